This is an optimization exercise on Yosys and OpenROAD, whose aim is small area, not a production implementation. RTL that was checked went through simulation tests only; none was proved equivalent to the original. Order is by start time. A run may have started before the one above it ended, and the first run may already hold edits. Not every run is shown, and edits may drop behaviour that the tests do not exercise. The RTL of run 1 was laid out without a check of its function. Power and IR drop assume default switching activity.

## design.v

```verilog
module lfsr (
    input clock,
    input reset,
    output [5:0] rnd_out  
);
    reg [15:0] lfsr_reg;
    wire feedback = lfsr_reg[15] ^ lfsr_reg[13] ^ lfsr_reg[12] ^ lfsr_reg[10];
    always @(posedge clock or posedge reset) begin
        if (reset)
            lfsr_reg <= 16'hACE1; 
        else
            lfsr_reg <= {lfsr_reg[14:0], feedback};
    end
    assign rnd_out = lfsr_reg [10:5];
endmodule
module debouncer(clock,reset,botao_in,out);
	input clock,reset,botao_in;
	output reg out;
	parameter limit_timer = 20'd500000;
	reg [19:0] contador;
	reg sync_0,sync_1;
	reg estado_estavel;
	reg estado_antigo;
	always @(posedge clock) begin
		sync_0 <= botao_in;
		sync_1 <= sync_0;
	end
	always @(posedge clock, posedge reset) begin
		if (reset) begin
			contador <= 0;
			estado_estavel <= 0;
		end
		else begin
			if (sync_1 != estado_estavel) begin
				if (contador >= limit_timer) begin
					estado_estavel <= sync_1;
					contador <= 0;
				end
				else begin
					contador <= contador +1;
				end
			end
			else begin 
				contador <= 0;
			end
		end
	end
	always @(posedge clock, posedge reset) begin
		if (reset) begin 
			out <=0;
			estado_antigo <=0;
		end
		else begin
			estado_antigo <= estado_estavel;
			if (estado_estavel == 1 && estado_antigo == 0)
				out <= 1;
			else 
				out <= 0;
		end
	end
endmodule
module bin2BCD(binary,Dezenas,Unidades);
	input [5:0] binary;
	output reg [3:0] Dezenas,Unidades; 
	integer i;
	always @* begin
		Dezenas = 4'b0000;
		Unidades = 4'b0000;
		for (i=5;i>=0;i=i-1) begin 
			if (Dezenas >= 5) Dezenas = Dezenas + 3;
			if (Unidades >= 5) Unidades = Unidades + 3;
			Dezenas = Dezenas << 1;
			Dezenas[0] = Unidades[3];  
			Unidades = Unidades << 1;
			Unidades[0] = binary[i];  
		end
	end
endmodule
module driver7seg(b,d);
	input [3:0] b;
	output reg [6:0] d;
	always @* begin 
		case (b)
			4'b0000: d = 7'b1000000;
			4'b0001: d = 7'b1111001;
			4'b0010: d = 7'b0100100;
			4'b0011: d = 7'b0110000;
			4'b0100: d = 7'b0011001;
			4'b0101: d = 7'b0010010;
			4'b0110: d = 7'b0110010;
			4'b0111: d = 7'b1111000;
			4'b1000: d = 7'b0000000;
			4'b1001: d = 7'b0010000;
			default: d = 7'b1111111;
		endcase
	end
endmodule
module baralho #(
    parameter SHUFFLE_LIMIT = 128 
)(
    input clock,
    input reset,
    input embaralhar_start,       
    input [5:0] ler_endereco,     
    output reg [3:0] q,           
    output reg embaralhar_ok      
);
    reg [3:0] ram [0:51];
    reg [7:0] swap_counter;      
    wire [5:0] random_num;       
    reg [5:0] pos_A, pos_B;
    reg [1:0] state; 
    integer i;
    lfsr RNG (
        .clock(clock),
        .reset(reset),
        .rnd_out(random_num)
    );
    parameter IDLE = 0, SWAP_GET_ADDR = 1, SWAP_DO = 2, FINISH = 3;
    reg [3:0] base_val;  
    always @(posedge clock or posedge reset) begin
        if (reset) begin
            for (i = 0; i < 52; i = i + 1) begin
                if ((i % 13) == 0) 
                    ram[i] <= 4'd1;         
                else if ((i % 13) < 10)
                    ram[i] <= (i % 13) + 1;  
                else
                    ram[i] <= 4'd11;        
            end
            state <= IDLE;
            embaralhar_ok <= 0;
            swap_counter <= 0;
        end
        else begin
            case (state)
                IDLE: begin
                    embaralhar_ok <= 0;
                    if (embaralhar_start) begin
                        swap_counter <= SHUFFLE_LIMIT;  
                        state <= SWAP_GET_ADDR;
                    end
                end
                SWAP_GET_ADDR: begin
                    if (random_num < 52) begin
                        pos_A <= random_num;
                        pos_B <= (random_num + swap_counter) % 52; 
                        state <= SWAP_DO;
                    end
                end
                SWAP_DO: begin
                    ram[pos_A] <= ram[pos_B];
                    ram[pos_B] <= ram[pos_A];
                    if (swap_counter == 0)
                        state <= FINISH;
                    else begin
                        swap_counter <= swap_counter - 1;
                        state <= SWAP_GET_ADDR;
                    end
                end
                FINISH: begin
                    embaralhar_ok <= 1;
                end
            endcase
        end
    end
    always @(*) begin
        if (ler_endereco < 52)
            q = ram[ler_endereco];
        else
            q = 4'd0;  
    end
endmodule
module pontuacao(clock,reset,carta,endereco,pjogador,pdealer,pts_jogador,pts_dealer,cartaok);
	input clock,reset,pjogador,pdealer;
	input [3:0] carta;  
	output reg [5:0] pts_jogador, pts_dealer;
	output reg cartaok;
	output reg [5:0] endereco;
	parameter inicio = 4'b0000,
				 ler_carta = 4'b0001,
				 espera = 4'b0010,
				 verifica_carta = 4'b0011,
				 soma = 4'b0100,
				 check = 4'b0101,
				 fim=4'b0110;
	reg [3:0] estado_atual, estado_futuro;
	reg temJQK_jog, temJQK_dealer, temAS_jog,temAS_dealer;
	reg as_contabilizado_jog, as_contabilizado_dealer;  
	reg [3:0] valor;  
	reg check_jog, check_dealer;
	always @(*) begin
		if (carta >= 10) 
			valor = 10;  
		else if (carta == 1)
			valor = 1;  
		else
			valor = carta;
	end
	always @(*) begin
		estado_futuro = estado_atual;
		case (estado_atual)
			inicio: begin
				if (pjogador || pdealer)
					estado_futuro = ler_carta;
			end
			ler_carta: begin
				estado_futuro = espera;
			end
			espera: begin
				estado_futuro = verifica_carta;
			end
			verifica_carta: begin
				estado_futuro = soma;
			end
			soma: begin
				estado_futuro = check;
			end
			check: begin
				estado_futuro = fim;
			end
			fim: begin
				if (!pjogador && !pdealer)
				estado_futuro = inicio;
			else
				estado_futuro = fim;
			end
		endcase
	end
	always @(posedge clock,posedge reset) begin
		if (reset) begin
			temAS_jog <= 0;
            temAS_dealer <= 0;
            as_contabilizado_jog <= 0;
            as_contabilizado_dealer <= 0;
            endereco <= 0;
            pts_jogador <= 0;
            pts_dealer <= 0;
            cartaok <= 0;
            estado_atual <= inicio;
		end
		else begin
			estado_atual <= estado_futuro;
			case (estado_atual)
                inicio: begin
                    cartaok <= 0;
                end
                verifica_carta: begin
                    if (pjogador && carta == 1) temAS_jog <= 1;
                    if (pdealer && carta == 1) temAS_dealer <= 1;
                end
                soma: begin
                    if (pjogador) pts_jogador <= pts_jogador + valor;
                    else if (pdealer) pts_dealer <= pts_dealer + valor;
                end
                check: begin
                    endereco <= endereco + 1;  
                    if (pjogador) begin
                        if (temAS_jog && !as_contabilizado_jog && (pts_jogador + 10 <= 21)) begin
                            pts_jogador <= pts_jogador + 10;
                            as_contabilizado_jog <= 1;  
                        end
                    end
                    else if (pdealer) begin  
                        if (temAS_dealer && !as_contabilizado_dealer && (pts_dealer + 10 <= 21)) begin
                            pts_dealer <= pts_dealer + 10;
                            as_contabilizado_dealer <= 1;
                        end
                    end
                end
                fim: begin
                    cartaok <= 1;
                end
            endcase
        end    
    end
endmodule
module blackjack #( 
    parameter TIMER_LIMIT = 27'd100000000
)(
    input embaralhar_ok, clock, reset, hit, stay, cartaok,
    input [5:0] pts_jogador, pts_dealer,
    output reg pjogador, pdealer, player_hit, dealer_hit, player_stay, dealer_stay, win, lose, tie, embaralhar_start
);
    parameter inicio          = 5'b00000,
              embaralhar      = 5'b00001,
              carta1_jogador  = 5'b00010,
              wait1_jogador   = 5'b00011,
              carta1_dealer   = 5'b00100,
              wait1_dealer    = 5'b00101, 
              carta2_jogador  = 5'b00110,
              wait2_jogador   = 5'b00111,
              carta2_dealer   = 5'b01000,
              wait2_dealer    = 5'b01001,
              vez_jogador     = 5'b01010,
              hit_jogador     = 5'b01011,  
              fetch_hit_jog   = 5'b01100,  
              wait_jogador    = 5'b01101,  
              stay_jogador    = 5'b01110,
              vez_dealer      = 5'b01111,
              hit_dealer      = 5'b10000,  
              fetch_hit_deal  = 5'b10001,  
              wait_dealer     = 5'b10010,
              stay_dealer     = 5'b10011,
              check           = 5'b10100,
              fim_jogo        = 5'b10101;
    reg [4:0] estado_atual, proximo_estado;
    reg [26:0] contador_tempo;
    reg ativar_timer;
    wire timer_done;
    assign timer_done = (contador_tempo >= TIMER_LIMIT);
    always @(posedge clock, posedge reset) begin
        if (reset) begin
            estado_atual <= inicio;
            contador_tempo <= 0;
        end
        else begin
            estado_atual <= proximo_estado;
            if (ativar_timer) begin
                if (!timer_done)
                    contador_tempo <= contador_tempo + 1;
                else
                    contador_tempo <= 0;  
            end
            else begin
                contador_tempo <= 0;
            end
        end
    end
    always @(*) begin
        proximo_estado = estado_atual;
        pjogador = 0;
        pdealer = 0;
        ativar_timer = 0;
        player_hit = 0;
        player_stay = 0;
        dealer_stay = 0;
        dealer_hit = 0;
        win = 0;
        lose = 0;
        tie = 0;
        embaralhar_start = 0;
        case(estado_atual)
            inicio: begin
                if (hit) proximo_estado = embaralhar;  
            end
            embaralhar: begin
                embaralhar_start = 1;
                if (embaralhar_ok)
                    proximo_estado = carta1_jogador;
            end
            carta1_jogador: begin
                pjogador = 1;
                if (cartaok) proximo_estado = wait1_jogador;
            end
            wait1_jogador: begin
                if (!cartaok) proximo_estado = carta1_dealer;
            end
            carta1_dealer: begin
                pdealer = 1;
                if (cartaok) proximo_estado = wait1_dealer;
            end
            wait1_dealer: begin
                if (!cartaok) proximo_estado = carta2_jogador;
            end
            carta2_jogador: begin
                pjogador = 1;
                if (cartaok) proximo_estado = wait2_jogador;
            end
            wait2_jogador: begin
                if (!cartaok) proximo_estado = carta2_dealer;
            end
            carta2_dealer: begin
                pdealer = 1;
                if (cartaok) proximo_estado = wait2_dealer;
            end
            wait2_dealer: begin
                if (!cartaok) proximo_estado = vez_jogador;
            end
            vez_jogador: begin
                if (pts_jogador > 21)
                    proximo_estado = fim_jogo;
                else if (pts_jogador == 21)  
                    proximo_estado = vez_dealer;
                else begin
                    if (hit)
                        proximo_estado = hit_jogador;
                    else if (stay)
                        proximo_estado = stay_jogador;
                end
            end
            hit_jogador: begin 
                player_hit = 1;
                ativar_timer = 1;
                if (timer_done)
                    proximo_estado = fetch_hit_jog;
            end
            fetch_hit_jog: begin
                pjogador = 1;  
                if (cartaok)
                    proximo_estado = wait_jogador;
            end
            wait_jogador: begin
                if (!cartaok)
                    proximo_estado = vez_jogador;
            end
            stay_jogador: begin
                player_stay = 1;
                ativar_timer = 1;
                if (timer_done) 
                    proximo_estado = vez_dealer;
            end
            vez_dealer: begin
                if (pts_dealer > 21)
                    proximo_estado = fim_jogo;
                else if (pts_dealer >= 17)
                    proximo_estado = stay_dealer;
                else
                    proximo_estado = hit_dealer;
            end
            hit_dealer: begin
                dealer_hit = 1;
                ativar_timer = 1;
                if (timer_done)
                    proximo_estado = fetch_hit_deal;
            end
            fetch_hit_deal: begin
                pdealer = 1;
                if (cartaok)
                    proximo_estado = wait_dealer;
            end
            wait_dealer: begin
                if (!cartaok)
                    proximo_estado = vez_dealer;
            end
            stay_dealer: begin
                dealer_stay = 1;
                ativar_timer = 1;
                if (timer_done) 
                    proximo_estado = check;
            end
            check: proximo_estado = fim_jogo;
            fim_jogo: begin
                if (pts_jogador > 21)
                    lose = 1;
                else if (pts_dealer > 21)
                    win = 1;
                else if (pts_jogador > pts_dealer)
                    win = 1;
                else if (pts_dealer > pts_jogador)
                    lose = 1;
                else
                    tie = 1;
            end
            default: proximo_estado = inicio;
        endcase
    end
endmodule
module main #(
    parameter SIM_DEBOUNCE_TIMER = 20'd5,
    parameter SIM_GAME_TIMER = 27'd100,
    parameter SIM_SHUFFLE_LIMIT  = 128
)(
    input CLOCK_50,         
    input [3:0] KEY,        
    output [17:0] LEDR,     
    output [6:0] HEX0, HEX1,  
    output [6:0] HEX4, HEX5   
);
    assign LEDR[14:4] = 11'b0;  
    wire reset_clean, hit_clean, stay_clean;
    wire w_embaralhar_ok, w_embaralhar_start;
    wire w_pjogador, w_pdealer;
    wire w_cartaok;
    wire [5:0] w_pts_jogador, w_pts_dealer;
    wire [5:0] w_endereco;
    wire [3:0] w_carta_valor;
    wire [3:0] jog_uni, jog_dez, deal_uni, deal_dez;
    wire [6:0] disp_jog_uni, disp_jog_dez, disp_deal_uni, disp_deal_dez;
    debouncer #(.limit_timer(SIM_DEBOUNCE_TIMER)) db_rst  
        (.clock(CLOCK_50), .reset(1'b0), .botao_in(~KEY[0]), .out(reset_clean));
    debouncer #(.limit_timer(SIM_DEBOUNCE_TIMER)) db_hit  
        (.clock(CLOCK_50), .reset(reset_clean), .botao_in(~KEY[1]), .out(hit_clean));
    debouncer #(.limit_timer(SIM_DEBOUNCE_TIMER)) db_stay 
        (.clock(CLOCK_50), .reset(reset_clean), .botao_in(~KEY[2]), .out(stay_clean));
    blackjack #(.TIMER_LIMIT(SIM_GAME_TIMER)) FSM(
        .clock(CLOCK_50),
        .reset(reset_clean),
        .hit(hit_clean),
        .stay(stay_clean),
        .embaralhar_ok(w_embaralhar_ok),
        .cartaok(w_cartaok),
        .pts_jogador(w_pts_jogador),
        .pts_dealer(w_pts_dealer),
        .embaralhar_start(w_embaralhar_start),
        .pjogador(w_pjogador),
        .pdealer(w_pdealer),
        .player_hit(LEDR[0]),
        .player_stay(LEDR[1]),
        .dealer_hit(LEDR[2]),
        .dealer_stay(LEDR[3]),
        .win(LEDR[17]),
        .lose(LEDR[16]),
        .tie(LEDR[15])
    );
    baralho #( 
        .SHUFFLE_LIMIT(SIM_SHUFFLE_LIMIT)
    )MEMORIA(
        .clock(CLOCK_50),
        .reset(reset_clean),
        .embaralhar_start(w_embaralhar_start),
        .ler_endereco(w_endereco),
        .q(w_carta_valor),
        .embaralhar_ok(w_embaralhar_ok)
    );
    pontuacao SCORE (
        .clock(CLOCK_50),
        .reset(reset_clean),
        .carta(w_carta_valor),
        .pjogador(w_pjogador),
        .pdealer(w_pdealer),
        .endereco(w_endereco),
        .pts_jogador(w_pts_jogador),
        .pts_dealer(w_pts_dealer),
        .cartaok(w_cartaok)
    );
    bin2BCD bcd_jog (.binary(w_pts_jogador), .Dezenas(jog_dez), .Unidades(jog_uni));
    driver7seg seg_jog_u (.b(jog_uni), .d(HEX0));
    driver7seg seg_jog_d (.b(jog_dez), .d(HEX1));
    bin2BCD bcd_deal (.binary(w_pts_dealer), .Dezenas(deal_dez), .Unidades(deal_uni));
    driver7seg seg_deal_u (.b(deal_uni), .d(HEX4));
    driver7seg seg_deal_d (.b(deal_dez), .d(HEX5));
endmodule
```

## config.mk

```make
export PLATFORM = sky130hd
export DESIGN_NAME = main
export DESIGN_NICKNAME = main
export VERILOG_FILES = /design/flow/design.v
export SDC_FILE = /design/flow/constraint.sdc
export NUM_CORES = 4
export LEC_CHECK = 0
export CAP_MARGIN = 20
export CORE_MARGIN = 2
export CORE_UTILIZATION = 45
export PLACE_DENSITY = 0.6
export SLEW_MARGIN = 20
```

## constraint.sdc

```tcl
create_clock -name core_clock -period 10.0 [get_ports {CLOCK_50}]
set_input_delay 2.0000 -clock core_clock [delete_from_list [all_inputs] [get_ports {CLOCK_50}]]
set_output_delay 2.0000 -clock core_clock [all_outputs]
set_load 0.01 [all_outputs]
```

## run.sh

```bash
#!/bin/bash
# synth_recipe.tcl (not shown) runs the flow's synth.tcl, then flattens the netlist and writes it again
# the make line also repeats each setting of config.mk as NAME=value (left out here)
make -C /OpenROAD-flow-scripts/flow DESIGN_CONFIG=/design/flow/config.mk WORK_HOME=/design/flow/orfs CLKGATE_MAP_FILE= SYNTH_SCRIPT=/design/flow/synth_recipe.tcl finish
```

==> out/qor.yml, run 1 <==
worst_setup_path:
  end_kind: "output pin"
  setup.worst_path.start: "SCORE.pts_dealer[3]$_DFFE_PP0P_"
  criticalPathCategory: "reg -> out"
  crit_fanout: 8
  max_stage_delay_ps: 490
  r2r-start: "MEMORIA.pos_A[2]$_DFFE_PP_"
  critPathRequiredTime_ps: 8000
  slowest_stage: "clkdlybuf4s50_1"
  crit_family: "compound AO/OA/AOI/OAI gates"
  arrival_ps: 5430
  r2r_setup_slack_ps: 4280
  cp_cell_sequence: "inv_1 -> ha_1 -> inv_1 -> ha_1 -> a21oi_1 -> xnor2_1 -> ha_1 -> nand2b_1 -> a21boi_0 -> xnor2_1 -> ha_1 -> nand2b_1 -> a21oi_1 -> xnor2_1 -> inv_1 -> ha_1 -> a21boi_0 -> a21oi_1 -> clkdlybuf4s50_1"
  crit_path_start_kind: "register"
  crit_top_cell: "ha_1"
  crit_buf_inv: 4
logic_synthesis:
  synth_edf_count: 13
  synthArstFlopShare_pct: 89.21
  syn_area_um2: 25070
  yosysSeqAreaShare_pct: 38.19
  synth_cell_types: 102
  synth_top_area_share_pct: 22.66
  ys.flop_type: "dfrtp_1"
  yosys_warnings: 8
  synthCells: 2814
  synth_area_leaders: "dfrtp_1, dfstp_2, mux2_2, nand2_1, o21ai_0"
  yosys.area.top_type: "dfrtp_1"
  synth.avg_cell_area_um2: 8.908
  synth_seq_cells: 380
final_layout:
  drive_above_1_share_pct: 17.96
  layout_common_cells: "nand2_1, nor2_1, dfrtp_1"
  largest_reg_flops: 208
  area_growth_pct: 11.66
  fin_nets: 2967
  final_cells: 3671
  fillCellCount: 5058
  layout_commonest_cell: "nand2_1"
  largest_register: "MEMORIA.ram"
floorplanning:
  dieArea_um2: 57610
  die_h_um: 240.0
  io_pins: 51
  dieWidth_um: 240.0
  rows: 86
  start_util_pct: 45.50
  core_um2: 55090
clock_network:
  ctsResizeCount: 0
  cts_root_buf: "clkbuf_16"
  numCtsBuffers: 44
  cts_tree: "done"
  cts_sinks: 380
  cts_hold_buffers: 0
  clkTransAtPathRegs_ps: 60
  cts_setup_buffers: 0
  clk_latency_ps: 630
  cts.htree.levels: 2
  clock_tree.buffer_depth: 3
route:
  firstDrtPassIters: 14
  vias: 26210
  drt-total-wl_um: 140400
  ant_nets: 0
  vias_per_cell: 7.139
  route.detailed.drc: 0
  wire_per_inst_um: 38.24
  drt_iter0_markers: 4105
place:
  place_inst: 3577
  routabilityCongestion: 1.166
  hpwl_um: 102600
  port_buffers: 38
  place_ws_ps: 3270
grt:
  grt_pass1_vias: 24690
  grt_max_degree: 165
  grt_pass1_wl_um: 193700
  antenna_found_initial: 24
  grt_usage_pct: 48.67
  grt-ovfl-total: 0
sta:
  max_slew_margin_pct: 10.34
  max_freq_mhz: 134.5
  tns_ps: 0
  fin_crit_sh_pct: 74.33
  tightest_slew_ps: 1340
  fin_crit_ps: 7433
  hold_viol: 0
  finalMaxSlewViolations: 0
  rsz0062_at_grt: "false"
  skew_ps: 31.90
  worst_slack_ps: 2567
  finalSetupViolCount: 0
  holdWs_ps: 328.7
job:
  cap_viol_max_count: 0
pwr:
  p_leak_nw: 11.07
  power.density_nw_per_um2: 208.1
  ir_worst_vdd_mv: 0.3839
hold_path:
  hp-start: "db_stay.sync_0$_DFF_P_"
  min_path_type: "reg -> reg"
status:
  status: "finished clean"
[synth_stat cells (59+ instances only)]
master      n
nor2_1    236
nand2_1   416
mux2_2    224
dfstp_2   112
o21ai_1    97
clkbuf_1   82
a22oi_1   123
o21ai_0   224
nand3_1    90
a21oi_1    89
ha_1       83
inv_1      59
dfrtp_1   227
[layout make-up]
class	instances	area, um2	share of cell area [%]
Antenna cell	11	27.53	0.09834
Clock buffer	60	1261	4.506
Clock inverter	22	316.6	1.131
Inverter	60	232.7	0.8314
Multi-Input combinational cell	2289	14780	52.79
Sequential cell	380	9575	34.21
Tap cell	748	935.9	3.343
Timing Repair Buffer	101	865.8	3.093
[cells by family after synthesis]
family	after synthesis	synth area share [%]
other cells	1	0.01496
fa+ha+maj	88	4.467
compound gates	811	21.48
flops	380	38.19
buf+inv	223	4.562
xor+xnor	55	1.922
simple gates	1001	18.04
mux	255	11.32
[metal layers]
metal	part of all wire (%)	GRT usage (%)
met1	36	59.39
met5	0.14	1.905
met2	39	66.37
met4	10	37.87
met3	15	21.50
[through the flow]
stage	util, %	cell area, um2	power (W)
global route	50.77	27970	0.006074
finish	50.81	27990	0.005825
global placement	47.86	26370	0.003865
CTS	50.73	27950	0.005778
floorplan	-	25360	0.003110
detailed placement	47.87	26370	0.004025
[report_power, final]
| part | switching [W] | internal [W] | total [W] |
|---|---|---|---|
| clock | 0.000729 | 0.00103 | 0.00176 |
| combinational | 0.00131 | 0.00103 | 0.00234 |
| sequential | 0.000129 | 0.00160 | 0.00173 |
| total | 0.00217 | 0.00366 | 0.00583 |
[final timing paths]
path	end	depth (start not counted)
max	HEX4[0]	19
min reg2reg	db_stay.sync_1$_DFF_P_	0
max in group asynchronous	SCORE.endereco[2]$_DFFE_PP0P_	3
min in group asynchronous	MEMORIA.swap_counter[4]$_DFFE_PP0P_	1
max reg2reg	MEMORIA.ram[29][3]$_DFFE_PP0P_	12
min	db_stay.sync_1$_DFF_P_	0
==> run 2, diff against run 1 <==
==> design.v (replaced) <==
module lfsr (
    input             clock,
    input             reset,
    output reg [15:0] lfsr_reg
);
    wire feedback = lfsr_reg[15] ^ lfsr_reg[13] ^ lfsr_reg[12] ^ lfsr_reg[10];
    always @(posedge clock or posedge reset) begin
        if (reset)
            lfsr_reg <= 16'hACE1;
        else
            lfsr_reg <= {lfsr_reg[14:0], feedback};
    end
endmodule
module debouncer #(
    parameter limit_timer = 5
)(
    input      clock,
    input      reset,
    input      botao_in,
    output reg out,
    output     pre
);
    function integer bits(input integer n);    
        begin bits = 1; while ((1 << bits) < n) bits = bits + 1; end
    endfunction
    localparam W = bits(limit_timer + 2);
    localparam [W-1:0] JC = limit_timer + 1;
    reg         sync_0, sync_1;
    reg         estado_estavel;
    reg [W-1:0] contador;
    wire         just = (contador == JC);
    wire [W-1:0] c    = just ? {W{1'b0}} : contador;
    assign pre = estado_estavel & just;
    always @(posedge clock) begin
        sync_0 <= botao_in;
        sync_1 <= sync_0;
        if (reset) begin
            contador       <= 0;
            estado_estavel <= 0;
            out            <= 0;
        end else begin
            out <= pre;
            if (sync_1 != estado_estavel) begin
                if (c >= limit_timer) begin
                    estado_estavel <= sync_1;
                    contador       <= JC;
                end else
                    contador <= c + 1'b1;
            end else
                contador <= 0;
        end
    end
endmodule
module driver7seg(b, d);
    input      [3:0] b;
    output reg [6:0] d;
    always @* begin
        case (b)
            4'd0: d = 7'b1000000;
            4'd1: d = 7'b1111001;
            4'd2: d = 7'b0100100;
            4'd3: d = 7'b0110000;
            4'd4: d = 7'b0011001;
            4'd5: d = 7'b0010010;
            4'd6: d = 7'b0110010;
            4'd7: d = 7'b1111000;
            4'd8: d = 7'b0000000;
            4'd9: d = 7'b0010000;
            default: d = 7'b1111111;
        endcase
    end
endmodule
module baralho (
    input            clock,
    input            reset,
    input            we,
    input      [5:0] wa,
    input      [3:0] wd,
    input      [5:0] ra,
    output reg [3:0] q
);
    reg [3:0] ram [0:51];
    function [3:0] init_val(input integer i);
        init_val = (i % 13) == 0 ? 4'd1 : (i % 13) < 10 ? (i % 13) + 1 : 4'd10;
    endfunction
    genvar g;
    generate
        for (g = 0; g < 52; g = g + 1) begin : ent
            always @(posedge clock)
                if (reset)
                    ram[g] <= init_val(g);
                else if (we && wa == g)
                    ram[g] <= wd;
        end
    endgenerate
    integer i;
    always @(*) begin
        q = 4'd0;
        for (i = 0; i < 52; i = i + 1)
            if (ra == i) q = ram[i];
    end
endmodule
module pontuacao (
    input            clock,
    input            reset,
    input            add,
    input            bonus,
    input      [3:0] v,
    output reg [1:0] tens,
    output reg [3:0] units
);
    wire [4:0] s     = units + v;
    wire       carry = (s >= 10);
    always @(posedge clock) begin
        if (reset) begin
            tens  <= 0;
            units <= 0;
        end else if (add) begin
            units <= carry ? s - 5'd10 : s;
            tens  <= tens + carry;
        end else if (bonus)
            tens  <= tens + 1'b1;
    end
endmodule
module main #(
    parameter SIM_DEBOUNCE_TIMER = 20'd5,
    parameter SIM_GAME_TIMER     = 27'd100,
    parameter SIM_SHUFFLE_LIMIT  = 128
)(
    input        CLOCK_50,
    input  [3:0] KEY,
    output [17:0] LEDR,
    output [6:0] HEX0, HEX1,
    output [6:0] HEX4, HEX5
);
    wire reset_clean, reset_pre, hit, stay;
    wire rst = reset_pre | reset_clean;
    debouncer #(.limit_timer(SIM_DEBOUNCE_TIMER)) db_rst
        (.clock(CLOCK_50), .reset(1'b0), .botao_in(~KEY[0]), .out(reset_clean), .pre(reset_pre));
    debouncer #(.limit_timer(SIM_DEBOUNCE_TIMER)) db_hit
        (.clock(CLOCK_50), .reset(rst), .botao_in(~KEY[1]), .out(hit), .pre());
    debouncer #(.limit_timer(SIM_DEBOUNCE_TIMER)) db_stay
        (.clock(CLOCK_50), .reset(rst), .botao_in(~KEY[2]), .out(stay), .pre());
    wire [15:0] lf;
    lfsr RNG (.clock(CLOCK_50), .reset(reset_clean), .lfsr_reg(lf));
    localparam [4:0] S_IDLE = 0,  S_PRE = 1,  S_G  = 2,  S_GW = 3,  S_S  = 4,
                     S_F1   = 5,  S_F2  = 6,  S_CP = 7,  S_CD = 8,  S_VJ = 9,
                     S_HJ   = 10, S_SJ  = 11, S_VD = 12, S_HD = 13, S_SD = 14,
                     S_CHK  = 15, S_FIM = 16;
    reg [4:0] st, nst;
    localparam MAXV = (SIM_SHUFFLE_LIMIT > SIM_GAME_TIMER) ? SIM_SHUFFLE_LIMIT : SIM_GAME_TIMER;
    function integer bits(input integer n);    
        begin bits = 1; while ((1 << bits) < n) bits = bits + 1; end
    endfunction
    localparam QW   = bits(MAXV / 52 + 1);
    localparam [QW+5:0] L_SHUF = (SIM_SHUFFLE_LIMIT / 52) * 64 + SIM_SHUFFLE_LIMIT % 52;
    localparam [QW+5:0] L_TIM  = (SIM_GAME_TIMER / 52) * 64 + SIM_GAME_TIMER % 52;
    localparam [QW+5:0] L_CARD = 10;
    reg  [QW+5:0] cnt;
    wire [5:0]    r    = cnt[5:0];
    wire [QW-1:0] qq   = cnt[QW+5:6];
    wire          zero = (cnt == 0);
    wire [QW+5:0] dec  = (r == 0) ? {qq - 1'b1, 6'd51} : {qq, r - 1'b1};
    wire          step_add   = (cnt == 6);
    wire          step_bonus = (cnt == 5);
    wire [1:0] pjt, pdt;
    wire [3:0] pju, pdu;
    wire [5:0] pj = {pjt, pju};
    wire [5:0] pd = {pdt, pdu};
    wire pj_over = (pjt == 3) || (pjt == 2 && pju >= 2);
    wire pj_21   = (pjt == 2) && (pju == 1);
    wire pd_over = (pdt == 3) || (pdt == 2 && pdu >= 2);
    wire pd_17   = (pdt >= 2) || (pdt == 1 && pdu >= 7);
    wire pj_le11 = (pjt == 0) || (pjt == 1 && pju <= 1);
    wire pd_le11 = (pdt == 0) || (pdt == 1 && pdu <= 1);
    reg [4:0] endereco;
    always @(*) begin
        nst = st;
        case (st)
            S_IDLE: if (hit) nst = S_PRE;
            S_PRE:  nst = S_G;
            S_G, S_GW: if (lf[10:5] < 52) nst = S_S;
                       else nst = S_G;
            S_S:    nst = zero ? S_F1 : S_GW;
            S_F1:   nst = S_F2;
            S_F2:   nst = S_CP;
            S_CP:   if (zero) nst = (endereco < 4) ? S_CD : S_VJ;
            S_CD:   if (zero) nst = (endereco < 3) ? S_CP : (endereco < 5) ? S_VJ : S_VD;
            S_VJ: begin
                if (pj_over)    nst = S_FIM;
                else if (pj_21) nst = S_VD;
                else if (hit)   nst = S_HJ;
                else if (stay)  nst = S_SJ;
            end
            S_HJ:   if (zero) nst = S_CP;
            S_SJ:   if (zero) nst = S_VD;
            S_VD:   nst = pd_over ? S_FIM : pd_17 ? S_SD : S_HD;
            S_HD:   if (zero) nst = S_CD;
            S_SD:   if (zero) nst = S_CHK;
            S_CHK:  nst = S_FIM;
            S_FIM:  nst = S_FIM;
            default: nst = S_IDLE;
        endcase
    end
    always @(posedge CLOCK_50) begin
        if (rst) st <= S_IDLE;
        else     st <= nst;
    end
    always @(posedge CLOCK_50) begin
        case (st)
            S_PRE:                    cnt <= L_SHUF;
            S_F2, S_VJ, S_VD:         cnt <= (st == S_F2) ? L_CARD : L_TIM;
            S_CP, S_CD, S_HJ, S_HD:   cnt <= zero ? L_CARD : dec;
            S_G, S_GW, S_F1:          cnt <= cnt;
            default:                  cnt <= dec;
        endcase
    end
    wire [5:0] a_s   = lf[11:6];             
    wire [5:0] a_w   = lf[12:7];             
    wire [6:0] sumab = a_s + r;
    wire [5:0] b_s   = (sumab >= 52) ? sumab - 7'd52 : sumab[5:0];
    wire       in_s  = (st == S_S);
    wire       in_w  = (st == S_GW) || (st == S_F1);
    wire       card  = (st == S_CP) || (st == S_CD);
    reg  [3:0] T;
    wire [3:0] q;
    wire [5:0] ra = in_s ? b_s : card ? {1'b0, endereco} : lf[10:5];
    baralho MEMORIA (
        .clock(CLOCK_50), .reset(rst),
        .we(in_s | in_w), .wa(in_s ? b_s : a_w), .wd(T),
        .ra(ra), .q(q)
    );
    always @(posedge CLOCK_50)
        if (!(st == S_GW && lf[10:5] == a_w))
            T <= q;
    wire is_p  = (st == S_CP);
    wire is_d  = (st == S_CD);
    wire ace   = (q == 4'd1);
    always @(posedge CLOCK_50) begin
        if (rst) endereco <= 0;
        else if (card && step_bonus) endereco <= endereco + 1'b1;
    end
    pontuacao SCORE_J (.clock(CLOCK_50), .reset(rst),
        .add(is_p && step_add), .bonus(is_p && step_bonus && ace && pj_le11),
        .v(q), .tens(pjt), .units(pju));
    pontuacao SCORE_D (.clock(CLOCK_50), .reset(rst),
        .add(is_d && step_add), .bonus(is_d && step_bonus && ace && pd_le11),
        .v(q), .tens(pdt), .units(pdu));
    wire fim = (st == S_FIM);
    assign LEDR[0]    = (st == S_HJ);
    assign LEDR[1]    = (st == S_SJ);
    assign LEDR[2]    = (st == S_HD);
    assign LEDR[3]    = (st == S_SD);
    assign LEDR[14:4] = 11'b0;
    assign LEDR[17]   = fim && !pj_over && (pd_over || pj > pd);
    assign LEDR[16]   = fim && (pj_over || (!pd_over && pd > pj));
    assign LEDR[15]   = fim && !pj_over && !pd_over && pj == pd;
    driver7seg seg_jog_u  (.b(pju),          .d(HEX0));
    driver7seg seg_jog_d  (.b({2'b0, pjt}),  .d(HEX1));
    driver7seg seg_deal_u (.b(pdu),          .d(HEX4));
    driver7seg seg_deal_d (.b({2'b0, pdt}),  .d(HEX5));
endmodule
--- a/config.mk
+++ b/config.mk
@@ -7,2 +7,3 @@
 export LEC_CHECK = 0
+export ABC_AREA = 1
 export CAP_MARGIN = 20
==> run 2 against run 1 <==
Net effect: still clean; core utilization is 0.69 points higher; clock skew is 9.3 ps lower; global-route usage is 25 points lower; synthesized cell count is 28% lower; count of clock-buffer cells in the layout is 9 lower; via count is 50% lower; clock power is 22% lower; non-clock buffer count is 56 lower; synthesized area is 41% lower; worst hold slack worse by 41 ps; wire length is 71% lower; total power is 1.8% lower; critical endpoint is now HEX0[3]$_DFF_P_.
==> out/qor.yml, run 2 <==
status:
  status: "finished clean"  # unchanged
pwr:
  p_leak_nw: 7.450  # was 11.07 nW
  power.total_w: 0.005719  # was 0.005825 W
  power.density_nw_per_um2: 343.0  # was 208.1 nW/um2
  ir_worst_vdd_mv: 0.2126  # was 0.3839 mV
worst_setup_path:
  crit_top_cell: "nand2_1"  # was ha_1
  end_kind: "register"  # was output pin
  max_stage_delay_ps: 580  # was 490 ps
  setup.worst_path.start: "RNG.lfsr_reg[6]$_DFF_PP1_"  # was SCORE.pts_dealer[3]$_DFFE_PP0P_
  crit_fanout: 16  # was 8
  r2r-start: "RNG.lfsr_reg[6]$_DFF_PP1_"  # was MEMORIA.pos_A[2]$_DFFE_PP_
  crit_path_start_kind: "register"  # unchanged
  arrival_ps: 9220  # was 5430 ps
  criticalPathCategory: "reg -> reg"  # was reg -> out
  slowest_stage: "dfstp_2"  # was clkdlybuf4s50_1
  critPathRequiredTime_ps: 10400  # was 8000 ps
logic_synthesis:
  synthCells: 2032  # was 2814
  syn_area_um2: 14710  # was 25070 um2
  yosysSeqAreaShare_pct: 42.72  # was 38.19%
  synth_top_area_share_pct: 37.28  # was 22.66%
  synthArstFlopShare_pct: 5.281  # was 89.21%
  ys.flop_type: "dfxtp_1"  # was dfrtp_1
  synth_cell_types: 55  # was 102
  synth_area_leaders: "dfxtp_1, nand2_1, nor2_1, inv_1, a21oi_1"  # was dfrtp_1, dfstp_2, mux2_2, nand2_1, o21ai_0
  yosys-top-cells-count: "nand2_1, nor2_1, dfxtp_1"  # was nand2_1, nor2_1, dfrtp_1
  synth.avg_cell_area_um2: 7.241  # was 8.908 um2
  synth_seq_cells: 303  # was 380
  synth_edf_count: 13  # unchanged
  yosys_warnings: 7  # was 8
  synth.most_common_cell: "nand2_1"  # unchanged
  yosys.area.top_type: "dfxtp_1"  # was dfrtp_1
grt:
  grt_pass1_wl_um: 65120  # was 193700 um
  grt_pass1_vias: 12470  # was 24690
  grt_usage_pct: 24.09  # was 48.67%
  grt_max_degree: 91  # was 165
  antenna_found_initial: 0  # was 24
  grt-ovfl-total: 0  # unchanged
route:
  vias: 13130  # was 26210
  wire_per_inst_um: 15.93  # was 38.24 um
  drt_iter0_markers: 906  # was 4105
  drt-total-wl_um: 40240  # was 140400 um
  ant_nets: 0  # unchanged
  vias_per_cell: 5.196  # was 7.139
  firstDrtPassIters: 6  # was 14
  route.detailed.drc: 0  # unchanged
final_layout:
  layout_common_cells: "nand2_1, nor2_1, dfxtp_1"  # was nand2_1, nor2_1, dfrtp_1
  utilization_pct: 51.50  # was 50.81%
  layout_commonest_cell: "nand2_1"  # unchanged
  fin_nets: 2106  # was 2967
  area_growth_pct: 13.30  # was 11.66%
  fin_area_um2: 16670  # was 27990 um2
  largest_reg_flops: 208  # unchanged
  antenna_cells: 0  # was 11
  drive_above_1_share_pct: 6.667  # was 17.96%
clock_network:
  cts_setup_buffers: 0  # unchanged
  clk_latency_ps: 540  # was 630 ps
  cts_tree: "done"  # unchanged
  clkTransAtPathRegs_ps: 60  # about the same
  clock_tree.buffer_depth: 3  # unchanged
  numCtsBuffers: 36  # was 44
  cts.htree.levels: 2  # unchanged
  cts_root_buf: "clkbuf_16"  # unchanged
  cts_hold_buffers: 0  # unchanged
  cts_sinks: 303  # was 380
  ctsResizeCount: 0  # unchanged
floorplanning:
  dieWidth_um: 184.8  # was 240.0 um
  dieArea_um2: 34160  # was 57610 um2
  rows: 66  # was 86
  io_pins: 51  # unchanged
  die_h_um: 184.8  # was 240.0 um
  core_um2: 32370  # was 55090 um2
  start_util_pct: 45.45  # was 45.50%
sta:
  hold_viol: 0  # unchanged
  skew_ps: 22.59  # was 31.90 ps
  fin_crit_sh_pct: 88.19  # was 74.33%
  tns_ps: 0  # unchanged
  max_slew_margin_pct: 29.45  # was 10.34%
  rsz0062_at_grt: "false"  # unchanged
  max_freq_mhz: 113.4  # was 134.5 MHz
  finalSetupViolCount: 0  # unchanged
  worst_slack_ps: 1181  # was 2567 ps
  tightest_slew_ps: 1050  # was 1340 ps
  finalMaxSlewViolations: 0  # unchanged
  fin_crit_ps: 8819  # was 7433 ps
place:
  routabilityCongestion: 0.9119  # was 1.166
  hpwl_um: 27680  # was 102600 um
  port_buffers: 36  # was 38
  place_area_um2: 15410  # was 26370 um2
  place_ws_ps: 1259  # was 3270 ps
job:
  cap_viol_max_count: 0  # unchanged
hold_path:
  min_path_type: "reg -> async"  # was reg -> reg
run 2: path summary, 6_finish.rpt:
path	end	slack [ps]	cells after the start
max	HEX0[3]$_DFF_P_	1180	68
min	RNG.lfsr_reg[14]$_DFF_PP0_	290	1
max reg2reg	HEX0[3]$_DFF_P_	1180	68
min reg2reg	RNG.lfsr_reg[14]$_DFF_PP0_	290	1
max in group asynchronous	RNG.lfsr_reg[7]$_DFF_PP1_	9340	1
min in group core_clock	db_rst.sync_1$_DFF_P_	320	0
run 2: report_power, final:
part | switching (W) | leakage [nW] | internal, W | total [W]
clock network | 0.000529 | 0.626 | 0.000840 | 0.00137
logic | 0.00171 | 4.25 | 0.000884 | 0.00259
registers | 0.000219 | 2.58 | 0.00154 | 0.00176
total | 0.00246 | 7.45 | 0.00326 | 0.00572
run 2: cell type report:
| cell class | count | area (um2) |
|---|---|---|
| clock buffer | 51 | 1089 |
| clock inverter | 15 | 167.7 |
| fill | 3244 | 15700 |
| inverter | 273 | 1026 |
| multi-input combinational | 1398 | 7122 |
| sequential | 303 | 6286 |
| tap | 442 | 553.0 |
| timing repair buffer | 45 | 427.9 |
run 2: critical path, delay by kind of cell, from the launching register on:
family / cells / cell delay (ps)
AO/OA/AOI/OAI: 5 / 770
XOR/XNOR: 2 / 360
adder cells (fa/ha/maj): 7 / 1710
buffers and inverters: 8 / 690
flip-flops: 1 / 580
AND/OR/NAND/NOR: 46 / 4540
run 2: logic make-up (layout without fill, tap and decap cells):
| group | after synthesis | after routing | share of synthesized area [%] |
|---|---|---|---|
| and+or+nand+nor | 854 | 854 | 24.55 |
| xor gates and xnor gates | 19 | 19 | 1.182 |
| DFF | 303 | 303 | 42.72 |
| buffers and inverters | 343 | 384 | 9.269 |
| adders and majority gates | 44 | 44 | 3.895 |
| AOI/OAI and AO/OA | 467 | 467 | 18.28 |
| muxes | 1 | 1 | 0.07653 |
| other | 1 | 13 | 0.02549 |
run 2: routing by layer:
metal	vias up	wire, um	track usage [%]
li1	6725	-	-
met1	6005	18170	31.72
met4	0	1340	8.508
met5	-	0	0
met2	323	18470	39.90
met3	77	2267	4.070
run 2: metrics by stage:
stage,hold WS (ps),cells
after floorplan,206.5,2044
after global placement,296.2,2461
after detailed placement,303.0,2461
after CTS,310.2,2527
after global routing,331.5,2527
final,287.6,2527
==> run 3, diff against run 2 <==
--- a/design.v
+++ b/design.v
@@ -26,3 +26,3 @@
     localparam W = bits(limit_timer + 2);
-    localparam [W-1:0] JC = limit_timer + 1;
+    localparam [W-1:0] JC = {W{1'b1}};           
     reg         sync_0, sync_1;
@@ -54,19 +54,10 @@
 module driver7seg(b, d);
-    input      [3:0] b;
-    output reg [6:0] d;
-    always @* begin
-        case (b)
-            4'd0: d = 7'b1000000;
-            4'd1: d = 7'b1111001;
-            4'd2: d = 7'b0100100;
-            4'd3: d = 7'b0110000;
-            4'd4: d = 7'b0011001;
-            4'd5: d = 7'b0010010;
-            4'd6: d = 7'b0110010;
-            4'd7: d = 7'b1111000;
-            4'd8: d = 7'b0000000;
-            4'd9: d = 7'b0010000;
-            default: d = 7'b1111111;
-        endcase
-    end
+    input  [3:0] b;
+    output [6:0] d;
+    localparam [111:0] TAB = {
+        7'b0010000, 7'b0000000, 7'b0010000, 7'b0000000,    
+        7'b0010000, 7'b0000000, 7'b0010000, 7'b0000000,    
+        7'b1111000, 7'b0110010, 7'b0010010, 7'b0011001,    
+        7'b0110000, 7'b0100100, 7'b1111001, 7'b1000000};   
+    assign d = TAB[b * 7 +: 7];
 endmodule
@@ -79,5 +70,4 @@
     input      [5:0] ra,
-    output reg [3:0] q
-);
-    reg [3:0] ram [0:51];
+    output     [3:0] q
+);
     function [3:0] init_val(input integer i);
@@ -85,18 +75,48 @@
     endfunction
-    genvar g;
+    wire [6:0] wrow; wire [7:0] wcol;
+    wire [6:0] rrow; wire [7:0] rcol;
+    genvar g, b;
+    generate
+        for (g = 0; g < 7; g = g + 1) begin : wrows
+            assign wrow[g] = reset | (we && wa[5:3] == g);
+        end
+        for (g = 0; g < 8; g = g + 1) begin : wcols
+            assign wcol[g] = reset | (wa[2:0] == g);
+        end
+        for (g = 0; g < 7; g = g + 1) begin : rrows
+            assign rrow[g] = (ra[5:3] == g);
+        end
+        for (g = 0; g < 8; g = g + 1) begin : rcols
+            assign rcol[g] = (ra[2:0] == g);
+        end
+    endgenerate
+    wire [3:0] wd0 = wd & {4{~reset}};
+    wire [3:0] wd1 = wd | {4{reset}};
+    wire [3:0] rv [0:51];
     generate
         for (g = 0; g < 52; g = g + 1) begin : ent
-            always @(posedge clock)
-                if (reset)
-                    ram[g] <= init_val(g);
-                else if (we && wa == g)
-                    ram[g] <= wd;
+            reg  [3:0] val;
+            wire       en  = wrow[g / 8] & wcol[g % 8];
+            wire [3:0] iv  = init_val(g);
+            for (b = 0; b < 4; b = b + 1) begin : bits
+                always @(posedge clock)
+                    if (en) val[b] <= iv[b] ? wd1[b] : wd0[b];
+            end
+            assign rv[g] = val;
         end
     endgenerate
-    integer i;
+    reg [3:0] grp [0:7];
+    reg [3:0] acc;
+    integer i, k;
     always @(*) begin
-        q = 4'd0;
-        for (i = 0; i < 52; i = i + 1)
-            if (ra == i) q = ram[i];
-    end
+        for (k = 0; k < 8; k = k + 1) begin
+            grp[k] = 4'd0;
+            for (i = k; i < 52; i = i + 8)
+                grp[k] = grp[k] | (rv[i] & {4{rrow[i/8]}});
+        end
+        acc = 4'd0;
+        for (k = 0; k < 8; k = k + 1)
+            acc = acc | (grp[k] & {4{rcol[k]}});
+    end
+    assign q = acc;
 endmodule
@@ -105,19 +125,22 @@
     input            reset,
-    input            add,
-    input            bonus,
+    input            sel_d,           
+    input            add_j, bonus_j,
+    input            add_d, bonus_d,
     input      [3:0] v,
-    output reg [1:0] tens,
-    output reg [3:0] units
-);
-    wire [4:0] s     = units + v;
+    output reg [1:0] tens_j, tens_d,
+    output reg [3:0] units_j, units_d
+);
+    wire [4:0] s     = (sel_d ? units_d : units_j) + v;
     wire       carry = (s >= 10);
+    wire [3:0] u     = carry ? s - 5'd10 : s;
     always @(posedge clock) begin
         if (reset) begin
-            tens  <= 0;
-            units <= 0;
-        end else if (add) begin
-            units <= carry ? s - 5'd10 : s;
-            tens  <= tens + carry;
-        end else if (bonus)
-            tens  <= tens + 1'b1;
+            tens_j <= 0; units_j <= 0;
+            tens_d <= 0; units_d <= 0;
+        end else begin
+            if (add_j) units_j <= u;
+            if (add_d) units_d <= u;
+            if ((add_j & carry) | bonus_j) tens_j <= tens_j + 1'b1;
+            if ((add_d & carry) | bonus_d) tens_d <= tens_d + 1'b1;
+        end
     end
@@ -145,7 +168,7 @@
     lfsr RNG (.clock(CLOCK_50), .reset(reset_clean), .lfsr_reg(lf));
-    localparam [4:0] S_IDLE = 0,  S_PRE = 1,  S_G  = 2,  S_GW = 3,  S_S  = 4,
-                     S_F1   = 5,  S_F2  = 6,  S_CP = 7,  S_CD = 8,  S_VJ = 9,
-                     S_HJ   = 10, S_SJ  = 11, S_VD = 12, S_HD = 13, S_SD = 14,
-                     S_CHK  = 15, S_FIM = 16;
-    reg [4:0] st, nst;
+    localparam [3:0] S_IDLE = 4'd0,  S_PRE = 4'd1,  S_G   = 4'd2,  S_GW  = 4'd3,
+                     S_S    = 4'd6,  S_CP  = 4'd8,  S_CD  = 4'd9,  S_VJ  = 4'd10,
+                     S_VD   = 4'd11, S_HJ  = 4'd12, S_HD  = 4'd13, S_SJ  = 4'd14,
+                     S_SD   = 4'd15, S_CHK = 4'd4,  S_FIM = 4'd5;
+    reg [3:0] st, nst;
     localparam MAXV = (SIM_SHUFFLE_LIMIT > SIM_GAME_TIMER) ? SIM_SHUFFLE_LIMIT : SIM_GAME_TIMER;
@@ -154,3 +177,3 @@
     endfunction
-    localparam QW   = bits(MAXV / 52 + 1);
+    localparam QW   = bits(MAXV / 52 + 2);     
     localparam [QW+5:0] L_SHUF = (SIM_SHUFFLE_LIMIT / 52) * 64 + SIM_SHUFFLE_LIMIT % 52;
@@ -162,2 +185,3 @@
     wire          zero = (cnt == 0);
+    wire          wrap = &qq;
     wire [QW+5:0] dec  = (r == 0) ? {qq - 1'b1, 6'd51} : {qq, r - 1'b1};
@@ -176,2 +200,3 @@
     reg [4:0] endereco;
+    wire acc = (lf[10:5] < 52);
     always @(*) begin
@@ -181,7 +206,5 @@
             S_PRE:  nst = S_G;
-            S_G, S_GW: if (lf[10:5] < 52) nst = S_S;
-                       else nst = S_G;
-            S_S:    nst = zero ? S_F1 : S_GW;
-            S_F1:   nst = S_F2;
-            S_F2:   nst = S_CP;
+            S_G:    nst = wrap ? S_CP : acc ? S_S : S_G;
+            S_GW:   nst = (acc && !wrap) ? S_S : S_G;
+            S_S:    nst = S_GW;
             S_CP:   if (zero) nst = (endereco < 4) ? S_CD : S_VJ;
@@ -211,5 +234,6 @@
             S_PRE:                    cnt <= L_SHUF;
-            S_F2, S_VJ, S_VD:         cnt <= (st == S_F2) ? L_CARD : L_TIM;
+            S_G:                      cnt <= wrap ? L_CARD : cnt;
+            S_GW:                     cnt <= cnt;
+            S_VJ, S_VD:               cnt <= L_TIM;
             S_CP, S_CD, S_HJ, S_HD:   cnt <= zero ? L_CARD : dec;
-            S_G, S_GW, S_F1:          cnt <= cnt;
             default:                  cnt <= dec;
@@ -222,3 +246,3 @@
     wire       in_s  = (st == S_S);
-    wire       in_w  = (st == S_GW) || (st == S_F1);
+    wire       in_w  = (st == S_GW);
     wire       card  = (st == S_CP) || (st == S_CD);
@@ -242,8 +266,6 @@
     end
-    pontuacao SCORE_J (.clock(CLOCK_50), .reset(rst),
-        .add(is_p && step_add), .bonus(is_p && step_bonus && ace && pj_le11),
-        .v(q), .tens(pjt), .units(pju));
-    pontuacao SCORE_D (.clock(CLOCK_50), .reset(rst),
-        .add(is_d && step_add), .bonus(is_d && step_bonus && ace && pd_le11),
-        .v(q), .tens(pdt), .units(pdu));
+    pontuacao SCORE (.clock(CLOCK_50), .reset(rst), .sel_d(is_d),
+        .add_j(is_p && step_add), .bonus_j(is_p && step_bonus && ace && pj_le11),
+        .add_d(is_d && step_add), .bonus_d(is_d && step_bonus && ace && pd_le11),
+        .v(q), .tens_j(pjt), .units_j(pju), .tens_d(pdt), .units_d(pdu));
     wire fim = (st == S_FIM);
==> flow/run.sh (new file) <==
#!/bin/bash
# Own layout flow: the standard flow, except that synthesis maps the logic
# for area only (ORFS synthesis with its ABC script replaced by flow/abc_area.script
# and without full-adder extraction; the flip-flops are mapped before ABC runs, so
# the registers are the standard synthesis's), and the ports are buffered with
# the smallest buffer.
set -euo pipefail
W=$(pwd)

# ORFS scripts folder with our ABC script in place of abc_area.script
mkdir -p "$W/scripts_area"
for f in "$FLOW_HOME"/scripts/*; do
    ln -sfn "$f" "$W/scripts_area/$(basename "$f")"
done
rm -f "$W/scripts_area/abc_area.script"
cp "$W/flow/abc_area.script" "$W/scripts_area/abc_area.script"

bash standard.sh SCRIPTS_DIR="$W/scripts_area" ADDER_MAP_FILE= synth > "$W/synth.log" 2>&1

export BUFFER_PORTS_ARGS="-buffer_cell sky130_fd_sc_hd__buf_1"
bash standard.sh finish > "$W/layout.log" 2>&1
==> flow/abc_area.script (new file) <==
strash
balance
rewrite
refactor
balance
rewrite
rewrite -z
balance
refactor -z
rewrite -z
balance
dch
map -a
strash
dch
map -a
topo
dnsize -c
==> standard.sh (new file) <==
#!/bin/bash
# synth_recipe.tcl (not shown) runs the flow's synth.tcl, then flattens the netlist and writes it again
# the make line also repeats each setting of config.mk as NAME=value (left out here)
make -C /OpenROAD-flow-scripts/flow DESIGN_CONFIG=/design/flow/config.mk WORK_HOME=/design/flow/orfs CLKGATE_MAP_FILE= SYNTH_SCRIPT=/design/flow/synth_recipe.tcl "${@:-finish}"
--- a/config.mk
+++ b/config.mk
@@ -8,6 +8,9 @@
 export ABC_AREA = 1
-export CAP_MARGIN = 20
+export CAP_MARGIN = 0
 export CORE_MARGIN = 2
-export CORE_UTILIZATION = 45
-export PLACE_DENSITY = 0.6
-export SLEW_MARGIN = 20
+export CORE_UTILIZATION = 65
+export CTS_BUF_LIST = sky130_fd_sc_hd__clkbuf_16
+export CTS_CLUSTER_DIAMETER = 100
+export CTS_CLUSTER_SIZE = 25
+export PLACE_DENSITY = 0.75
+export SLEW_MARGIN = 0
removed: run.sh
==> run 3 against run 2 <==
Net effect: still clean; final cell count fell by 46%; synthesized area fell by 20%; clock power fell by 54%; combinational power fell by 53%; critical path depth fell by 25; final area fell by 24%; core utilization rose by 20 points; die area fell by 44%; global-route usage rose by 4.9 points; critical path type unchanged; largest cell class is now flip-flops and latches; largest power group is now sequential cells.
==> out/qor.yml, run 3 <==
status:
  status: "finished clean"  # unchanged
worst_setup_path:
  end_kind: "register"  # unchanged
  slowest_stage: "dfstp_2"  # unchanged
  r2r_setup_slack_ps: 3270  # was 1180 ps
  crit_path_start_kind: "register"  # unchanged
  timing.rr.end: "SCORE.units_d[2]$_SDFFE_PP0P_"  # was HEX0[3]$_DFF_P_
  r2r_cells: 43  # was 68
  setup.worst_path.start: "RNG.lfsr_reg[6]$_DFF_PP1_"  # unchanged
  crit_fanout: 23  # was 16
  r2r-start: "RNG.lfsr_reg[6]$_DFF_PP1_"  # unchanged
  arrival_ps: 7110  # was 9220 ps
  criticalPathCategory: "reg -> reg"  # unchanged
  crit_top_cell: "nor2_1"  # was nand2_1
  critPathRequiredTime_ps: 10380  # was 10400 ps
  max_stage_delay_ps: 570  # was 580 ps
logic_synthesis:
  synth.most_common_cell: "edfxtp_1"  # was nand2_1
  synthCells: 1054  # was 2032
  synth_seq_cells: 278  # was 303
  yosys_warnings: 6  # was 7
  synthAdderAreaFrac_pct: 0  # was 3.895%
  ys.flop_type: "edfxtp_1"  # was dfxtp_1
  yosysSeqAreaShare_pct: 66.84  # was 42.72%
  syn_area_um2: 11770  # was 14710 um2
  yosys-top-cells-count: "edfxtp_1, nor2_1, clkinv_1"  # was nand2_1, nor2_1, dfxtp_1
  synthArstFlopShare_pct: 5.755  # was 5.281%
  synth-simple-area-share_pct: 12.44  # was 24.55%
  synth_edf_count: 221  # was 13
  synth.avg_cell_area_um2: 11.17  # was 7.241 um2
  synth_xor_xnor_area_share_pct: 1.116  # was 1.182%
  synth_cell_types: 41  # was 55
  yosys.area.top_type: "edfxtp_1"  # was dfxtp_1
  synth_compound_area_share_pct: 14.91  # was 18.28%
  synth_area_leaders: "edfxtp_1, dfxtp_1, nor2_1, a22oi_1, clkinv_1"  # was dfxtp_1, nand2_1, nor2_1, inv_1, a21oi_1
  synth_top_area_share_pct: 56.38  # was 37.28%
  synth_top_family_by_area: "compound AO/OA/AOI/OAI gates"  # was simple AND/OR/NAND/NOR gates
  muxShareOfSynthArea_pct: 0  # was 0.07653%
place:
  place_area_um2: 12250  # was 15410 um2
  routabilityCongestion: 0.8985  # was 0.9119
  hpwl_um: 18470  # was 27680 um
  place_ws_ps: 3441  # was 1259 ps
  port_buffers: 36  # unchanged
job:
  cap_viol_max_count: 0  # unchanged
sta:
  max_freq_mhz: 148.7  # was 113.4 MHz
  rsz0062_at_grt: "false"  # unchanged
  tns_ps: 0  # unchanged
  finalMaxSlewViolations: 0  # unchanged
  finalSetupViolCount: 0  # unchanged
  worst_slack_ps: 3274  # was 1181 ps
  hold_viol: 0  # unchanged
  max_slew_margin_pct: 12.48  # was 29.45%
  fin_crit_ps: 6726  # was 8819 ps
  fin_crit_sh_pct: 67.26  # was 88.19%
  skew_ps: 21.30  # was 22.59 ps
  tightest_slew_ps: 1307  # was 1050 ps
final_layout:
  layout_common_cells: "edfxtp_1, nor2_1, clkinv_1"  # was nand2_1, nor2_1, dfxtp_1
  largest_reg_flops: 208  # unchanged
  fin_nets: 1122  # was 2106
  drive_above_1_share_pct: 4.444  # was 6.667%
  antenna_cells: 0  # unchanged
  fillCellCount: 1308  # was 3244
  utilization_pct: 71.11  # was 51.50%
  layout_commonest_cell: "edfxtp_1"  # was nand2_1
  multi_input_area_um2: 3425  # was 7122 um2
  area_growth_pct: 7.781  # was 13.30%
  seq_area_um2: 7868  # was 6286 um2
  fin_area_um2: 12690  # was 16670 um2
route:
  vias_per_cell: 6.257  # was 5.196
  drt_iter0_markers: 939  # was 906
  firstDrtPassIters: 5  # was 6
  drt-total-wl_um: 28010  # was 40240 um
  vias: 8472  # was 13130
  ant_nets: 0  # unchanged
  route.detailed.drc: 0  # unchanged
  wire_per_inst_um: 20.69  # was 15.93 um
grt:
  grt-ovfl-total: 0  # unchanged
  grt_usage_pct: 28.95  # was 24.09%
  grt_pass1_wl_um: 43150  # was 65120 um
  grt_pass1_vias: 8102  # was 12470
  antenna_found_initial: 0  # unchanged
  grt_max_degree: 37  # was 91
clock_network:
  clkTransAtPathRegs_ps: 100  # was 60 ps
  clk_latency_ps: 490  # was 540 ps
  cts_setup_buffers: 0  # unchanged
  ctsResizeCount: 0  # unchanged
  cts_tree: "done"  # unchanged
  cts.htree.levels: 1  # was 2
  cts_sinks: 278  # was 303
  numCtsBuffers: 15  # was 36
  clock_tree.buffer_depth: 3  # unchanged
  cts_hold_buffers: 0  # unchanged
  cts_root_buf: "clkbuf_16"  # unchanged
floorplanning:
  io_pins: 51  # unchanged
  rows: 49  # was 66
  core_um2: 17840  # was 32370 um2
  dieArea_um2: 19200  # was 34160 um2
  start_util_pct: 65.97  # was 45.45%
  dieWidth_um: 138.6  # was 184.8 um
  die_h_um: 138.6  # was 184.8 um
pwr:
  ir_worst_vdd_mv: 0.2194  # was 0.2126 mV
  p_leak_nw: 4.198  # was 7.450 nW
  power.density_nw_per_um2: 268.5  # was 343.0 nW/um2
hold_path:
  min_path_type: "reg -> async"  # unchanged
==> run 3: critical path, delay by kind of cell, from the launching register on <==
kind | cells | cell delay, ps
AOI/OAI and AO/OA | 10 | 1610
and+or+nand+nor | 25 | 3150
buffers and inverters | 8 | 1290
DFF | 1 | 570
==> run 3: final cells by class <==
cell class              instances  area share (%)
clock buffers                  15           2.959
clock inverters                10          0.5030
inverters                     112           3.314
multi-input cells             659           26.99
flip-flops and latches        278           62.02
well taps                     229           2.259
repair buffers                 51           1.953
==> run 3: cells by family after synthesis <==
kind of cell | count (synthesis)
AND/OR/NAND/NOR | 360
flip-flops | 278
AO/OA/AOI/OAI | 271
buffers and inverters | 129
XOR/XNOR | 15
other | 1
==> run 3: worst max-delay path by stage <==
stage	slack (ps)	end	cells past startpoint
floorplan	4260	SCORE.units_d[2]$_SDFFE_PP0P_	40
global placement	3630	SCORE.units_d[2]$_SDFFE_PP0P_	43
detailed placement	3440	SCORE.units_d[2]$_SDFFE_PP0P_	43
global route	2590	SCORE.units_d[2]$_SDFFE_PP0P_	41
CTS	3370	SCORE.units_d[2]$_SDFFE_PP0P_	43
finish	3270	SCORE.units_d[2]$_SDFFE_PP0P_	43
==> run 3: stage by stage <==
stage,power [W],hold slack (ps),cells
2_1_floorplan,0.002370,144.7,1066
3_3_place_gp,0.002742,179.6,1329
3_5_place_dp,0.002771,189.5,1329
4_1_cts,0.003390,197.1,1354
5_1_grt,0.003584,232.9,1354
6_report,0.003406,181.9,1354
==> run 3: power breakdown <==
part	total, W	switching, W	internal (W)
clock	0.000634	0.000353	0.000281
combinational	0.00122	0.000866	0.000358
sequential	0.00155	0.0000816	0.00147
total	0.00341	0.00130	0.00211
==> run 3: routing by layer <==
metal	global-route usage (%)	share of wire, %	up-vias	routed length, um
li1	-	-	3950	-
met1	39.21	39	3996	11010
met2	48.62	49	460	13630
met3	4.351	8.9	66	2499
met4	10.15	3.1	0	873
met5	0	0	-	0
==> run 4, diff against run 3 <==
==> run.sh (new file) <==
#!/bin/bash
# synth_recipe.tcl (not shown) runs the flow's synth.tcl, then flattens the netlist and writes it again
# the make line also repeats each setting of config.mk as NAME=value (left out here)
make -C /OpenROAD-flow-scripts/flow DESIGN_CONFIG=/design/flow/config.mk WORK_HOME=/design/flow/orfs CLKGATE_MAP_FILE= SYNTH_SCRIPT=/design/flow/synth_recipe.tcl finish
--- a/config.mk
+++ b/config.mk
@@ -8,2 +8,3 @@
 export ABC_AREA = 1
+export ABC_CLOCK_PERIOD_IN_PS = 10000
 export CAP_MARGIN = 0
removed: flow/run.sh
removed: flow/abc_area.script
removed: standard.sh
==> run 4 against run 3 <==
Net effect: maximum frequency down 4.8%; synthesized cell count up 43%; non-clock buffer count fell by 5; final cell count is 33% higher; first-iteration DRC count increased by 7.1%; synthesized area up 17%; global-route usage grew 0.11 points; count of clock-buffer cells in the layout stayed put; worst hold slack improved by 77 ps; die area increased by 17%; critical path type unchanged; largest power group is now combinational logic; highest routed layer unchanged.
==> out/qor.yml, run 4 <==
route:
  route.detailed.drc: 0  # unchanged
  firstDrtPassIters: 5  # unchanged
  drt-total-wl_um: 32350  # was 28010 um
  vias_per_cell: 5.725  # was 6.257
  vias: 10330  # was 8472
  drt_iter0_markers: 1006  # was 939
  wire_per_inst_um: 17.93  # was 20.69 um
  ant_nets: 0  # unchanged
place:
  port_buffers: 36  # unchanged
  place_area_um2: 14330  # was 12250 um2
  routabilityCongestion: 0.9363  # was 0.8985
  place_ws_ps: 3015  # was 3441 ps
  hpwl_um: 21370  # was 18470 um
floorplanning:
  start_util_pct: 66.00  # was 65.97%
  dieWidth_um: 149.9  # was 138.6 um
  dieArea_um2: 22460  # was 19200 um2
  die_h_um: 149.9  # was 138.6 um
  core_um2: 20960  # was 17840 um2
  rows: 53  # was 49
  io_pins: 51  # unchanged
logic_synthesis:
  yosysSeqAreaShare_pct: 56.89  # was 66.84%
  synth_area_leaders: "edfxtp_1, nand2_1, nor2_1, dfxtp_1, inv_1"  # was edfxtp_1, dfxtp_1, nor2_1, a22oi_1, clkinv_1
  syn_area_um2: 13830  # was 11770 um2
  synth_top_area_share_pct: 47.99  # was 56.38%
  synth_edf_count: 221  # unchanged
  synth.most_common_cell: "nand2_1"  # was edfxtp_1
  yosys_warnings: 6  # unchanged
  synth_seq_cells: 278  # unchanged
  synthCells: 1502  # was 1054
  synthArstFlopShare_pct: 5.755  # unchanged
  ys.flop_type: "edfxtp_1"  # unchanged
  synth_cell_types: 48  # was 41
  yosys.area.top_type: "edfxtp_1"  # unchanged
  yosys-top-cells-count: "nand2_1, nor2_1, edfxtp_1"  # was edfxtp_1, nor2_1, clkinv_1
  synth.avg_cell_area_um2: 9.207  # was 11.17 um2
worst_setup_path:
  arrival_ps: 7460  # was 7110 ps
  crit_fanout: 40  # was 23
  slowest_stage: "dfstp_2"  # unchanged
  max_stage_delay_ps: 570  # about the same
  crit_top_cell: "nand2_1"  # was nor2_1
  end_kind: "register"  # unchanged
  crit_path_start_kind: "register"  # unchanged
  r2r_cells: 34  # was 43
  r2r-start: "RNG.lfsr_reg[6]$_DFF_PP1_"  # unchanged
  timing.rr.end: "SCORE.units_j[3]$_SDFFE_PP0P_"  # was SCORE.units_d[2]$_SDFFE_PP0P_
  r2r_setup_slack_ps: 2940  # was 3270 ps
  criticalPathCategory: "reg -> reg"  # unchanged
  critPathRequiredTime_ps: 10400  # was 10380 ps
final_layout:
  layout_commonest_cell: "nand2_1"  # was edfxtp_1
  utilization_pct: 70.36  # was 71.11%
  drive_above_1_share_pct: 5.036  # was 4.444%
  layout_common_cells: "nand2_1, nor2_1, edfxtp_1"  # was edfxtp_1, nor2_1, clkinv_1
  area_growth_pct: 6.613  # was 7.781%
  fin_nets: 1580  # was 1122
  fin_area_um2: 14740  # was 12690 um2
  largest_reg_flops: 208  # unchanged
  antenna_cells: 0  # unchanged
grt:
  grt_pass1_vias: 9772  # was 8102
  antenna_found_initial: 0  # unchanged
  grt_usage_pct: 29.06  # was 28.95%
  grt_pass1_wl_um: 50200  # was 43150 um
  grt_max_degree: 52  # was 37
  grt-ovfl-total: 0  # unchanged
hold_path:
  min_path_type: "reg -> async"  # unchanged
clock_network:
  cts_root_buf: "clkbuf_16"  # unchanged
  ctsResizeCount: 0  # unchanged
  cts.htree.levels: 1  # unchanged
  clkTransAtPathRegs_ps: 90  # was 100 ps
  clock_tree.buffer_depth: 3  # unchanged
  numCtsBuffers: 15  # unchanged
  cts_sinks: 278  # unchanged
  cts_tree: "done"  # unchanged
  cts_hold_buffers: 0  # unchanged
  cts_setup_buffers: 0  # unchanged
  clk_latency_ps: 500  # was 490 ps
sta:
  rsz0062_at_grt: "false"  # unchanged
  finalSetupViolCount: 0  # unchanged
  fin_crit_sh_pct: 70.64  # was 67.26%
  tightest_slew_ps: 1256  # was 1307 ps
  finalMaxSlewViolations: 0  # unchanged
  skew_ps: 25.43  # was 21.30 ps
  worst_slack_ps: 2936  # was 3274 ps
  hold_viol: 0  # unchanged
  tns_ps: 0  # unchanged
  max_freq_mhz: 141.6  # was 148.7 MHz
  fin_crit_ps: 7064  # was 6726 ps
  max_slew_margin_pct: 16.30  # was 12.48%
  holdWs_ps: 259.0  # was 181.9 ps
pwr:
  ir_worst_vdd_mv: 0.1554  # was 0.2194 mV
  p_leak_nw: 6.251  # was 4.198 nW
  power.density_nw_per_um2: 257.4  # was 268.5 nW/um2
job:
  cap_viol_max_count: 0  # unchanged
status:
  status: "finished clean"  # unchanged
[run 4: how the worst max path moves through the flow]
stage	from	to	depth (start not counted)
5_1_grt	RNG.lfsr_reg[6]$_DFF_PP1_	SCORE.units_j[3]$_SDFFE_PP0P_	34
6_report	RNG.lfsr_reg[6]$_DFF_PP1_	SCORE.units_j[3]$_SDFFE_PP0P_	34
4_1_cts	RNG.lfsr_reg[6]$_DFF_PP1_	SCORE.units_d[3]$_SDFFE_PP0P_	34
3_5_place_dp	RNG.lfsr_reg[6]$_DFF_PP1_	SCORE.units_j[3]$_SDFFE_PP0P_	34
2_1_floorplan	RNG.lfsr_reg[6]$_DFF_PP1_	SCORE.units_d[3]$_SDFFE_PP0P_	37
3_3_place_gp	RNG.lfsr_reg[6]$_DFF_PP1_	SCORE.units_j[3]$_SDFFE_PP0P_	34
[run 4: worst max-delay path: cells and delay by family (launching register included)]
family                   cells  cell delay [ps]
AND/OR/NAND/NOR             19             3290
flip-flops                   1              570
AO/OA/AOI/OAI                3              540
XOR/XNOR                     1              270
buffers and inverters        6              880
adder cells (fa/ha/maj)      5             1440
[run 4: kinds of logic (layout without fill, tap and decap cells)]
logic type                 count (synthesis)  in the layout  share of synthesized area [%]
buffers and inverters                    239            254                          7.582
and+or+nand+nor                          790            790                          24.64
DFF                                      278            278                          56.89
adders and majority gates                 51             51                          4.723
other                                      1             13                        0.02712
xor gates and xnor gates                  12             12                         0.7600
AOI/OAI and AO/OA                        131            131                          5.383
[run 4: area by class of cell]
| cell class | instances | area [um2] |
|---|---|---|
| Clock buffer | 15 | 375.4 |
| Clock inverter | 7 | 42.54 |
| Fill cell | 1628 | 6211 |
| Inverter | 186 | 700.7 |
| Multi-Input combinational cell | 997 | 4979 |
| Sequential cell | 278 | 7868 |
| Tap cell | 275 | 344.1 |
| Timing Repair Buffer | 46 | 435.4 |
[run 4: where the power goes]
part,switching [W],total (W),internal (W)
clock,0.000360,0.000638,0.000279
combinational,0.00114,0.00161,0.000462
sequential,0.0000698,0.00155,0.00148
[run 4: per-stage QoR]
step	power [W]	std cells
finish	0.003795	1804
global route	0.004033	1804
CTS	0.003780	1804
detailed placement	0.003152	1782
global placement	0.003118	1782
floorplan	0.002659	1514
[run 4: layer usage]
layer | track usage (%) | routed length, um
met5 | 0 | 0
met1 | 38.14 | 12840
met3 | 4.024 | 2966
met4 | 9.434 | 949
met2 | 50.18 | 15600
==> run 5, diff against run 4 <==
--- a/design.v
+++ b/design.v
@@ -22,13 +22,4 @@
 );
-    function integer bits(input integer n);    
-        begin bits = 1; while ((1 << bits) < n) bits = bits + 1; end
-    endfunction
-    localparam W = bits(limit_timer + 2);
-    localparam [W-1:0] JC = {W{1'b1}};           
-    reg         sync_0, sync_1;
-    reg         estado_estavel;
-    reg [W-1:0] contador;
-    wire         just = (contador == JC);
-    wire [W-1:0] c    = just ? {W{1'b0}} : contador;
-    assign pre = estado_estavel & just;
+    reg sync_0, sync_1;
+    reg estado_estavel;
     always @(posedge clock) begin
@@ -36,18 +27,55 @@
         sync_1 <= sync_0;
-        if (reset) begin
-            contador       <= 0;
-            estado_estavel <= 0;
-            out            <= 0;
-        end else begin
-            out <= pre;
-            if (sync_1 != estado_estavel) begin
-                if (c >= limit_timer) begin
-                    estado_estavel <= sync_1;
-                    contador       <= JC;
+    end
+    generate if (limit_timer == 5) begin : codes
+        localparam [2:0] K0 = 3'd0, K1 = 3'd1, KJ = 3'd2;
+        localparam [23:0] SUCC = {3'd6, 3'd4, 3'd4, 3'd4, 3'd7, 3'd1, 3'd3, 3'd1};
+        reg [2:0] contador;
+        wire just = (contador == KJ);
+        wire term = contador == 3'd4 || contador == 3'd5;
+        assign pre = estado_estavel & just;
+        always @(posedge clock) begin
+            if (reset) begin
+                contador       <= K0;
+                estado_estavel <= 0;
+                out            <= 0;
+            end else begin
+                out <= pre;
+                if (sync_1 != estado_estavel) begin
+                    if (term) begin
+                        estado_estavel <= sync_1;
+                        contador       <= KJ;
+                    end else
+                        contador <= SUCC[contador * 3 +: 3];
                 end else
-                    contador <= c + 1'b1;
-            end else
-                contador <= 0;
-        end
-    end
+                    contador <= K0;
+            end
+        end
+    end else begin : counter
+        function integer bits(input integer n);    
+            begin bits = 1; while ((1 << bits) < n) bits = bits + 1; end
+        endfunction
+        localparam W = bits(limit_timer + 2);
+        localparam [W-1:0] JC = {W{1'b1}};
+        reg [W-1:0] contador;
+        wire         just = (contador == JC);
+        wire [W-1:0] c    = just ? {W{1'b0}} : contador;
+        assign pre = estado_estavel & just;
+        always @(posedge clock) begin
+            if (reset) begin
+                contador       <= 0;
+                estado_estavel <= 0;
+                out            <= 0;
+            end else begin
+                out <= pre;
+                if (sync_1 != estado_estavel) begin
+                    if (c >= limit_timer) begin
+                        estado_estavel <= sync_1;
+                        contador       <= JC;
+                    end else
+                        contador <= c + 1'b1;
+                end else
+                    contador <= 0;
+            end
+        end
+    end endgenerate
 endmodule
==> flow/run.sh (new file) <==
#!/bin/bash
# Own layout flow: the standard flow, except that synthesis maps the logic
# for area only (ORFS synthesis with its ABC script replaced by flow/abc_area.script
# and without full-adder extraction; the flip-flops are mapped before ABC runs, so
# the registers are the standard synthesis's), and the ports are buffered with
# the smallest buffer.
set -euo pipefail
W=$(pwd)

# ORFS scripts folder with our ABC script in place of abc_area.script
mkdir -p "$W/scripts_area"
for f in "$FLOW_HOME"/scripts/*; do
    ln -sfn "$f" "$W/scripts_area/$(basename "$f")"
done
rm -f "$W/scripts_area/abc_area.script"
cp "$W/flow/abc_area.script" "$W/scripts_area/abc_area.script"

bash standard.sh SCRIPTS_DIR="$W/scripts_area" ADDER_MAP_FILE= synth > "$W/synth.log" 2>&1

export BUFFER_PORTS_ARGS="-buffer_cell sky130_fd_sc_hd__buf_1"
# the standard clock tree arguments, without dummy loads
export CTS_ARGS="-sink_clustering_enable -repair_clock_nets -sink_clustering_size 25 -sink_clustering_max_diameter 100 -buf_list sky130_fd_sc_hd__clkbuf_16 -dont_use_dummy_load"
bash standard.sh finish > "$W/layout.log" 2>&1
==> flow/abc_area.script (new file) <==
strash
balance
rewrite
refactor
balance
rewrite
rewrite -z
balance
refactor -z
rewrite -z
balance
&get -n
&dch -f
&nf -R 1000 -a
&put
topo
dnsize -c
==> standard.sh (new file) <==
#!/bin/bash
# synth_recipe.tcl (not shown) runs the flow's synth.tcl, then flattens the netlist and writes it again
# the make line also repeats each setting of config.mk as NAME=value (left out here)
make -C /OpenROAD-flow-scripts/flow DESIGN_CONFIG=/design/flow/config.mk WORK_HOME=/design/flow/orfs CLKGATE_MAP_FILE= SYNTH_SCRIPT=/design/flow/synth_recipe.tcl "${@:-finish}"
--- a/config.mk
+++ b/config.mk
@@ -8,3 +8,2 @@
 export ABC_AREA = 1
-export ABC_CLOCK_PERIOD_IN_PS = 10000
 export CAP_MARGIN = 0
removed: run.sh
==> run 5 against run 4 <==
Net effect: still clean on timing, DRC and antenna; first-iteration DRC count is 3.0% lower; non-clock buffer count is 3 higher; setup slack worse by 210 ps; critical endpoint is now SCORE.tens_j[1]$_SDFFE_PP0P_.
==> out/qor.yml, run 5 <==
status:
  status: "finished clean"  # unchanged
logic_synthesis:
  yosys_warnings: 6  # unchanged
  synth_edf_count: 221  # unchanged
  yosysSeqAreaShare_pct: 67.96  # was 56.89%
  synthCells: 932  # was 1502
  synth_cell_types: 51  # was 48
  synth_top_area_share_pct: 57.32  # was 47.99%
  syn_area_um2: 11580  # was 13830 um2
  synth_seq_cells: 278  # unchanged
  yosys.area.top_type: "edfxtp_1"  # unchanged
  yosys-top-cells-count: "edfxtp_1, nor2_1, nand2_1"  # was nand2_1, nor2_1, edfxtp_1
  ys.flop_type: "edfxtp_1"  # unchanged
  synth.avg_cell_area_um2: 12.42  # was 9.207 um2
  synthArstFlopShare_pct: 5.755  # unchanged
  synth.most_common_cell: "edfxtp_1"  # was nand2_1
  synth_area_leaders: "edfxtp_1, dfxtp_1, nor2_1, a22oi_1, a222oi_1"  # was edfxtp_1, nand2_1, nor2_1, dfxtp_1, inv_1
sta:
  tightest_slew_ps: 1268  # was 1256 ps
  finalMaxSlewViolations: 0  # unchanged
  holdWs_ps: 270.4  # was 259.0 ps
  max_slew_margin_pct: 15.50  # was 16.30%
  rsz0062_at_grt: "false"  # unchanged
  fin_crit_ps: 7271  # was 7064 ps
  max_freq_mhz: 137.5  # was 141.6 MHz
  fin_crit_sh_pct: 72.71  # was 70.64%
  hold_viol: 0  # unchanged
  tns_ps: 0  # unchanged
  skew_ps: 32.70  # was 25.43 ps
  finalSetupViolCount: 0  # unchanged
worst_setup_path:
  crit_fanout: 16  # was 40
  r2r-start: "RNG.lfsr_reg[7]$_DFF_PP1_"  # was RNG.lfsr_reg[6]$_DFF_PP1_
  slowest_stage: "nor4_1"  # was dfstp_2
  max_stage_delay_ps: 850  # was 570 ps
  crit_path_start_kind: "register"  # unchanged
  r2r_setup_slack_ps: 2730  # was 2940 ps
  r2r_cells: 30  # was 34
  critPathRequiredTime_ps: 10400  # about the same
  end_kind: "register"  # unchanged
  arrival_ps: 7670  # was 7460 ps
  timing.rr.end: "SCORE.tens_j[1]$_SDFFE_PP0P_"  # was SCORE.units_j[3]$_SDFFE_PP0P_
  criticalPathCategory: "reg -> reg"  # unchanged
route:
  vias_per_cell: 6.720  # was 5.725
  firstDrtPassIters: 8  # was 5
  drt-total-wl_um: 28190  # was 32350 um
  route.detailed.drc: 0  # unchanged
  drt_iter0_markers: 976  # was 1006
  vias: 8171  # was 10330
  wire_per_inst_um: 23.19  # was 17.93 um
  ant_nets: 0  # unchanged
job:
  cap_viol_max_count: 0  # unchanged
hold_path:
  min_path_type: "reg -> async"  # unchanged
grt:
  grt-ovfl-total: 0  # unchanged
  antenna_found_initial: 0  # unchanged
  grt_usage_pct: 30.77  # was 29.06%
  grt_pass1_vias: 7991  # was 9772
  grt_max_degree: 37  # was 52
  grt_pass1_wl_um: 43730  # was 50200 um
final_layout:
  utilization_pct: 71.45  # was 70.36%
  area_growth_pct: 7.122  # was 6.613%
  layout_commonest_cell: "edfxtp_1"  # was nand2_1
  largest_reg_flops: 208  # unchanged
  antenna_cells: 0  # unchanged
  fillCellCount: 1177  # was 1628
  layout_common_cells: "edfxtp_1, nor2_1, nand2_1"  # was nand2_1, nor2_1, edfxtp_1
  multi_input_area_um2: 3540  # was 4979 um2
  final_cells: 1216  # was 1804
  fin_nets: 998  # was 1580
  seq_area_um2: 7868  # unchanged
  drive_above_1_share_pct: 4.238  # was 5.036%
clock_network:
  clk_latency_ps: 490  # was 500 ps
  clkTransAtPathRegs_ps: 90  # about the same
  ctsResizeCount: 0  # unchanged
  cts.htree.levels: 1  # unchanged
  cts_setup_buffers: 0  # unchanged
  cts_tree: "done"  # unchanged
  numCtsBuffers: 15  # unchanged
  cts_sinks: 278  # unchanged
  cts_hold_buffers: 0  # unchanged
  cts_root_buf: "clkbuf_16"  # unchanged
  clock_tree.buffer_depth: 3  # unchanged
pwr:
  ir_worst_vdd_mv: 0.1501  # was 0.1554 mV
  p_leak_nw: 4.091  # was 6.251 nW
  power.density_nw_per_um2: 227.2  # was 257.4 nW/um2
place:
  hpwl_um: 18360  # was 21370 um
  routabilityCongestion: 0.8797  # was 0.9363
  port_buffers: 36  # unchanged
  place_inst: 1201  # was 1782
floorplanning:
  dieWidth_um: 137.5  # was 149.9 um
  io_pins: 51  # unchanged
  die_h_um: 137.5  # was 149.9 um
  start_util_pct: 66.70  # was 66.00%
  core_um2: 17360  # was 20960 um2
  rows: 48  # was 53
  dieArea_um2: 18900  # was 22460 um2
## run 5: worst max path at each step
stage	start	to	cells past startpoint
floorplan	RNG.lfsr_reg[7]$_DFF_PP1_	SCORE.tens_d[1]$_SDFFE_PP0P_	30
global placement	RNG.lfsr_reg[7]$_DFF_PP1_	SCORE.tens_j[1]$_SDFFE_PP0P_	30
detailed placement	RNG.lfsr_reg[7]$_DFF_PP1_	SCORE.tens_j[1]$_SDFFE_PP0P_	30
CTS	RNG.lfsr_reg[7]$_DFF_PP1_	SCORE.tens_j[1]$_SDFFE_PP0P_	30
global route	RNG.lfsr_reg[7]$_DFF_PP1_	SCORE.tens_j[1]$_SDFFE_PP0P_	30
finish	RNG.lfsr_reg[7]$_DFF_PP1_	SCORE.tens_j[1]$_SDFFE_PP0P_	30
## run 5: worst max-delay path, delay by kind of cell (launching register included)
kind            cells  cell delay [ps]
compound gates      9             2620
xor+xnor            2              450
buf+inv             3              450
flops               1              630
simple gates       16             3040
## run 5: power breakdown
| group | internal, W | switching (W) | total, W | leakage [nW] |
|---|---|---|---|---|
| clock network | 0.000270 | 0.000330 | 0.000599 | 0.185 |
| logic | 0.000199 | 0.000480 | 0.000679 | 1.35 |
| registers | 0.00147 | 0.0000725 | 0.00154 | 2.55 |
## run 5: cell families after synthesis
group / after synthesis / synth area share, %
mux: 4 / 0.3458
flops: 278 / 67.96
fa+ha+maj: 1 / 0.08646
other cells: 1 / 0.03239
buf+inv: 45 / 2.010
simple gates: 339 / 13.36
xor+xnor: 29 / 2.194
compound gates: 235 / 14.02
## run 5: routing by layer
metal / track usage, % / part of all wire (%) / vias up
met5: 0 / 0 / -
li1: - / - / 3680
met3: 3.274 / 9.0 / 67
met1: 41.21 / 38 / 3949
met2: 53.65 / 51 / 475
met4: 8.992 / 2.6 / 0
## run 5: layout make-up
class,count,area share [%]
Sequential cell,278,63.44
Clock buffer,15,3.027
Multi-Input combinational cell,621,28.54
Tap cell,225,2.270
Timing Repair Buffer,49,1.877
Inverter,28,0.8475
## run 5: per-stage QoR
step	worst slack, ps	area [um2]	power (W)
final	2729	12400	0.002817
after CTS	2911	12400	0.002804
after global placement	3315	12030	0.002194
after global routing	1918	12400	0.002923
after detailed placement	2975	12030	0.002225
after floorplan	3374	11620	0.001982
==> run 6, diff against run 5 <==
--- a/flow/run.sh
+++ b/flow/run.sh
@@ -20,4 +20,2 @@
 export BUFFER_PORTS_ARGS="-buffer_cell sky130_fd_sc_hd__buf_1"
-# the standard clock tree arguments, without dummy loads
-export CTS_ARGS="-sink_clustering_enable -repair_clock_nets -sink_clustering_size 25 -sink_clustering_max_diameter 100 -buf_list sky130_fd_sc_hd__clkbuf_16 -dont_use_dummy_load"
 bash standard.sh finish > "$W/layout.log" 2>&1
==> run 6 against run 5 <==
Net effect: register-to-register slack got worse by 97 ps; die area did not move; global-route usage barely moved; critical endpoint unchanged; largest power group unchanged; highest routed layer unchanged.
==> out/qor.yml, run 6 <==
pwr:
  p_comb_share_pct: 23.7  # was 24.1%
  power.density_nw_per_um2: 228.5  # was 227.2 nW/um2
  p_leak_nw: 4.145  # was 4.091 nW
  switchingPower_w: 0.0009003  # was 0.0008822 W
  p_clk_share_pct: 22.2  # was 21.3%
  seqPwrFrac_pct: 54.0  # was 54.6%
  ir_worst_vdd_mv: 0.1545  # was 0.1501 mV
  p_int_w: 0.001946  # was 0.001935 W
  sw_frac_of_total_pct: 31.63  # was 31.31%
final_layout:
  area_growth_pct: 7.597  # was 7.122%
  layout_commonest_cell: "edfxtp_1"  # unchanged
  fin_nets: 998  # unchanged
  fin_area_um2: 12460  # was 12400 um2
  final_cells: 1226  # was 1216
  drive_above_1_share_pct: 4.396  # was 4.238%
  layout_common_cells: "edfxtp_1, nor2_1, nand2_1"  # unchanged
  antenna_cells: 0  # unchanged
  largest_reg_flops: 208  # unchanged
clock_network:
  clock_tree.buffer_depth: 3  # unchanged
  numCtsBuffers: 15  # unchanged
  cts_tree: "done"  # unchanged
  cts_sinks: 278  # unchanged
  clk_latency_ps: 490  # about the same
  cts_root_buf: "clkbuf_16"  # unchanged
  clkTransAtPathRegs_ps: 90  # about the same
  cts_hold_buffers: 0  # unchanged
  cts.htree.levels: 1  # unchanged
  cts_setup_buffers: 0  # unchanged
  ctsResizeCount: 0  # unchanged
place:
  port_buffers: 36  # unchanged
  hpwl_um: 18360  # unchanged
  place_ws_ps: 2975  # unchanged
  place_area_um2: 12030  # unchanged
  place_inst: 1201  # unchanged
  routabilityCongestion: 0.8797  # unchanged
route:
  wire_per_inst_um: 22.84  # was 23.19 um
  vias: 8182  # was 8171
  route.detailed.drc: 0  # unchanged
  drt-total-wl_um: 28000  # was 28190 um
  drt_iter0_markers: 979  # was 976
  vias_per_cell: 6.674  # was 6.720
  ant_nets: 0  # unchanged
  firstDrtPassIters: 9  # was 8
sta:
  tns_ps: 0  # unchanged
  worst_slack_ps: 2632  # was 2729 ps
  fin_crit_sh_pct: 73.68  # was 72.71%
  hold_viol: 0  # unchanged
  tightest_slew_ps: 1235  # was 1268 ps
  max_slew_margin_pct: 16.83  # was 15.50%
  skew_ps: 13.97  # was 32.70 ps
  max_freq_mhz: 135.7  # was 137.5 MHz
  fin_crit_ps: 7368  # was 7271 ps
  rsz0062_at_grt: "false"  # unchanged
  finalSetupViolCount: 0  # unchanged
  finalMaxSlewViolations: 0  # unchanged
logic_synthesis:
  synth_top_area_share_pct: 57.32  # unchanged
  synth.avg_cell_area_um2: 12.42  # unchanged
  synth_seq_cells: 278  # unchanged
  synth_compound_area_share_pct: 14.02  # unchanged
  yosys-top-cells-count: "edfxtp_1, nor2_1, nand2_1"  # unchanged
  synthArstFlopShare_pct: 5.755  # unchanged
  yosys_warnings: 6  # unchanged
  synthCells: 932  # unchanged
  syn_area_um2: 11580  # unchanged
  synthAdderAreaFrac_pct: 0.08646  # unchanged
  yosysSeqAreaShare_pct: 67.96  # unchanged
  synth_area_leaders: "edfxtp_1, dfxtp_1, nor2_1, a22oi_1, a222oi_1"  # unchanged
  synth_top_family_by_area: "compound AO/OA/AOI/OAI gates"  # unchanged
  synth_edf_count: 221  # unchanged
  yosys.area.top_type: "edfxtp_1"  # unchanged
  ys.flop_type: "edfxtp_1"  # unchanged
  synth-simple-area-share_pct: 13.36  # unchanged
  muxShareOfSynthArea_pct: 0.3458  # unchanged
  synth.most_common_cell: "edfxtp_1"  # unchanged
  synth_cell_types: 51  # unchanged
  synth_xor_xnor_area_share_pct: 2.194  # unchanged
grt:
  grt_usage_pct: 30.72  # was 30.77%
  met3_usage_pct: 3.238  # was 3.274%
  grt_max_degree: 37  # unchanged
  antenna_found_initial: 0  # unchanged
  grt-ovfl-total: 0  # unchanged
  grt_pass1_vias: 7928  # was 7991
  grt_pass1_wl_um: 43710  # was 43730 um
  grt-busiest-layer: "met2"  # unchanged
  met1_usage_pct: 41.58  # was 41.21%
  globalRouteMet2Util_pct: 53.21  # was 53.65%
floorplanning:
  dieArea_um2: 18900  # unchanged
  die_h_um: 137.5  # unchanged
  start_util_pct: 66.70  # unchanged
  dieWidth_um: 137.5  # unchanged
  core_um2: 17360  # unchanged
  rows: 48  # unchanged
  io_pins: 51  # unchanged
worst_setup_path:
  crit_family: "simple AND/OR/NAND/NOR gates"  # unchanged
  crit_buf_inv: 3  # unchanged
  crit_fanout: 16  # unchanged
  arrival_ps: 7780  # was 7670 ps
  end_kind: "register"  # unchanged
  slowest_stage: "nor4_1"  # unchanged
  criticalPathCategory: "reg -> reg"  # unchanged
  crit_path_start_kind: "register"  # unchanged
  max_stage_delay_ps: 860  # was 850 ps
  critPathRequiredTime_ps: 10410  # was 10400 ps
hold_path:
  min_path_type: "reg -> async"  # unchanged
status:
  status: "finished clean"  # unchanged
job:
  cap_viol_max_count: 0  # unchanged
-- run 6: final cells by class --
type / instances / area, um2
sequential: 278 / 7868
clock buffer: 15 / 375.4
timing repair buffer: 49 / 232.7
fill: 1169 / 4900
tap: 225 / 281.5
inverter: 28 / 105.1
clock inverter: 10 / 55.05
multi-input combinational: 621 / 3540
-- run 6: cell families after synthesis --
kind of cell	after synthesis
compound gates	235
flops	278
other cells	1
mux	4
xor+xnor	29
buf+inv	45
simple gates	339
fa+ha+maj	1
-- run 6: path summary, 6_finish.rpt --
path | endpoint | slack, ps | cells past startpoint | startpoint
worst max-delay path | SCORE.tens_j[1]$_SDFFE_PP0P_ | 2630 | 30 | RNG.lfsr_reg[7]$_DFF_PP1_
worst min-delay path | RNG.lfsr_reg[4]$_DFF_PP0_ | 290 | 1 | db_rst.out$_DFF_P_
worst max register to register | SCORE.tens_j[1]$_SDFFE_PP0P_ | 2630 | 30 | RNG.lfsr_reg[7]$_DFF_PP1_
worst min register to register | RNG.lfsr_reg[4]$_DFF_PP0_ | 290 | 1 | db_rst.out$_DFF_P_
max in group asynchronous | RNG.lfsr_reg[6]$_DFF_PP1_ | 9390 | 1 | db_rst.out$_DFF_P_
min in group core_clock | db_rst.sync_1$_DFF_P_ | 330 | 0 | db_rst.sync_0$_DFF_P_
-- run 6: per-layer routing --
metal	wire length, um	vias to the layer above
met5	0	-
met4	739	0
met3	2290	57
met2	14110	450
met1	10860	3971
li1	-	3704
-- run 6: stage by stage --
stage	hold slack, ps	total power, W	util, %
6_report	293.9	0.002847	71.77
5_1_grt	336.3	0.002956	71.77
4_1_cts	307.9	0.002835	71.77
3_5_place_dp	303.0	0.002225	69.29
3_3_place_gp	280.3	0.002194	69.29
2_1_floorplan	185.3	0.001982	-
-- run 6: power groups by stage --
stage,Sequential (W),Combinational [W],Clock [W]
global route,0.00155,0.000734,0.000672
finish,0.00154,0.000676,0.000633
global placement,0.00156,0.000638,0
detailed placement,0.00156,0.000662,0
floorplan,0.00154,0.000440,0
CTS,0.00154,0.000664,0.000634
==> run 7, diff against run 6 <==
--- a/flow/run.sh
+++ b/flow/run.sh
@@ -20,2 +20,4 @@
 export BUFFER_PORTS_ARGS="-buffer_cell sky130_fd_sc_hd__buf_1"
+# the standard clock tree arguments, without dummy loads
+export CTS_ARGS="-sink_clustering_enable -repair_clock_nets -sink_clustering_size 25 -sink_clustering_max_diameter 100 -buf_list sky130_fd_sc_hd__clkbuf_16 -dont_use_dummy_load"
 bash standard.sh finish > "$W/layout.log" 2>&1
--- a/config.mk
+++ b/config.mk
@@ -10,3 +10,3 @@
 export CORE_MARGIN = 2
-export CORE_UTILIZATION = 65
+export CORE_UTILIZATION = 75
 export CTS_BUF_LIST = sky130_fd_sc_hd__clkbuf_16
@@ -14,3 +14,3 @@
 export CTS_CLUSTER_SIZE = 25
-export PLACE_DENSITY = 0.75
+export PLACE_DENSITY = 0.85
 export SLEW_MARGIN = 0
==> run 7 against run 6 <==
Net effect: total power fell by 1.1%; still clean; synthesized cell count did not move; combinational power fell by 0.6%; critical path type unchanged; global-route usage rose by 4.1 points; critical path depth did not move; worst hold slack got worse by 70 ps; highest routed layer unchanged; maximum frequency barely moved; sequential power barely moved; die area fell by 13%.
==> out/qor.yml, run 7 <==
floorplanning:
  core_um2: 15150  # was 17360 um2
  die_h_um: 128.2  # was 137.5 um
  rows: 45  # was 48
  dieWidth_um: 128.2  # was 137.5 um
  start_util_pct: 76.44  # was 66.70%
  dieArea_um2: 16450  # was 18900 um2
  io_pins: 51  # unchanged
place:
  port_buffers: 36  # unchanged
  routabilityCongestion: 0.9150  # was 0.8797
  place_area_um2: 11970  # was 12030 um2
  place_inst: 1162  # was 1201
  place_ws_ps: 2951  # was 2975 ps
  hpwl_um: 18240  # was 18360 um
grt:
  grt_pass1_wl_um: 43440  # was 43710 um
  grt_max_degree: 37  # unchanged
  grt-ovfl-total: 0  # unchanged
  grt_usage_pct: 34.87  # was 30.72%
  grt_pass1_vias: 8252  # was 7928
  antenna_found_initial: 0  # unchanged
logic_synthesis:
  yosys.area.top_type: "edfxtp_1"  # unchanged
  syn_area_um2: 11580  # unchanged
  yosys_warnings: 6  # unchanged
  synth.most_common_cell: "edfxtp_1"  # unchanged
  synth_seq_cells: 278  # unchanged
  synth_top_area_share_pct: 57.32  # unchanged
  synth.avg_cell_area_um2: 12.42  # unchanged
  synth_edf_count: 221  # unchanged
  yosys-top-cells-count: "edfxtp_1, nor2_1, nand2_1"  # unchanged
  yosysSeqAreaShare_pct: 67.96  # unchanged
  synthCells: 932  # unchanged
  synth_area_leaders: "edfxtp_1, dfxtp_1, nor2_1, a22oi_1, a222oi_1"  # unchanged
  synth_cell_types: 51  # unchanged
  ys.flop_type: "edfxtp_1"  # unchanged
  synthArstFlopShare_pct: 5.755  # unchanged
pwr:
  sw_frac_of_total_pct: 31.39  # was 31.63%
  p_comb_share_pct: 23.9  # was 23.7%
  ir_worst_vdd_mv: 0.1510  # was 0.1545 mV
  power.density_nw_per_um2: 228.2  # was 228.5 nW/um2
  p_int_w: 0.001932  # was 0.001946 W
  switchingPower_w: 0.0008842  # was 0.0009003 W
  seqPwrFrac_pct: 54.8  # was 54.0%
  p_leak_nw: 4.082  # was 4.145 nW
  p_clk_share_pct: 21.4  # was 22.2%
final_layout:
  layout_common_cells: "edfxtp_1, nor2_1, nand2_1"  # unchanged
  multi_input_area_um2: 3540  # unchanged
  largest_reg_flops: 208  # unchanged
  drive_above_1_share_pct: 4.044  # was 4.396%
  area_growth_pct: 6.593  # was 7.597%
  antenna_cells: 0  # unchanged
  seq_area_um2: 7868  # unchanged
  fillCellCount: 840  # was 1169
  final_cells: 1177  # was 1226
  fin_area_um2: 12340  # was 12460 um2
  layout_commonest_cell: "edfxtp_1"  # unchanged
  utilization_pct: 81.48  # was 71.77%
  fin_nets: 996  # was 998
route:
  wire_per_inst_um: 23.92  # was 22.84 um
  vias_per_cell: 7.142  # was 6.674
  drt-total-wl_um: 28160  # was 28000 um
  vias: 8406  # was 8182
  firstDrtPassIters: 13  # was 9
  ant_nets: 0  # unchanged
  route.detailed.drc: 0  # unchanged
  drt_iter0_markers: 1435  # was 979
worst_setup_path:
  max_stage_delay_ps: 830  # was 860 ps
  crit_fanout: 32  # was 16
  setup.worst_path.start: "RNG.lfsr_reg[7]$_DFF_PP1_"  # unchanged
  r2r_cells: 30  # unchanged
  crit_top_cell: "nand2_1"
  slowest_stage: "nor4_1"  # unchanged
  crit_buf_inv: 3  # unchanged
  timing.rr.end: "SCORE.tens_j[1]$_SDFFE_PP0P_"  # unchanged
  r2r_setup_slack_ps: 2630  # about the same
  crit_path_start_kind: "register"  # unchanged
  crit_family: "simple AND/OR/NAND/NOR gates"  # unchanged
  arrival_ps: 7770  # was 7780 ps
  end_kind: "register"  # unchanged
  critPathRequiredTime_ps: 10400  # was 10410 ps
  criticalPathCategory: "reg -> reg"  # unchanged
  r2r-start: "RNG.lfsr_reg[7]$_DFF_PP1_"  # unchanged
sta:
  hold_viol: 0  # unchanged
  worst_slack_ps: 2629  # was 2632 ps
  rsz0062_at_grt: "false"  # unchanged
  max_freq_mhz: 135.7  # about the same
  finalSetupViolCount: 0  # unchanged
  skew_ps: 53.42  # was 13.97 ps
  tightest_slew_ps: 1342  # was 1235 ps
  fin_crit_ps: 7371  # was 7368 ps
  max_slew_margin_pct: 10.53  # was 16.83%
  tns_ps: 0  # unchanged
  finalMaxSlewViolations: 0  # unchanged
  fin_crit_sh_pct: 73.71  # was 73.68%
clock_network:
  cts_sinks: 278  # unchanged
  clock_tree.buffer_depth: 3  # unchanged
  cts_tree: "done"  # unchanged
  numCtsBuffers: 15  # unchanged
  cts_setup_buffers: 0  # unchanged
  ctsResizeCount: 0  # unchanged
  cts.htree.levels: 1  # unchanged
  cts_root_buf: "clkbuf_16"  # unchanged
  clk_latency_ps: 460  # was 490 ps
  clkTransAtPathRegs_ps: 100  # was 90 ps
  cts_hold_buffers: 0  # unchanged
job:
  cap_viol_max_count: 0  # unchanged
status:
  status: "finished clean"  # unchanged
hold_path:
  min_path_type: "reg -> async"  # unchanged
[run 7: layer usage]
layer,GRT usage (%),wire (um)
met5,0,0
met2,58.70,13640
met4,16.29,1521
met1,44.89,9626
met3,5.760,3369
[run 7: per-stage QoR]
step	total power, W	hold WS (ps)
2_1_floorplan	0.001982	185.3
3_3_place_gp	0.002179	253.5
3_5_place_dp	0.002210	267.4
4_1_cts	0.002795	248.8
5_1_grt	0.002908	263.3
6_report	0.002817	223.6
[run 7: logic make-up (layout without fill, tap and decap cells)]
group / count (synthesis) / count (layout) / synth area share, %
buf+inv: 45 / 90 / 2.010
other cells: 1 / 13 / 0.03239
mux: 4 / 4 / 0.3458
flops: 278 / 278 / 67.96
simple gates: 339 / 339 / 13.36
xor+xnor: 29 / 29 / 2.194
compound gates: 235 / 235 / 14.02
fa+ha+maj: 1 / 1 / 0.08646
[run 7: worst max-delay path by stage]
| stage | to | slack, ps | cells past startpoint |
|---|---|---|---|
| floorplan | SCORE.tens_d[1]$_SDFFE_PP0P_ | 3370 | 30 |
| global placement | SCORE.tens_j[1]$_SDFFE_PP0P_ | 3360 | 30 |
| detailed placement | SCORE.tens_j[1]$_SDFFE_PP0P_ | 2950 | 30 |
| CTS | SCORE.tens_j[1]$_SDFFE_PP0P_ | 2910 | 30 |
| global route | SCORE.tens_j[1]$_SDFFE_PP0P_ | 1960 | 30 |
| finish | SCORE.tens_j[1]$_SDFFE_PP0P_ | 2630 | 30 |
[run 7: worst reg2reg max path, delay by kind of cell (launching register included)]
kind / cells / cell delay, ps
compound gates: 9 / 2600
xor+xnor: 2 / 470
buf+inv: 3 / 510
flops: 1 / 610
simple gates: 16 / 3120
[run 7: power by group through the flow]
| stage | registers [W] | clock network [W] | logic (W) |
|---|---|---|---|
| floorplan | 0.00154 | 0 | 0.000440 |
| global placement | 0.00156 | 0 | 0.000620 |
| detailed placement | 0.00157 | 0 | 0.000645 |
| CTS | 0.00154 | 0.000604 | 0.000651 |
| global route | 0.00155 | 0.000635 | 0.000720 |
| finish | 0.00154 | 0.000602 | 0.000672 |
[run 7: layout make-up]
| type | count | area share, % |
|---|---|---|
| clock buffers | 15 | 3.042 |
| well taps | 188 | 1.906 |
| inverters | 28 | 0.8517 |
| repair buffers | 47 | 1.764 |
| flip-flops and latches | 278 | 63.75 |
| multi-input cells | 621 | 28.68 |
==> run 8, diff against run 7 <==
--- a/flow/run.sh
+++ b/flow/run.sh
@@ -21,3 +21,3 @@
 # the standard clock tree arguments, without dummy loads
-export CTS_ARGS="-sink_clustering_enable -repair_clock_nets -sink_clustering_size 25 -sink_clustering_max_diameter 100 -buf_list sky130_fd_sc_hd__clkbuf_16 -dont_use_dummy_load"
+export CTS_ARGS="-sink_clustering_enable -repair_clock_nets -sink_clustering_size 32 -sink_clustering_max_diameter 100 -buf_list sky130_fd_sc_hd__clkbuf_16 -dont_use_dummy_load"
 bash standard.sh finish > "$W/layout.log" 2>&1
--- a/config.mk
+++ b/config.mk
@@ -13,3 +13,3 @@
 export CTS_CLUSTER_DIAMETER = 100
-export CTS_CLUSTER_SIZE = 25
+export CTS_CLUSTER_SIZE = 32
 export PLACE_DENSITY = 0.85
==> run 8 against run 7 <==
Net effect: final cell count shrank 0.25%; core utilization is 0.50 points lower; sequential power hardly changed; via count hardly changed; critical endpoint unchanged; largest power group unchanged; highest routed layer unchanged.
==> out/qor.yml, run 8 <==
status:
  status: "finished clean"  # unchanged
logic_synthesis:
  syn_area_um2: 11580  # unchanged
  synth.avg_cell_area_um2: 12.42  # unchanged
  ys.flop_type: "edfxtp_1"  # unchanged
  synthCells: 932  # unchanged
  synthArstFlopShare_pct: 5.755  # unchanged
  synth_cell_types: 51  # unchanged
  synth_top_area_share_pct: 57.32  # unchanged
  synth_area_leaders: "edfxtp_1, dfxtp_1, nor2_1, a22oi_1, a222oi_1"  # unchanged
  synth_edf_count: 221  # unchanged
  yosys-top-cells-count: "edfxtp_1, nor2_1, nand2_1"  # unchanged
  synth.most_common_cell: "edfxtp_1"  # unchanged
  yosys_warnings: 6  # unchanged
  yosys.area.top_type: "edfxtp_1"  # unchanged
  synth_seq_cells: 278  # unchanged
  yosysSeqAreaShare_pct: 67.96  # unchanged
clock_network:
  clock_tree.buffer_depth: 3  # unchanged
  clkTransAtPathRegs_ps: 120  # was 100 ps
  ctsResizeCount: 0  # unchanged
  cts_root_buf: "clkbuf_16"  # unchanged
  cts_setup_buffers: 0  # unchanged
  cts.htree.levels: 1  # unchanged
  numCtsBuffers: 12  # was 15
  cts_sinks: 278  # unchanged
  clk_latency_ps: 490  # was 460 ps
  cts_hold_buffers: 0  # unchanged
  cts_tree: "done"  # unchanged
final_layout:
  layout_commonest_cell: "edfxtp_1"  # unchanged
  area_growth_pct: 5.944  # was 6.593%
  antenna_cells: 0  # unchanged
  multi_input_area_um2: 3540  # unchanged
  fillCellCount: 859  # was 840
  fin_nets: 993  # was 996
  largest_reg_flops: 208  # unchanged
  layout_common_cells: "edfxtp_1, nor2_1, nand2_1"  # unchanged
  seq_area_um2: 7868  # unchanged
  utilization_pct: 80.98  # was 81.48%
  fin_area_um2: 12270  # was 12340 um2
  drive_above_1_share_pct: 3.753  # was 4.044%
floorplanning:
  dieArea_um2: 16450  # unchanged
  die_h_um: 128.2  # unchanged
  dieWidth_um: 128.2  # unchanged
  start_util_pct: 76.44  # unchanged
  rows: 45  # unchanged
  io_pins: 51  # unchanged
  core_um2: 15150  # unchanged
route:
  vias: 8400  # was 8406
  vias_per_cell: 7.155  # was 7.142
  drt-total-wl_um: 27990  # was 28160 um
  ant_nets: 0  # unchanged
  route.detailed.drc: 0  # unchanged
  wire_per_inst_um: 23.84  # was 23.92 um
  firstDrtPassIters: 10  # was 13
  drt_iter0_markers: 1383  # was 1435
pwr:
  p_leak_nw: 4.045  # was 4.082 nW
  power.density_nw_per_um2: 224.0  # was 228.2 nW/um2
  ir_worst_vdd_mv: 0.1614  # was 0.1510 mV
place:
  routabilityCongestion: 0.9150  # unchanged
  hpwl_um: 18240  # unchanged
  place_area_um2: 11970  # unchanged
  place_ws_ps: 2951  # unchanged
  port_buffers: 36  # unchanged
sta:
  max_freq_mhz: 134.4  # was 135.7 MHz
  tns_ps: 0  # unchanged
  finalMaxSlewViolations: 0  # unchanged
  tightest_slew_ps: 1348  # was 1342 ps
  fin_crit_sh_pct: 74.39  # was 73.71%
  finalSetupViolCount: 0  # unchanged
  hold_viol: 0  # unchanged
  skew_ps: 30.40  # was 53.42 ps
  max_slew_margin_pct: 10.15  # was 10.53%
  worst_slack_ps: 2561  # was 2629 ps
  rsz0062_at_grt: "false"  # unchanged
  fin_crit_ps: 7439  # was 7371 ps
job:
  cap_viol_max_count: 0  # unchanged
worst_setup_path:
  crit_path_start_kind: "register"  # unchanged
  slowest_stage: "nor4_1"  # unchanged
  end_kind: "register"  # unchanged
  arrival_ps: 7850  # was 7770 ps
  crit_fanout: 16  # was 32
  max_stage_delay_ps: 850  # was 830 ps
  criticalPathCategory: "reg -> reg"  # unchanged
  setup.worst_path.start: "RNG.lfsr_reg[7]$_DFF_PP1_"  # unchanged
  r2r-start: "RNG.lfsr_reg[7]$_DFF_PP1_"  # unchanged
  critPathRequiredTime_ps: 10410  # was 10400 ps
grt:
  antenna_found_initial: 0  # unchanged
  grt_usage_pct: 34.58  # was 34.87%
  grt_pass1_vias: 8161  # was 8252
  grt_max_degree: 37  # unchanged
  grt-ovfl-total: 0  # unchanged
  grt_pass1_wl_um: 43260  # was 43440 um
hold_path:
  min_path_type: "reg -> async"  # unchanged
==> run 8: cell count changes in the layout (fill, tap and decap cells not counted) <==
cell / before / now
clkbuf_16: 15 / 12
==> run 8: final timing paths <==
kind                       slack, ps                            to  cells past startpoint
max in group asynchronous       9430     RNG.lfsr_reg[6]$_DFF_PP1_                      1
setup / recovery                2560  SCORE.tens_j[1]$_SDFFE_PP0P_                     30
hold / removal                   230     RNG.lfsr_reg[9]$_DFF_PP0_                      1
min in group core_clock          340         db_rst.sync_1$_DFF_P_                      0
hold reg to reg                  230     RNG.lfsr_reg[9]$_DFF_PP0_                      1
setup reg to reg                2560  SCORE.tens_j[1]$_SDFFE_PP0P_                     30
==> run 8: cells by family after synthesis <==
family | after synthesis | share of synthesized area, %
AND/OR/NAND/NOR | 339 | 13.36
flip-flops | 278 | 67.96
AO/OA/AOI/OAI | 235 | 14.02
buffers and inverters | 45 | 2.010
XOR/XNOR | 29 | 2.194
multiplexers | 4 | 0.3458
adder cells (fa/ha/maj) | 1 | 0.08646
other | 1 | 0.03239
==> run 8: routing by layer <==
layer	routed length [um]	track usage (%)	share of wire [%]
met1	9891	45.43	35
met2	13720	58.70	49
met3	3116	5.008	11
met4	1263	14.22	4.5
met5	0	0	0
==> run 8: area by class of cell <==
cell class | count | area share [%]
multi-input cells | 621 | 28.86
well taps | 188 | 1.918
repair buffers | 47 | 1.775
clock buffers | 12 | 2.448
inverters | 28 | 0.8569
flip-flops and latches | 278 | 64.14
==> run 8: stage by stage <==
step	hold WS, ps	cells	power [W]
3_3_place_gp	253.5	1162	0.002179
4_1_cts	250.5	1174	0.002717
5_1_grt	293.2	1174	0.002835
3_5_place_dp	267.4	1162	0.002210
6_report	231.7	1174	0.002747
2_1_floorplan	185.3	944	0.001982
==> run 8: worst max-delay path, delay by kind of cell (launching register included) <==
family / cells / cell delay, ps
AND/OR/NAND/NOR: 16 / 3140
AO/OA/AOI/OAI: 9 / 2610
flip-flops: 1 / 610
XOR/XNOR: 2 / 500
buffers and inverters: 3 / 500
==> run 8: report_power, final <==
part | total (W) | switching, W | internal, W
Sequential | 0.00154 | 0.0000738 | 0.00147
Combinational | 0.000671 | 0.000476 | 0.000195
Clock | 0.000534 | 0.000316 | 0.000219
Total | 0.00275 | 0.000866 | 0.00188
==> run 9, diff against run 8 <==
--- a/design.v
+++ b/design.v
@@ -22,2 +22,5 @@
 );
+    function integer bits(input integer n);    
+        begin bits = 1; while ((1 << bits) < n) bits = bits + 1; end
+    endfunction
     reg sync_0, sync_1;
@@ -53,5 +56,2 @@
     end else begin : counter
-        function integer bits(input integer n);    
-            begin bits = 1; while ((1 << bits) < n) bits = bits + 1; end
-        endfunction
         localparam W = bits(limit_timer + 2);
--- a/flow/run.sh
+++ b/flow/run.sh
@@ -19,5 +19,8 @@
 
+# remove the buffers synthesis left on pass-through nets (placement is not
+# timing driven, so global placement does not remove them)
+export REMOVE_ABC_BUFFERS=1
 export BUFFER_PORTS_ARGS="-buffer_cell sky130_fd_sc_hd__buf_1"
 # the standard clock tree arguments, without dummy loads
-export CTS_ARGS="-sink_clustering_enable -repair_clock_nets -sink_clustering_size 32 -sink_clustering_max_diameter 100 -buf_list sky130_fd_sc_hd__clkbuf_16 -dont_use_dummy_load"
+export CTS_ARGS="-sink_clustering_enable -repair_clock_nets -sink_clustering_size 30 -sink_clustering_max_diameter 100 -buf_list sky130_fd_sc_hd__clkbuf_16 -dont_use_dummy_load"
 bash standard.sh finish > "$W/layout.log" 2>&1
--- a/flow/abc_area.script
+++ b/flow/abc_area.script
@@ -12,4 +12,5 @@
 &get -n
-&dch -f
-&nf -R 1000 -a
+&dc2
+&dch
+&nf -R 2000 -a
 &put
--- a/config.mk
+++ b/config.mk
@@ -13,3 +13,4 @@
 export CTS_CLUSTER_DIAMETER = 100
-export CTS_CLUSTER_SIZE = 32
+export CTS_CLUSTER_SIZE = 30
+export GPL_TIMING_DRIVEN = 0
 export PLACE_DENSITY = 0.85
==> run 9 against run 8 <==
Net effect: non-clock buffer count stayed put; final cell count fell by 0.68%; clock skew increased by 31 ps; critical path depth down 1; core utilization is 0.82 points higher; clock power up 4.7%; sequential power hardly changed; sequential share of layout area down 0.41 points; wire length down 1.6%; setup slack improved by 340 ps; combinational power grew about 30%; register-to-register slack improved by 340 ps.
==> out/qor.yml, run 9 <==
final_layout:
  drive_above_1_share_pct: 3.885  # was 3.753%
  fin_nets: 985  # was 993
  fin_area_um2: 12340  # was 12270 um2
  largest_reg_flops: 208  # unchanged
  layout_common_cells: "edfxtp_1, nor2_1, nand2_1"  # unchanged
  utilization_pct: 81.81  # was 80.98%
  antenna_cells: 0  # unchanged
  area_growth_pct: 7.402  # was 5.944%
  layout_commonest_cell: "edfxtp_1"  # unchanged
clock_network:
  cts_sinks: 278  # unchanged
  cts.htree.levels: 1  # unchanged
  cts_root_buf: "clkbuf_16"  # unchanged
  clkTransAtPathRegs_ps: 110  # was 120 ps
  clk_latency_ps: 490  # about the same
  clock_tree.buffer_depth: 3  # unchanged
  cts_hold_buffers: 0  # unchanged
  ctsResizeCount: 0  # unchanged
  numCtsBuffers: 13  # was 12
  cts_setup_buffers: 0  # unchanged
  cts_tree: "done"  # unchanged
pwr:
  p_leak_nw: 4.027  # was 4.045 nW
  power.density_nw_per_um2: 241.0  # was 224.0 nW/um2
  ir_worst_vdd_mv: 0.2100  # was 0.1614 mV
sta:
  finalSetupViolCount: 0  # unchanged
  max_freq_mhz: 140.8  # was 134.4 MHz
  finalMaxSlewViolations: 0  # unchanged
  tightest_slew_ps: 1367  # was 1348 ps
  skew_ps: 61.19  # was 30.40 ps
  tns_ps: 0  # unchanged
  rsz0062_at_grt: "false"  # unchanged
  max_slew_margin_pct: 8.418  # was 10.15%
  fin_crit_ps: 7101  # was 7439 ps
  fin_crit_sh_pct: 71.01  # was 74.39%
  hold_viol: 0  # unchanged
logic_synthesis:
  synthCells: 923  # was 932
  synth_cell_types: 46  # was 51
  yosys.area.top_type: "edfxtp_1"  # unchanged
  yosys-top-cells-count: "edfxtp_1, nor2_1, nand2_1"  # unchanged
  ys.flop_type: "edfxtp_1"  # unchanged
  synth.avg_cell_area_um2: 12.45  # was 12.42 um2
  syn_area_um2: 11490  # was 11580 um2
  synth.most_common_cell: "edfxtp_1"  # unchanged
  synth_top_area_share_pct: 57.74  # was 57.32%
  synth_seq_cells: 278  # unchanged
  yosys_warnings: 6  # unchanged
  synthArstFlopShare_pct: 5.755  # unchanged
  yosysSeqAreaShare_pct: 68.45  # was 67.96%
  synth_edf_count: 221  # unchanged
  synth_area_leaders: "edfxtp_1, dfxtp_1, nor2_1, a222oi_1, a21oi_1"  # was edfxtp_1, dfxtp_1, nor2_1, a22oi_1, a222oi_1
route:
  drt-total-wl_um: 27550  # was 27990 um
  route.detailed.drc: 0  # unchanged
  ant_nets: 0  # unchanged
  vias_per_cell: 7.172  # was 7.155
  wire_per_inst_um: 23.63  # was 23.84 um
  vias: 8363  # was 8400
  firstDrtPassIters: 6  # was 10
  drt_iter0_markers: 1223  # was 1383
worst_setup_path:
  arrival_ps: 7460  # was 7850 ps
  crit_fanout: 19  # was 16
  crit_buf_inv: 3  # unchanged
  crit_path_start_kind: "register"  # unchanged
  critPathRequiredTime_ps: 10360  # was 10410 ps
  end_kind: "register"  # unchanged
  crit_top_cell: "nand2_1"
  crit_family: "compound AO/OA/AOI/OAI gates"  # was simple AND/OR/NAND/NOR gates
  max_stage_delay_ps: 730  # was 850 ps
  slowest_stage: "nor2_2"  # was nor4_1
  criticalPathCategory: "reg -> reg"  # unchanged
floorplanning:
  die_h_um: 127.8  # was 128.2 um
  core_um2: 15090  # was 15150 um2
  io_pins: 51  # unchanged
  dieArea_um2: 16330  # was 16450 um2
  rows: 45  # unchanged
  start_util_pct: 76.17  # was 76.44%
  dieWidth_um: 127.8  # was 128.2 um
grt:
  grt_pass1_vias: 7929  # was 8161
  grt-ovfl-total: 0  # unchanged
  grt_max_degree: 33  # was 37
  antenna_found_initial: 0  # unchanged
  grt_pass1_wl_um: 42320  # was 43260 um
  grt_usage_pct: 33.84  # was 34.58%
place:
  port_buffers: 36  # unchanged
  routabilityCongestion: 0.9651  # was 0.9150
  place_area_um2: 12020  # was 11970 um2
  hpwl_um: 18850  # was 18240 um
hold_path:
  min_path_type: "reg -> async"  # unchanged
job:
  cap_viol_max_count: 0  # unchanged
status:
  status: "finished clean"  # unchanged
==> run 9: cell count changes after synthesis, sizes merged, moves of 13 or more <==
cell	delta
a21oi	+19
a222oi	+16
nand3	-13
a22oi	-22
==> run 9: final timing paths <==
check,start,end,slack [ps],cells after the start
worst max-delay path,RNG.lfsr_reg[7]$_DFF_PP1_,SCORE.tens_d[1]$_SDFFE_PP0P_,2900,29
worst min-delay path,db_rst.out$_DFF_P_,RNG.lfsr_reg[8]$_DFF_PP0_,280,1
worst max register to register,RNG.lfsr_reg[7]$_DFF_PP1_,SCORE.tens_d[1]$_SDFFE_PP0P_,2900,29
worst min register to register,db_rst.out$_DFF_P_,RNG.lfsr_reg[8]$_DFF_PP0_,280,1
max in group asynchronous,db_rst.out$_DFF_P_,RNG.lfsr_reg[1]$_DFF_PP0_,9360,1
min in group core_clock,RNG.lfsr_reg[2]$_DFF_PP0_,RNG.lfsr_reg[3]$_DFF_PP0_,290,0
==> run 9: cell type report <==
type	count	area (um2)
multi-input combinational	611	3452
sequential	278	7868
inverter	29	108.9
clock buffer	13	325.3
tap	188	235.2
timing repair buffer	47	355.3
fill	833	2745
==> run 9: where the power goes <==
part           switching [W]  internal [W]
Combinational       0.000609      0.000262
Clock               0.000323      0.000236
Sequential         0.0000765       0.00147
==> run 9: per-layer routing <==
| metal | routed length, um | up-vias | global-route usage (%) |
|---|---|---|---|
| li1 | - | 3653 | - |
| met1 | 9979 | 3949 | 44.79 |
| met2 | 13380 | 644 | 57.12 |
| met3 | 2845 | 117 | 5.718 |
| met4 | 1343 | 0 | 13.06 |
| met5 | 0 | - | 0 |
==> run 9: logic make-up (layout without fill, tap and decap cells) <==
| group | count (synthesis) | in the layout | share of synthesized area [%] |
|---|---|---|---|
| mux | 4 | 4 | 0.3484 |
| xor+xnor | 22 | 22 | 1.677 |
| flops | 278 | 278 | 68.45 |
| buf+inv | 46 | 89 | 2.057 |
| compound gates | 244 | 244 | 14.49 |
| simple gates | 328 | 328 | 12.94 |
| other cells | 1 | 13 | 0.03263 |
==> run 9: stage by stage <==
stage / hold slack [ps] / power, W / setup slack (ps) / instances
CTS: 287.5 / 0.002941 / 3110 / 1166
floorplan: 185.3 / 0.002106 / 3542 / 918
global route: 291.7 / 0.003091 / 2380 / 1166
detailed placement: 279.1 / 0.002412 / 3151 / 1153
global placement: 246.2 / 0.002334 / 1485 / 1142
finish: 276.6 / 0.002975 / 2899 / 1166
==> run 10, diff against run 9 <==
--- a/flow/run.sh
+++ b/flow/run.sh
@@ -19,5 +19,2 @@
 
-# remove the buffers synthesis left on pass-through nets (placement is not
-# timing driven, so global placement does not remove them)
-export REMOVE_ABC_BUFFERS=1
 export BUFFER_PORTS_ARGS="-buffer_cell sky130_fd_sc_hd__buf_1"
--- a/config.mk
+++ b/config.mk
@@ -14,3 +14,2 @@
 export CTS_CLUSTER_SIZE = 30
-export GPL_TIMING_DRIVEN = 0
 export PLACE_DENSITY = 0.85
==> run 10 against run 9 <==
Net effect: synthesized cell count unchanged; synthesized area unchanged; via count down 1.8%.
==> out/qor.yml, run 10 <==
status:
  status: "finished clean"  # unchanged
sta:
  finalMaxSlewViolations: 0  # unchanged
  tns_ps: 0  # unchanged
  hold_viol: 0  # unchanged
  rsz0062_at_grt: "false"  # unchanged
  max_slew_margin_pct: 6.859  # was 8.418%
  max_freq_mhz: 139.9  # was 140.8 MHz
  holdWs_ps: 271.8  # was 276.6 ps
  fin_crit_ps: 7148  # was 7101 ps
  fin_crit_sh_pct: 71.48  # was 71.01%
  finalSetupViolCount: 0  # unchanged
  tightest_slew_ps: 1397  # was 1367 ps
  skew_ps: 54.69  # was 61.19 ps
  worst_slack_ps: 2852  # was 2899 ps
worst_setup_path:
  crit_buf_inv: 4  # was 3
  crit_path_start_kind: "register"  # unchanged
  crit_family: "compound AO/OA/AOI/OAI gates"  # unchanged
  arrival_ps: 7530  # was 7460 ps
  criticalPathCategory: "reg -> reg"  # unchanged
  max_stage_delay_ps: 640  # was 730 ps
  end_kind: "register"  # unchanged
  slowest_stage: "dfstp_2"  # was nor2_2
  crit_fanout: 32  # was 19
  critPathRequiredTime_ps: 10380  # was 10360 ps
place:
  port_buffers: 36  # unchanged
  place_ws_ps: 3021  # was 3151 ps
  routabilityCongestion: 0.9325  # was 0.9651
  hpwl_um: 17950  # was 18850 um
route:
  vias_per_cell: 7.039  # was 7.172
  firstDrtPassIters: 9  # was 6
  ant_nets: 0  # unchanged
  vias: 8214  # was 8363
  drt_iter0_markers: 1075  # was 1223
  route.detailed.drc: 0  # unchanged
  wire_per_inst_um: 23.80  # was 23.63 um
  drt-total-wl_um: 27770  # was 27550 um
logic_synthesis:
  ys.flop_type: "edfxtp_1"  # unchanged
  synth_area_leaders: "edfxtp_1, dfxtp_1, nor2_1, a222oi_1, a21oi_1"  # unchanged
  synthArstFlopShare_pct: 5.755  # unchanged
  yosys-top-cells-count: "edfxtp_1, nor2_1, nand2_1"  # unchanged
  synth_seq_cells: 278  # unchanged
  synthCells: 923  # unchanged
  synth_cell_types: 46  # unchanged
  yosys.area.top_type: "edfxtp_1"  # unchanged
  syn_area_um2: 11490  # unchanged
  synth_top_area_share_pct: 57.74  # unchanged
  synth_edf_count: 221  # unchanged
  synth.most_common_cell: "edfxtp_1"  # unchanged
  yosysSeqAreaShare_pct: 68.45  # unchanged
  yosys_warnings: 6  # unchanged
  synth.avg_cell_area_um2: 12.45  # unchanged
clock_network:
  clkTransAtPathRegs_ps: 110  # about the same
  cts_hold_buffers: 0  # unchanged
  numCtsBuffers: 13  # unchanged
  cts_root_buf: "clkbuf_16"  # unchanged
  clock_tree.buffer_depth: 3  # unchanged
  cts.htree.levels: 1  # unchanged
  cts_tree: "done"  # unchanged
  clk_latency_ps: 490  # about the same
  cts_setup_buffers: 0  # unchanged
  ctsResizeCount: 0  # unchanged
  cts_sinks: 278  # unchanged
grt:
  grt_max_degree: 37  # was 33
  antenna_found_initial: 0  # unchanged
  grt_usage_pct: 34.50  # was 33.84%
  grt_pass1_wl_um: 43130  # was 42320 um
  grt-ovfl-total: 0  # unchanged
  grt_pass1_vias: 8125  # was 7929
pwr:
  power.total_w: 0.002962  # was 0.002975 W
  ir_worst_vdd_mv: 0.1944  # was 0.2100 mV
  power.density_nw_per_um2: 242.5  # was 241.0 nW/um2
  p_leak_nw: 3.988  # was 4.027 nW
floorplanning:
  die_h_um: 127.8  # unchanged
  dieWidth_um: 127.8  # unchanged
  rows: 45  # unchanged
  start_util_pct: 76.17  # unchanged
  io_pins: 51  # unchanged
  core_um2: 15090  # unchanged
  dieArea_um2: 16330  # unchanged
final_layout:
  drive_above_1_share_pct: 3.984  # was 3.885%
  layout_commonest_cell: "edfxtp_1"  # unchanged
  largest_reg_flops: 208  # unchanged
  antenna_cells: 0  # unchanged
  layout_common_cells: "edfxtp_1, nor2_1, nand2_1"  # unchanged
  fillCellCount: 855  # was 833
  fin_nets: 986  # was 985
  area_growth_pct: 6.270  # was 7.402%
  utilization_pct: 80.95  # was 81.81%
job:
  cap_viol_max_count: 0  # unchanged
hold_path:
  min_path_type: "reg -> async"  # unchanged
## run 10: cell count changes in the layout (fill, tap and decap cells not counted)
| cell | change |
|---|---|
| buf_4 | +12 |
| buf_16 | -5 |
| buf_8 | -4 |
| buf_6 | -2 |
| and2_0 | +1 |
| and2_1 | -1 |
## run 10: worst reg2reg max path: cells and delay by family (launching register included)
kind | cells | cell delay, ps
compound gates | 13 | 3570
xor+xnor | 4 | 850
buf+inv | 4 | 690
flops | 1 | 640
simple gates | 9 | 1270
## run 10: worst paths after layout
check,slack (ps),to,from,cells past startpoint
worst max-delay path,2850,SCORE.tens_d[1]$_SDFFE_PP0P_,RNG.lfsr_reg[7]$_DFF_PP1_,30
worst min-delay path,270,RNG.lfsr_reg[8]$_DFF_PP0_,db_rst.out$_DFF_P_,1
worst max register to register,2850,SCORE.tens_d[1]$_SDFFE_PP0P_,RNG.lfsr_reg[7]$_DFF_PP1_,30
worst min register to register,270,RNG.lfsr_reg[8]$_DFF_PP0_,db_rst.out$_DFF_P_,1
max in group asynchronous,9320,RNG.lfsr_reg[15]$_DFF_PP1_,db_rst.out$_DFF_P_,1
min in group core_clock,300,RNG.lfsr_reg[2]$_DFF_PP0_,RNG.lfsr_reg[1]$_DFF_PP0_,0
## run 10: through the flow
stage          cells  cell area [um2]
3_5_place_dp    1154            11890
2_1_floorplan    935            11540
5_1_grt         1167            12210
3_3_place_gp    1154            11890
6_report        1167            12210
4_1_cts         1167            12210
## run 10: layer usage
metal	up-vias	share of wire (%)	wire length, um	GRT usage [%]
li1	3648	-	-	-
met4	0	4.1	1148	13.96
met1	3910	35	9728	43.97
met2	556	50	14000	59.86
met5	-	0	0	0
met3	100	10	2891	5.551
## run 10: area by class of cell
| class | count | area [um2] | share of cell area (%) |
|---|---|---|---|
| sequential | 278 | 7868 | 64.41 |
| clock buffer | 13 | 325.3 | 2.663 |
| timing repair buffer | 48 | 225.2 | 1.844 |
| inverter | 29 | 108.9 | 0.8912 |
| tap | 188 | 235.2 | 1.926 |
| multi-input combinational | 611 | 3452 | 28.26 |
## run 10: kinds of logic after synthesis
group / share of synthesized area (%)
AO/OA/AOI/OAI: 14.49
XOR/XNOR: 1.677
buffers and inverters: 2.057
flip-flops: 68.45
multiplexers: 0.3484
other: 0.03263
AND/OR/NAND/NOR: 12.94
## run 10: report_power, final
part           leakage, nW  internal [W]  total (W)  switching (W)
Combinational         1.27      0.000243   0.000857       0.000613
Clock                0.160      0.000236   0.000559       0.000323
Sequential            2.56       0.00147    0.00155      0.0000777
==> run 11, diff against run 10 <==
--- a/flow/run.sh
+++ b/flow/run.sh
@@ -19,2 +19,4 @@
 
+# one tie cell for all constant outputs
+export SKIP_REPAIR_TIE_FANOUT=1
 export BUFFER_PORTS_ARGS="-buffer_cell sky130_fd_sc_hd__buf_1"
==> run 11 against run 10 <==
Net effect: final cell count is 0.94% lower; largest cell class unchanged; largest power group unchanged; final area fell by 0.31%; combinational power is 1% lower; wire length grew 0.35%.
==> out/qor.yml, run 11 <==
logic_synthesis:
  synth_edf_count: 221  # unchanged
  synth.avg_cell_area_um2: 12.45  # unchanged
  synth_cell_types: 46  # unchanged
  synthCells: 923  # unchanged
  yosys-top-cells-count: "edfxtp_1, nor2_1, nand2_1"  # unchanged
  yosys_warnings: 6  # unchanged
  synth_area_leaders: "edfxtp_1, dfxtp_1, nor2_1, a222oi_1, a21oi_1"  # unchanged
  synth.most_common_cell: "edfxtp_1"  # unchanged
  synth_top_area_share_pct: 57.74  # unchanged
  synthArstFlopShare_pct: 5.755  # unchanged
  ys.flop_type: "edfxtp_1"  # unchanged
  syn_area_um2: 11490  # unchanged
  synth_seq_cells: 278  # unchanged
  yosysSeqAreaShare_pct: 68.45  # unchanged
  yosys.area.top_type: "edfxtp_1"  # unchanged
sta:
  tns_ps: 0  # unchanged
  finalSetupViolCount: 0  # unchanged
  skew_ps: 52.67  # was 54.69 ps
  max_slew_margin_pct: 14.29  # was 6.859%
  fin_crit_sh_pct: 71.82  # was 71.48%
  finalMaxSlewViolations: 0  # unchanged
  rsz0062_at_grt: "false"  # unchanged
  tightest_slew_ps: 1286  # was 1397 ps
  fin_crit_ps: 7182  # was 7148 ps
  hold_viol: 0  # unchanged
  max_freq_mhz: 139.2  # was 139.9 MHz
worst_setup_path:
  timing.rr.end: "SCORE.tens_d[1]$_SDFFE_PP0P_"  # unchanged
  end_kind: "register"  # unchanged
  r2r-start: "RNG.lfsr_reg[7]$_DFF_PP1_"  # unchanged
  arrival_ps: 7570  # was 7530 ps
  criticalPathCategory: "reg -> reg"  # unchanged
  critPathRequiredTime_ps: 10390  # was 10380 ps
  slowest_stage: "dfstp_2"  # unchanged
  r2r_setup_slack_ps: 2820  # was 2850 ps
  crit_fanout: 32  # unchanged
  max_stage_delay_ps: 630  # was 640 ps
  worstSetupEndpoint: "SCORE.tens_d[1]$_SDFFE_PP0P_"  # unchanged
  r2r_cells: 30  # unchanged
  crit_path_start_kind: "register"  # unchanged
  setup.worst_path.start: "RNG.lfsr_reg[7]$_DFF_PP1_"  # unchanged
pwr:
  power.density_nw_per_um2: 242.4  # was 242.5 nW/um2
  p_leak_nw: 3.953  # was 3.988 nW
  ir_worst_vdd_mv: 0.1810  # was 0.1944 mV
clock_network:
  numCtsBuffers: 13  # unchanged
  cts_hold_buffers: 0  # unchanged
  cts.htree.levels: 1  # unchanged
  ctsResizeCount: 0  # unchanged
  cts_tree: "done"  # unchanged
  cts_root_buf: "clkbuf_16"  # unchanged
  clkTransAtPathRegs_ps: 110  # about the same
  cts_sinks: 278  # unchanged
  clk_latency_ps: 490  # about the same
  clock_tree.buffer_depth: 3  # unchanged
  cts_setup_buffers: 0  # unchanged
grt:
  grt_max_degree: 37  # unchanged
  antenna_found_initial: 0  # unchanged
  grt_usage_pct: 34.51  # was 34.50%
  grt-ovfl-total: 0  # unchanged
  grt_pass1_wl_um: 42940  # was 43130 um
  grt_pass1_vias: 8135  # was 8125
floorplanning:
  start_util_pct: 76.17  # unchanged
  die_h_um: 127.8  # unchanged
  core_um2: 15090  # unchanged
  dieArea_um2: 16330  # unchanged
  rows: 45  # unchanged
  io_pins: 51  # unchanged
  dieWidth_um: 127.8  # unchanged
route:
  ant_nets: 0  # unchanged
  firstDrtPassIters: 9  # unchanged
  drt-total-wl_um: 27870  # was 27770 um
  vias_per_cell: 7.141  # was 7.039
  wire_per_inst_um: 24.11  # was 23.80 um
  drt_iter0_markers: 1100  # was 1075
  route.detailed.drc: 0  # unchanged
  vias: 8255  # was 8214
final_layout:
  layout_common_cells: "edfxtp_1, nor2_1, nand2_1"  # unchanged
  antenna_cells: 0  # unchanged
  largest_reg_flops: 208  # unchanged
  drive_above_1_share_pct: 4.132  # was 3.984%
  fin_nets: 975  # was 986
  layout_commonest_cell: "edfxtp_1"  # unchanged
  utilization_pct: 80.70  # was 80.95%
  fillCellCount: 875  # was 855
  area_growth_pct: 5.944  # was 6.270%
place:
  routabilityCongestion: 0.9395  # was 0.9325
  hpwl_um: 18090  # was 17950 um
  port_buffers: 36  # unchanged
status:
  status: "finished clean"  # unchanged
job:
  cap_viol_max_count: 0  # unchanged
hold_path:
  min_path_type: "reg -> async"  # unchanged
[run 11: through the flow]
step           cells  setup slack, ps  cell area [um2]  hold slack (ps)  total power [W]
5_1_grt         1156             2466            12180            289.2         0.003057
3_5_place_dp    1143             3188            11850            265.2         0.002384
2_1_floorplan    923             3542            11490            185.3         0.002111
3_3_place_gp    1143             3697            11850            247.0         0.002334
4_1_cts         1156             3074            12180            276.9         0.002918
6_report        1156             2818            12180            264.5         0.002951
[run 11: area by class of cell]
class	count	area [um2]	area share, %
clock buffer	13	325.3	2.672
inverter	29	108.9	0.8940
multi-input combinational	599	3407	27.98
sequential	278	7868	64.61
tap	188	235.2	1.932
timing repair buffer	49	232.7	1.911
[run 11: per-layer routing]
metal | global-route usage [%] | routed length, um | vias up
li1 | - | - | 3643
met1 | 43.32 | 10040 | 3920
met2 | 60.43 | 13910 | 590
met3 | 5.927 | 2823 | 102
met4 | 13.70 | 1098 | 0
met5 | 0 | 0 | -
[run 11: power breakdown]
part           switching [W]  internal, W  leakage [nW]
clock network       0.000321     0.000236         0.160
logic               0.000603     0.000245          1.23
registers          0.0000783      0.00147          2.56
total                0.00100      0.00195          3.95
[run 11: worst min path at each step]
stage / end / from / cells after the start / slack [ps]
global placement: RNG.lfsr_reg[8]$_DFF_PP0_ / db_rst.out$_DFF_P_ / 1 / 250
floorplan: RNG.lfsr_reg[12]$_DFF_PP0_ / db_rst.out$_DFF_P_ / 1 / 190
CTS: RNG.lfsr_reg[8]$_DFF_PP0_ / db_rst.out$_DFF_P_ / 1 / 280
global route: db_rst.sync_1$_DFF_P_ / db_rst.sync_0$_DFF_P_ / 0 / 290
detailed placement: RNG.lfsr_reg[8]$_DFF_PP0_ / db_rst.out$_DFF_P_ / 1 / 270
finish: RNG.lfsr_reg[8]$_DFF_PP0_ / db_rst.out$_DFF_P_ / 1 / 260
[run 11: kinds of logic (layout without fill, tap and decap cells)]
logic type	Yosys count	count (layout)	share of synthesized area (%)
AOI/OAI and AO/OA	244	244	14.49
xor gates and xnor gates	22	22	1.677
buffers and inverters	46	91	2.057
DFF	278	278	68.45
muxes	4	4	0.3484
other	1	1	0.03263
and+or+nand+nor	328	328	12.94
[run 11: worst max-delay path, delay by kind of cell, from the launching register on]
kind / cells / cell delay, ps
AND/OR/NAND/NOR: 9 / 1310
AO/OA/AOI/OAI: 13 / 3580
XOR/XNOR: 4 / 840
flip-flops: 1 / 630
buffers and inverters: 4 / 710
==> run 12, diff against run 11 <==
--- a/flow/run.sh
+++ b/flow/run.sh
@@ -23,3 +23,3 @@
 # the standard clock tree arguments, without dummy loads
-export CTS_ARGS="-sink_clustering_enable -repair_clock_nets -sink_clustering_size 30 -sink_clustering_max_diameter 100 -buf_list sky130_fd_sc_hd__clkbuf_16 -dont_use_dummy_load"
+export CTS_ARGS="-sink_clustering_enable -repair_clock_nets -sink_clustering_size 30 -sink_clustering_max_diameter 100 -buf_list sky130_fd_sc_hd__clkbuf_16 -root_buf sky130_fd_sc_hd__clkbuf_8 -tree_buf sky130_fd_sc_hd__clkbuf_8 -sink_clustering_buffer sky130_fd_sc_hd__clkbuf_16 -dont_use_dummy_load"
 bash standard.sh finish > "$W/layout.log" 2>&1
==> run 12 against run 11 <==
Net effect: count of clock-buffer cells in the layout unchanged; sequential power about the same; synthesized cell count unchanged; first-iteration DRC count up 0.18%; final area down 0.28%; register-to-register slack better by 180 ps; combinational power about the same; critical path depth unchanged; critical path type unchanged; flip-flop and latch count unchanged; non-clock buffer count unchanged; largest cell class unchanged; final cell count unchanged; still clean.
==> out/qor.yml, run 12 <==
place:
  routabilityCongestion: 0.9395  # unchanged
  hpwl_um: 18090  # unchanged
  port_buffers: 36  # unchanged
  place_area_um2: 11850  # unchanged
worst_setup_path:
  arrival_ps: 7430  # was 7570 ps
  crit_family: "compound AO/OA/AOI/OAI gates"  # unchanged
  r2r-start: "RNG.lfsr_reg[7]$_DFF_PP1_"  # unchanged
  r2r_setup_slack_ps: 3000  # was 2820 ps
  crit_fanout: 32  # unchanged
  end_kind: "register"  # unchanged
  max_stage_delay_ps: 630  # about the same
  critPathRequiredTime_ps: 10430  # was 10390 ps
  slowest_stage: "dfstp_2"  # unchanged
  crit_buf_inv: 4  # unchanged
  criticalPathCategory: "reg -> reg"  # unchanged
  crit_path_start_kind: "register"  # unchanged
  setup.worst_path.start: "RNG.lfsr_reg[7]$_DFF_PP1_"  # unchanged
final_layout:
  layout_common_cells: "edfxtp_1, nor2_1, nand2_1"  # unchanged
  area_growth_pct: 5.650  # was 5.944%
  largest_reg_flops: 208  # unchanged
  fillCellCount: 886  # was 875
  drive_above_1_share_pct: 4.132  # unchanged
  fin_nets: 975  # unchanged
  layout_commonest_cell: "edfxtp_1"  # unchanged
  utilization_pct: 80.47  # was 80.70%
  antenna_cells: 0  # unchanged
  fin_area_um2: 12140  # was 12180 um2
hold_path:
  min_path_type: "reg -> async"  # unchanged
clock_network:
  cts_setup_buffers: 0  # unchanged
  cts_root_buf: "clkbuf_8"  # was clkbuf_16
  clk_latency_ps: 530  # was 490 ps
  cts.htree.levels: 1  # unchanged
  cts_hold_buffers: 0  # unchanged
  ctsResizeCount: 0  # unchanged
  clkTransAtPathRegs_ps: 110  # about the same
  cts_tree: "done"  # unchanged
  clock_tree.buffer_depth: 3  # unchanged
  cts_sinks: 278  # unchanged
  numCtsBuffers: 13  # unchanged
sta:
  max_slew_margin_pct: 16.94  # was 14.29%
  hold_viol: 0  # unchanged
  fin_crit_sh_pct: 70.04  # was 71.82%
  tightest_slew_ps: 1246  # was 1286 ps
  finalMaxSlewViolations: 0  # unchanged
  skew_ps: 51.77  # was 52.67 ps
  tns_ps: 0  # unchanged
  rsz0062_at_grt: "false"  # unchanged
  max_freq_mhz: 142.8  # was 139.2 MHz
  finalSetupViolCount: 0  # unchanged
  fin_crit_ps: 7004  # was 7182 ps
status:
  status: "finished clean"  # unchanged
floorplanning:
  start_util_pct: 76.17  # unchanged
  dieWidth_um: 127.8  # unchanged
  io_pins: 51  # unchanged
  dieArea_um2: 16330  # unchanged
  die_h_um: 127.8  # unchanged
  core_um2: 15090  # unchanged
  rows: 45  # unchanged
pwr:
  p_leak_nw: 3.938  # was 3.953 nW
  power.density_nw_per_um2: 240.3  # was 242.4 nW/um2
  ir_worst_vdd_mv: 0.1748  # was 0.1810 mV
logic_synthesis:
  synth_seq_cells: 278  # unchanged
  synth_top_area_share_pct: 57.74  # unchanged
  synth.avg_cell_area_um2: 12.45  # unchanged
  yosys.area.top_type: "edfxtp_1"  # unchanged
  synth_edf_count: 221  # unchanged
  syn_area_um2: 11490  # unchanged
  synthArstFlopShare_pct: 5.755  # unchanged
  synth_cell_types: 46  # unchanged
  yosys-top-cells-count: "edfxtp_1, nor2_1, nand2_1"  # unchanged
  ys.flop_type: "edfxtp_1"  # unchanged
  synthCells: 923  # unchanged
  yosysSeqAreaShare_pct: 68.45  # unchanged
  synth.most_common_cell: "edfxtp_1"  # unchanged
  synth_area_leaders: "edfxtp_1, dfxtp_1, nor2_1, a222oi_1, a21oi_1"  # unchanged
  yosys_warnings: 6  # unchanged
grt:
  grt_pass1_wl_um: 42880  # was 42940 um
  grt_pass1_vias: 8130  # was 8135
  grt-ovfl-total: 0  # unchanged
  antenna_found_initial: 0  # unchanged
  grt_usage_pct: 34.43  # was 34.51%
  grt_max_degree: 37  # unchanged
route:
  drt_iter0_markers: 1102  # was 1100
  vias: 8190  # was 8255
  route.detailed.drc: 0  # unchanged
  ant_nets: 0  # unchanged
  wire_per_inst_um: 24.07  # was 24.11 um
  drt-total-wl_um: 27820  # was 27870 um
  firstDrtPassIters: 8  # was 9
  vias_per_cell: 7.085  # was 7.141
job:
  cap_viol_max_count: 0  # unchanged
## run 12: per-stage QoR
step | hold WS [ps] | total power [W] | std cells | setup WS (ps)
after floorplan | 185.3 | 0.002111 | 923 | 3542
final | 266.2 | 0.002918 | 1156 | 2996
after detailed placement | 265.2 | 0.002384 | 1143 | 3188
after global routing | 289.3 | 0.003029 | 1156 | 2530
after CTS | 276.3 | 0.002890 | 1156 | 3135
after global placement | 247.0 | 0.002334 | 1143 | 3697
## run 12: metal layers
metal  up-vias  share of wire [%]  track usage, %
met1      3875                 35           42.74
met3        94                 11           6.636
li1       3650                  -               -
met4         0                3.7           13.70
met5         -                  0               0
met2       571                 50           60.24
## run 12: final cells by class
cell class / instances / area, um2 / area share (%)
Timing Repair Buffer: 49 / 232.7 / 1.917
Tap cell: 188 / 235.2 / 1.937
Sequential cell: 278 / 7868 / 64.79
Multi-Input combinational cell: 599 / 3407 / 28.06
Clock buffer: 13 / 291.5 / 2.401
Inverter: 29 / 108.9 / 0.8964
## run 12: cell families after synthesis
kind of cell | count (synthesis) | synth area share (%)
AND/OR/NAND/NOR | 328 | 12.94
flip-flops | 278 | 68.45
AO/OA/AOI/OAI | 244 | 14.49
buffers and inverters | 46 | 2.057
XOR/XNOR | 22 | 1.677
multiplexers | 4 | 0.3484
other | 1 | 0.03263
## run 12: report_power, final
part | switching, W | internal (W) | total [W]
logic | 0.000599 | 0.000245 | 0.000845
registers | 0.0000784 | 0.00147 | 0.00155
clock network | 0.000319 | 0.000208 | 0.000527
## run 12: final timing paths
path                                           endpoint  cells after the start
hold reg to reg               RNG.lfsr_reg[8]$_DFF_PP0_                      1
max in group asynchronous     RNG.lfsr_reg[6]$_DFF_PP1_                      1
setup reg to reg           SCORE.tens_d[1]$_SDFFE_PP0P_                     30
setup / recovery           SCORE.tens_d[1]$_SDFFE_PP0P_                     30
min in group core_clock           db_rst.sync_1$_DFF_P_                      0
hold / removal                RNG.lfsr_reg[8]$_DFF_PP0_                      1

what the ideal ports hide:
How much do the figures lean on ideal ports? The routed layouts below were timed once more, with nothing changed but the port constraints. Step 1, drivers: a clkbuf_16 drives CLOCK_50 and a buf_2 each remaining input, both assumed. Step 2 moves the port delays by t, midway between the first and last clock arrival at a register: inputs arrive t later, outputs are due t later. That takes back most of the time a late clock gives input paths. a / b / c = ideal / step 1 / step 2; a / b = the first two.
| run | t (ns) | setup WS [ns] | worst setup path after step 2 | worst register clock-pin slew, ns |
|---|---|---|---|---|
| run 1 | 0.678 | 2.567 / 2.499 / 3.177 | register to output | 0.07 / 0.07 |
| run 2 | 0.583 | 1.181 / 1.181 / 1.181 | register to register | 0.06 / 0.06 |
| run 3 | 0.524 | 3.274 / 3.274 / 3.274 | register to register | 0.10 / 0.10 |
| run 4 | 0.536 | 2.936 / 2.936 / 2.936 | register to register | 0.10 / 0.10 |
| run 5 | 0.520 | 2.729 / 2.729 / 2.729 | register to register | 0.09 / 0.09 |
| run 6 | 0.527 | 2.632 / 2.632 / 2.632 | register to register | 0.10 / 0.10 |
| run 7 | 0.504 | 2.629 / 2.629 / 2.629 | register to register | 0.11 / 0.11 |
| run 8 | 0.520 | 2.561 / 2.561 / 2.561 | register to register | 0.12 / 0.12 |
| run 9 | 0.500 | 2.899 / 2.899 / 2.899 | register to register | 0.11 / 0.11 |
| run 10 | 0.508 | 2.852 / 2.852 / 2.852 | register to register | 0.11 / 0.11 |
| run 11 | 0.505 | 2.818 / 2.818 / 2.818 | register to register | 0.11 / 0.11 |
| run 12 | 0.544 | 2.996 / 2.996 / 2.996 | register to register | 0.11 / 0.11 |
After both steps every run listed still meets setup and hold.
